This is an optimization exercise on Yosys and OpenROAD, whose aim is small area, not a production implementation.
Only simulation tests tie the RTL to the original design; equivalence was not proved.
The runs stand in the order in which they began. Some may have run side by side, so a run need not build on the results above it, and the first need not be the original design.
Some runs may be left out. An edit can pass the tests and still lose a function that they never use.
Power and IR drop assume default switching activity.

<file path="design.v">
module cal_fp(
    input clk,
    input rst,
    output logic [127:0] fp_data,
    output logic                fp_valid,
    input [511:0] din,
    input [127:0] din_valid,
    input  last
);
logic [127:0] hit;
always_comb begin
    hit = '0;
    for (int k = 0; k < 128; k++)
        if (din_valid[k]) hit[16*(k/16) + din[4*k +: 4]] = 1'b1;
end
logic [127:0] s1, s2, s3, s4, s5, acc;
logic [4:0] last_p;
always @(posedge clk) begin
    s1 <= hit;
    s2 <= s1;
    s3 <= s2;
    s4 <= s3;
    s5 <= s4;
    last_p <= {last_p[3:0], last};
    if (rst || last_p[4])
        acc <= '0;
    else
        acc <= acc | s5;
    fp_data <= acc;
    fp_valid <= rst ? 1'b0 : last_p[4];
end
endmodule
</file>
<file path="run.sh">
#!/bin/bash
# synth_recipe.tcl (not shown) runs the flow's synth.tcl, then flattens the netlist and writes it again
# the make line also repeats each setting of config.mk as NAME=value (left out here)
make -C /OpenROAD-flow-scripts/flow DESIGN_CONFIG=/design/flow/config.mk WORK_HOME=/design/flow/orfs CLKGATE_MAP_FILE= SYNTH_SCRIPT=/design/flow/synth_recipe.tcl finish
</file>
<file path="config.mk">
export PLATFORM = sky130hd
export DESIGN_NAME = cal_fp
export DESIGN_NICKNAME = cal_fp
export VERILOG_FILES = /design/flow/design.v
export SDC_FILE = /design/flow/constraint.sdc
export NUM_CORES = 4
export LEC_CHECK = 0
export CAP_MARGIN = 20
export CORE_MARGIN = 2
export CORE_UTILIZATION = 40
export SLEW_MARGIN = 20
</file>
<file path="constraint.sdc">
create_clock -name core_clock -period 4.0 [get_ports {clk}]
set_input_delay 0.8000 -clock core_clock [delete_from_list [all_inputs] [get_ports {clk}]]
set_output_delay 0.8000 -clock core_clock [all_outputs]
set_load 0.01 [all_outputs]
</file>
==> results of run 1 <==
==> flip-flops by register name (all words and copies together) (netlist names) <==
name,flops
s2,128
s5,128
acc,128
fp_data,128
last_p,5
s3,128
fp_valid,1
s1,128
s4,128
==> power by group through the flow <==
stage	Sequential (mW)	Clock (mW)	Combinational [mW]
final	10.8	8.82	3.79
after global routing	10.9	9.30	3.89
after CTS	10.8	8.95	3.61
after detailed placement	10.9	0	3.58
after global placement	10.9	0	3.63
after floorplan	10.8	0	1.46
==> cells in the mapped netlist (all sizes together), types with 7 or more instances <==
library cell,count
a2111oi,41
a211oi,16
a21oi,37
a22oi,25
a31oi,20
a32o,7
a32oi,26
and2,8
and3,20
and3b,8
buf,11
clkbuf,74
dfxtp,902
ha,54
inv,97
nand2,257
nand2b,261
nand3,232
nand3b,197
nand4,92
nand4b,10
nor2,282
nor2b,55
nor3,440
nor3b,32
nor4,182
nor4b,11
o2111ai,8
o211ai,16
o21a,129
o21ai,34
o221ai,11
o22ai,567
o311ai,9
o31ai,7
o32ai,67
or2,12
or3,20
or3b,80
or4,15
xnor2,13
xor2,10
==> area by class of cell <==
type                            instances  area [um^2]  area share, %
Sequential cell                       902        18100           34.6
Timing Repair Buffer                  830         8190           15.7
Antenna cell                           29         72.6          0.139
Tap cell                             1287         1610           3.09
Clock buffer                          108         2350           4.50
Inverter                               97          364          0.698
Clock inverter                         52          783           1.50
Multi-Input combinational cell       3374        20700           39.8
==> per-stage QoR <==
stage | power [mW] | cell area [um^2] | instances
after global routing | 24.0 | 52200 | 6676
after floorplan | 12.2 | 39500 | 4458
after CTS | 23.3 | 52100 | 6650
after global placement | 14.5 | 49000 | 6490
final | 23.4 | 52200 | 6679
after detailed placement | 14.5 | 49000 | 6490
==> logic make-up (layout without fill, tap and decap cells) <==
group	after synthesis	in the layout	share of synthesized area, %
adders and majority gates	54	54	1.71
other	0	29	0
AOI/OAI and AO/OA	1070	1070	18.9
DFF	902	902	45.7
xor gates and xnor gates	23	23	0.510
buffers and inverters	182	1087	1.76
and+or+nand+nor	2227	2227	31.4
==> layer usage <==
metal | track usage (%) | vias to the layer above | part of all wire, %
li1 | - | 19005 | -
met1 | 49.8 | 21121 | 38
met2 | 63.9 | 3762 | 44
met3 | 11.2 | 961 | 12
met4 | 23.0 | 22 | 6.8
met5 | 0 | - | 0.069
==> worst max-delay path, delay by kind of cell <==
family	cells	cell delay [ps]
AO/OA/AOI/OAI	2	280
XOR/XNOR	1	680
adder cells (fa/ha/maj)	1	340
buffers and inverters	3	860
AND/OR/NAND/NOR	3	920
==> worst paths after layout <==
path / from / to / cells after the start
setup / recovery: din[5] / s1[5] / 10
hold / removal: s3[55] / s4[55] / 0
setup reg to reg: last_p[4] / acc[62] / 3
hold reg to reg: s3[55] / s4[55] / 0
==> reports/results.txt, run 1 <==
Hold WC Path Type -> reg -> reg
Sink Count -> 902
Final core occ -> 53.2%
Port bufs -> 771
Clock share of power -> 37.7%
CTS Buf Count -> 87
DR iter-0 viols -> 7123
Synth area leaders -> dfxtp_1 (46%), o22ai_1 (9.0%), nor3_1 (5.6%)
Critical path data required time -> 4640 ps
Seq cells post-synth -> 902
Worst skew pair latency -> 700 ps
Final Setup Violations -> 0
WHS -> 282 ps
Mean Syn Cell Area -> 8.86 um^2
Vias in the first global route -> 42749
Post-Syn Nets -> 5155
WS Path Type -> in -> reg
Root Driver -> clkbuf_16
Maximum VDD drop -> 0.398 mV
Status -> timing/DRC/antenna clean
Htree depth -> 3
Most frequent cells in the layout -> dfxtp_1 (902), clkdlybuf4s50_1 (771), o22ai_1 (567), nor3_1 (440), nor2_1 (281)
CP max-delay cell -> xor2_1
Post-CTS Setup Inserts -> 0
Pre-CTS setup slack -> 208 ps
Slew HR -> 12.3%
Worst-path clk slew -> 70 ps
Final GP Congestion -> 1.11
Gr usage total -> 40.5%
Crit-path cells -> clkdlybuf4s50_1 > inv_1 > ha_1 > xor2_1 > nand3_1 > nor3_1 > a2111oi_0 > buf_4 > o2111a_1 > nand3_1
Hold buffer count at CTS -> 0
GR Overflow Total -> 0
Vias -> 44871
Cell internal pwr -> 16.8 mW
TNS Setup -> 0 ps
MaxCap Viol Count -> 0
Sequential area share after synthesis -> 45.7%
Flop pwr share -> 46.0%
Die footprint -> 101000 um^2
CTS tree -> done
Wirelength per Cell -> 32.3 um
Least-Margin Pin Slew -> 1300 ps
Lkg Pwr -> 18.4 nW
Largest net degree at the start of global routing -> 76
Fill count -> 8954
Commonest non-fill, non-tap cell in the layout -> dfxtp_1
First-pass GRT wire length -> 304000 um
Unrepaired setup endpoints after global routing -> no
Buffer depth of the longest clock path -> 3
Chip width -> 318 um
Slowest stage delay, CP -> 680 ps
Netlist Area Pre-Place -> 39500 um^2
Die H -> 318 um
Post-synth EDFFs -> 0
DR vias/cell -> 6.72
Resized cells post-CTS -> 0
Initial antenna violation count -> 41
Reg2reg setup slack -> 2650 ps
Sw Pwr -> 6.56 mW
Antenna-violating nets left -> 0
Share of cells above drive strength 1 -> 5.84%
Nets -> 5989
Setup WS post-layout -> 757 ps
YS warnings -> 1
Final hold vios -> 0
Synth area leader -> dfxtp_1
Fin. max-slew vios -> 0
Cell Rows -> 115
Core region area -> 98100 um^2
DRC -> 0
Comb pwr share -> 16.2%
CP Capture Type -> flop
Max Freq -> 0.308 GHz
Power Density -> 448 nW/um^2
Final Critical Period -> 3240 ps
Switching Share -> 28.1%
# IOs -> 772
Most frequent CP cell -> nand3_1
Crit path max fanout -> 8
DP HPWL -> 172000 um
Final wirelength -> 216000 um
Initial Utilization -> 40.2%
Post-synth top area share -> 45.7%
Netlist cell types -> 78
Router iterations before antenna repair -> 7
Ys async rst share -> 0%
Post-synth top flop -> dfxtp_1
P&R area growth vs syn -> 32.1%
Arrival @ worst endpoint -> 3890 ps
Setup Skew -> 65.7 ps
Post-synthesis cell count -> 4458
Crit start category -> input pin
Final worst path period share -> 81.1%
==> run 2: changes to the inputs <==
==> design.v (replaced) <==
module cal_fp(
    input clk,
    input rst,
    output logic [127:0] fp_data,
    output logic                fp_valid,
    input [511:0] din,
    input [127:0] din_valid,
    input  last
);
logic [3:0] lo [128];
logic [3:0] hi [128];
logic [127:0] hit;
always_comb begin
    for (int k = 0; k < 128; k++)
        for (int a = 0; a < 4; a++) begin
            lo[k][a] = din[4*k +: 2] == a;
            hi[k][a] = din_valid[k] && din[4*k+2 +: 2] == a;
        end
    for (int b = 0; b < 8; b++)
        for (int c = 0; c < 4; c++)
            for (int a = 0; a < 4; a++) begin
                hit[16*b + 4*c + a] = 1'b0;
                for (int j = 0; j < 16; j++)
                    hit[16*b + 4*c + a] = hit[16*b + 4*c + a] | (lo[16*b+j][a] & hi[16*b+j][c]);
            end
end
logic [127:0] bank0, bank1, bank2;
logic [2:0] wp;           
logic [2:0] rp;           
logic first;              
logic [4:0] v_p;          
logic [4:0] n_p;          
wire [2:0] cur = first ? {wp[1:0], wp[2]} : wp;
wire [2:0] we = last ? 3'b000 : cur;
wire [2:0] ow = first ? we : 3'b000;
wire [2:0] rs = n_p[4] ? rp : 3'b000;
always @(posedge clk) begin
    bank0 <= (bank0 & {128{~ow[0]}}) | (hit & {128{we[0]}});
    bank1 <= (bank1 & {128{~ow[1]}}) | (hit & {128{we[1]}});
    bank2 <= (bank2 & {128{~ow[2]}}) | (hit & {128{we[2]}});
    fp_data <= (bank0 & {128{rs[0]}}) | (bank1 & {128{rs[1]}}) | (bank2 & {128{rs[2]}});
    if (rst) begin
        wp <= 3'b100;
        rp <= 3'b001;
        first <= 1'b1;
        v_p <= '0;
        n_p <= '0;
        fp_valid <= 1'b0;
    end else begin
        if (!last) wp <= cur;
        if (n_p[4]) rp <= {rp[1:0], rp[2]};
        first <= last;
        v_p <= {v_p[3:0], last};
        n_p <= {n_p[3:0], last & ~first};
        fp_valid <= v_p[4];
    end
end
endmodule
==> run 2 against run 1 <==
  * Synthesized area decreased by 16%
  * Sequential share of layout area decreased by 10 points
  * Worst setup slack improved by 760 ps
  * Combinational power up 6.1%
  * Utilization increased by 0.14 points
  * Critical path depth is 9 lower
  * Total power fell by 29%
  * Clock skew fell by 36 ps
  * Still clean on timing, DRC and antenna
  * Design area fell by 16%
  * Routed wire length shrank 29%
==> reports/results.txt, run 2 <==
Setup Skew -> 30.1 ps (-35.6 ps)
Multiplexer area fraction after synthesis -> 0.0909% (+0.091 points)
Critical path data required time -> 3200 ps (-1440 ps)
First-pass GRT wire length -> 228000 um (-25%)
Slowest stage delay, CP -> 600 ps (-80 ps)
DR iter-0 viols -> 4058 (-43%)
Vias -> 39934 (-11%)
GR Overflow Total -> 0 (unchanged)
WS Path Type -> reg -> out
Die footprint -> 84900 um^2 (-16%)
Worst-path clk slew -> 60 ps (about the same)
Worst skew pair latency -> 600 ps (-100 ps)
Cell with the most instances after synthesis -> o22ai_1
Post-Synth XOR/XNOR Area -> 0% (-0.51 points)
Final wirelength -> 152000 um (-29%)
Power Density -> 378 nW/um^2 (-16%)
Post-Syn Nets -> 4944 (-4.1%)
CP max-delay cell -> clkdlybuf4s50_1
Buffer depth of the longest clock path -> 3 (unchanged)
Netlist cell types -> 32 (-59%)
Slew HR -> 35.0% (+23 points)
Main combinational cell family by area after synthesis -> simple AND/OR/NAND/NOR gates
Root Driver -> clkbuf_16
Hold wc startpoint -> bank0[81]
Final hold vios -> 0 (unchanged)
Reg2reg setup slack -> 1980 ps (-670 ps)
Synth Area in Adders -> 0% (-1.7 points)
CTS tree -> done
Final worst path period share -> 62.0% (-19 points)
Die H -> 291 um (-8.4%)
Least-Margin Pin Slew -> 975 ps (-329 ps)
Final Power -> 16.5 mW (-29%)
Port bufs -> 771 (unchanged)
Post-synthesis compound-gate area fraction -> 27.7% (+8.8 points)
Synth cell count leaders -> o22ai_1 (768), dfxtp_1 (530), nor3_1 (488), nand2_1 (415), nor2_1 (388)
Unrepaired setup endpoints after global routing -> no
YS warnings -> 3 (+2)
Arrival @ worst endpoint -> 1680 ps (-2210 ps)
Post-synth top flop -> dfxtp_1
Worst hold stages -> 2 (+2)
Sink Count -> 530 (-41%)
Fill count -> 7948 (-11%)
Netlist Area Pre-Place -> 33000 um^2 (-16%)
Post-synth top area share -> 32.1% (-14 points)
Hold WC Path Type -> reg -> reg
Max Freq -> 0.403 GHz (+31%)
Cell Rows -> 105 (-8.7%)
DP HPWL -> 118000 um (-32%)
Ys async rst share -> 0% (unchanged)
MaxCap Viol Count -> 0 (unchanged)
Most frequent cells in the layout -> clkdlybuf4s50_1 (771), o22ai_1 (768), dfxtp_1 (530), nor3_1 (488), nand2_1 (412)
Chip width -> 291 um (-8.4%)
Delay-heaviest family, CP -> buffers and inverters
Post-CTS Setup Inserts -> 0 (unchanged)
Core region area -> 82000 um^2 (-16%)
Fin. max-slew vios -> 0 (unchanged)
TNS Setup -> 0 ps (unchanged)
Crit-path cells -> clkdlybuf4s50_1
CP Capture Type -> output port
End of the worst register-to-register path -> bank2[45]
Hold buffer count at CTS -> 0 (unchanged)
Resized cells post-CTS -> 0 (unchanged)
Commonest non-fill, non-tap cell in the layout -> clkdlybuf4s50_1
Sequential area share after synthesis -> 32.1% (-14 points)
DR vias/cell -> 6.50 (-3.2%)
Nets -> 5659 (-5.5%)
DRC -> 0 (unchanged)
Crit start category -> flop
Non-Filler Instances -> 6141 (-8.1%)
Hold EP -> fp_data[81]
P&R area growth vs syn -> 32.3%
Htree depth -> 2 (-1)
Post-Synth Simple-Gate Area -> 38.3% (+6.9 points)
# IOs -> 772 (unchanged)
Synth area leaders -> dfxtp_1 (32%), o22ai_1 (15%), a22o_1 (9.5%)
Wirelength per Cell -> 24.8 um (-23%)
Placed instance count -> 6032 (-7.1%)
Router iterations before antenna repair -> 6 (-1)
Gr usage total -> 33.9% (-6.7 points)
Final Setup Violations -> 0 (unchanged)
Initial Utilization -> 40.3% (+0.062 points)
Post-synthesis cell count -> 4301 (-3.5%)
Initial antenna violation count -> 14 (-66%)
Final GP Congestion -> 1.12 (+0.58%)
Post-synth EDFFs -> 0 (unchanged)
CTS Buf Count -> 52 (-40%)
Antenna-violating nets left -> 0 (unchanged)
Share of cells above drive strength 1 -> 2.98% (-2.9 points)
Length in cells of the worst reg-to-reg path -> 4 (+1)
R2r startpoint -> first
Mean Syn Cell Area -> 7.68 um^2 (-13%)
Vias in the first global route -> 37204 (-13%)
Maximum VDD drop -> 0.320 mV (-19%)
Largest net degree at the start of global routing -> 73 (-3.9%)
Status -> timing/DRC/antenna clean
Crit path max fanout -> 1 (-7)
CP bufs+invs -> 1 (-2)
Seq cells post-synth -> 530 (-41%)
Final Critical Period -> 2480 ps (-764 ps)
Lkg Pwr -> 15.2 nW (-18%)
Synth area leader -> dfxtp_1
-- run 2: per-stage QoR --
stage	instance area (um^2)	util (%)	hold slack, ps	worst slack (ps)
final	43700	53.3	424	1520
after global routing	43700	53.3	443	1500
after CTS	43700	53.3	423	1510
after detailed placement	41800	51.0	424	979
after global placement	41800	51.0	416	1020
after floorplan	33000	-	414	2200
-- run 2: cell families (layout without fill, tap and decap cells) --
| family | Yosys count | in the layout |
|---|---|---|
| other cells | 0 | 12 |
| simple gates | 2349 | 2349 |
| flops | 530 | 530 |
| buf+inv | 129 | 887 |
| compound gates | 1290 | 1290 |
| mux | 3 | 3 |
-- run 2: area by class of cell --
type	count	area, um^2	share of cell area (%)
diodes	12	30.0	0.0687
clock buffers	76	1550	3.55
clock inverters	21	332	0.759
inverters	1	3.75	0.00859
multi-input cells	3642	21900	50.1
flip-flops and latches	530	10600	24.3
well taps	1070	1340	3.06
repair buffers	789	7950	18.2
-- run 2: worst max-delay path by stage --
stage / to / slack (ps) / cells after the start / startpoint
6_report: fp_data[77] / 1520 / 1 / fp_data[77]
3_3_place_gp: bank2[44] / 1020 / 6 / last
2_1_floorplan: bank0[112] / 2200 / 5 / din[459]
3_5_place_dp: bank2[46] / 980 / 6 / last
4_1_cts: fp_data[77] / 1510 / 1 / fp_data[77]
5_1_grt: bank2[0] / 1500 / 7 / last
-- run 2: power breakdown --
part | total, mW | internal [mW] | switching, mW
combinational | 4.02 | 1.97 | 2.04
sequential | 7.21 | 6.55 | 0.659
clock | 5.28 | 3.16 | 2.12
-- run 2: metal layers --
layer | global-route usage (%) | vias to the layer above | wire length (um) | part of all wire [%]
met2 | 55.0 | 2286 | 69300 | 46
met4 | 16.7 | 2 | 8470 | 5.6
met3 | 5.05 | 388 | 12900 | 8.4
met5 | 0 | - | 9 | 0.0059
li1 | - | 18535 | - | -
met1 | 43.9 | 18723 | 61600 | 40
==> run 3: changes to the inputs <==
==> flow/run.sh (new file) <==
#!/bin/bash
# The standard layout, with two changes to how it is made: ports are buffered
# with the smallest buffer (buf_1) instead of the one buffer_ports picks, and
# clock tree synthesis inserts no dummy loads.
set -euo pipefail
export BUFFER_PORTS_ARGS="-buffer_cell sky130_fd_sc_hd__buf_1"
export CTS_ARGS="-sink_clustering_enable -repair_clock_nets -dont_use_dummy_load"
bash standard.sh > standard.log 2>&1
==> standard.sh (new file) <==
#!/bin/bash
# synth_recipe.tcl (not shown) runs the flow's synth.tcl, then flattens the netlist and writes it again
# the make line also repeats each setting of config.mk as NAME=value (left out here)
make -C /OpenROAD-flow-scripts/flow DESIGN_CONFIG=/design/flow/config.mk WORK_HOME=/design/flow/orfs CLKGATE_MAP_FILE= SYNTH_SCRIPT=/design/flow/synth_recipe.tcl "${@:-finish}"
removed: run.sh
==> run 3 against run 2 <==
  * Sequential cell count unchanged
  * Sequential power about the same
  * Synthesized area unchanged
  * Largest power group unchanged
  * Maximum frequency increased by 11%
  * Combinational power decreased by 11%
  * Non-clock buffer count decreased by 1
  * Via count decreased by 0.46%
  * Still clean
==> reports/results.txt, run 3 <==
Initial antenna violation count -> 19 (+5)
TNS Setup -> 0 ps (unchanged)
Lkg Pwr -> 12.8 nW (-15%)
Slew HR -> 32.2% (-2.8 points)
Hold EP -> fp_data[22]
Commonest non-fill, non-tap cell in the layout -> buf_1
Post-DP Area -> 36900 um^2 (-12%)
First-pass GRT wire length -> 220000 um (-3.4%)
YS warnings -> 3 (unchanged)
Vias in the first global route -> 36506 (-1.9%)
Buffer depth of the longest clock path -> 3 (unchanged)
Max Freq -> 0.447 GHz (+11%)
DP HPWL -> 115000 um (-2.5%)
Seq cells post-synth -> 530 (unchanged)
Worst hold stages -> 2 (unchanged)
Core region area -> 82000 um^2 (unchanged)
Comb pwr share -> 23.9% (-0.4 points)
Maximum VDD drop -> 0.297 mV (-7.4%)
Setup WS post-layout -> 1760 ps (+242 ps)
Gr usage total -> 32.7% (-1.2 points)
Worst-path clk slew -> 60 ps (about the same)
Ys async rst share -> 0% (unchanged)
Length in cells of the worst reg-to-reg path -> 4 (unchanged)
Clock share of power -> 27.7% (-4.3 points)
Pre-CTS setup slack -> 1170 ps (+195 ps)
Final hold vios -> 0 (unchanged)
R2r startpoint -> first
Hold WC Path Type -> reg -> reg
Initial Utilization -> 40.3% (unchanged)
Status -> timing/DRC/antenna clean
Largest net degree at the start of global routing -> 97 (+33%)
Arrival @ worst endpoint -> 2720 ps (+1040 ps)
CP Capture Type -> flop
Crit path max fanout -> 4 (+3)
Final core occ -> 46.7% (-6.6 points)
Cell internal pwr -> 10.4 mW (-11%)
Chip width -> 291 um (unchanged)
Final GP Congestion -> 1.07 (-4.1%)
Worst skew pair latency -> 590 ps (about the same)
Netlist Area Pre-Place -> 33000 um^2 (unchanged)
Synth cell count leaders -> o22ai_1 (768), dfxtp_1 (530), nor3_1 (488), nand2_1 (415), nor2_1 (388)
Final worst path period share -> 55.9% (-6.0 points)
Power Density -> 389 nW/um^2 (+3.1%)
Mean Syn Cell Area -> 7.68 um^2 (unchanged)
Cell with the most instances after synthesis -> o22ai_1
DR iter-0 viols -> 3993 (-1.6%)
End of the worst register-to-register path -> bank1[43]
Hold wc startpoint -> bank0[22]
Fin. max-slew vios -> 0 (unchanged)
Root Driver -> clkbuf_16
Post-synthesis cell count -> 4301 (unchanged)
Htree depth -> 2 (unchanged)
P&R area growth vs syn -> 15.9%
Design area -> 38300 um^2 (-12%)
CTS tree -> done
Netlist cell types -> 32 (unchanged)
Post-CTS Setup Inserts -> 0 (unchanged)
Port bufs -> 771 (unchanged)
Crit start category -> input pin
CTS Buf Count -> 52 (unchanged)
Nets -> 5658 (-0.018%)
DRC -> 0 (unchanged)
Share of cells above drive strength 1 -> 2.27% (-0.71 points)
Router iterations before antenna repair -> 12 (+6)
Most frequent cells in the layout -> buf_1 (771), o22ai_1 (768), dfxtp_1 (530), nor3_1 (488), nand2_1 (412)
Die H -> 291 um (unchanged)
MaxCap Viol Count -> 0 (unchanged)
Critical path data required time -> 4480 ps (+1280 ps)
Synth area leaders -> dfxtp_1 (32%), o22ai_1 (15%), a22o_1 (9.5%)
Wirelength per Cell -> 24.3 um (-2.0%)
WS Path Type -> in -> reg
# IOs -> 772 (unchanged)
Sw Pwr -> 4.54 mW (-5.8%)
Post-synth EDFFs -> 0 (unchanged)
Setup Skew -> 35.3 ps (+5.19 ps)
Switching Share -> 30.5% (+1.2 points)
Post-Syn Nets -> 4944 (unchanged)
Final Setup Violations -> 0 (unchanged)
Reg2reg setup slack -> 1930 ps (-50 ps)
Die footprint -> 84900 um^2 (unchanged)
Synth area leader -> dfxtp_1
Hold buffer count at CTS -> 0 (unchanged)
Post-synth top area share -> 32.1% (unchanged)
DR vias/cell -> 6.51 (+0.17%)
Unrepaired setup endpoints after global routing -> no
Cell Rows -> 105 (unchanged)
GR Overflow Total -> 0 (unchanged)
Least-Margin Pin Slew -> 1020 ps (+41.9 ps)
Final Critical Period -> 2240 ps (-242 ps)
Final wirelength -> 148000 um (-2.6%)
Sequential area share after synthesis -> 32.1% (unchanged)
Flop pwr share -> 48.4% (+4.7 points)
Resized cells post-CTS -> 0 (unchanged)
Sink Count -> 530 (unchanged)
Antenna-violating nets left -> 0 (unchanged)
Post-synth top flop -> dfxtp_1
Vias -> 39749 (-0.46%)
[run 3: cells by family (layout without fill, tap and decap cells)]
logic type,after synthesis,in the layout,synth area share [%]
buffers and inverters,129,841,1.84
and+or+nand+nor,2349,2349,38.3
AOI/OAI and AO/OA,1290,1290,27.7
muxes,3,3,0.0909
DFF,530,530,32.1
other,0,19,0
[run 3: stage by stage]
stage               instances  hold slack, ps  total power [mW]
detailed placement       6031             425              10.8
finish                   6102             418              14.9
CTS                      6083             415              14.9
global placement         6031             420              10.7
global route             6101             446              15.6
floorplan                4301             414              9.37
[run 3: area by class of cell]
class	instances	area [um^2]
Clock buffer	52	1300
Sequential cell	530	10600
Timing Repair Buffer	788	3120
Tap cell	1070	1340
Fill cell	8550	43700
Inverter	1	3.75
Multi-Input combinational cell	3642	21900
Antenna cell	19	47.5
[run 3: worst max path at each step]
| stage | start | end | slack (ps) |
|---|---|---|---|
| after floorplan | din[459] | bank0[112] | 2200 |
| after global placement | last | bank2[12] | 1220 |
| after detailed placement | last | bank2[15] | 1170 |
| after CTS | last | bank2[15] | 1810 |
| after global routing | last | bank2[19] | 1650 |
| final | din[54] | bank1[12] | 1760 |
[run 3: layer usage]
metal	wire (um)	up-vias	share of wire, %	global-route usage [%]
met5	12	-	0.0081	0
met4	8570	2	5.8	17.3
met3	13200	386	8.9	4.87
met2	66700	2277	45	52.1
met1	59900	18598	40	42.7
li1	-	18486	-	-
[run 3: worst max-delay path, stage by stage]
cell	delay (ps)
buf_1	130
nand3_1	210
nor3_1	70
nor4_1	790
nand4_1	400
a22o_1	310
[run 3: power groups by stage]
stage	clock, mW	combinational, mW	sequential (mW)
2_1_floorplan	0	2.25	7.12
3_3_place_gp	0	3.42	7.28
3_5_place_dp	0	3.50	7.28
4_1_cts	4.24	3.50	7.20
5_1_grt	4.42	3.86	7.35
6_report	4.13	3.57	7.22
==> run 4: changes to the inputs <==
==> flow/run.sh (replaced) <==
#!/bin/bash
# The standard layout, with changes to how it is made: ports are buffered with
# the smallest buffer (buf_1) instead of the one buffer_ports picks, and clock
# tree synthesis builds the tree from clkbuf_4/clkbuf_8 and inserts no dummy
# loads.
set -euo pipefail
export BUFFER_PORTS_ARGS="-buffer_cell sky130_fd_sc_hd__buf_1"
export CTS_ARGS="-sink_clustering_enable -repair_clock_nets -dont_use_dummy_load -buf_list {sky130_fd_sc_hd__clkbuf_4 sky130_fd_sc_hd__clkbuf_8}"
bash standard.sh > standard.log 2>&1
==> run 4 against run 3 <==
  * Total power down 2.5%
  * Sequential share of layout area grew 0.084 points
  * Register-to-register slack about the same
  * Non-clock buffer count unchanged
  * Combinational power is essentially flat
  * Still clean
  * Utilization fell by 0.14 points
  * Highest routed layer unchanged
  * Maximum frequency increased by 2.7%
  * First-iteration DRC count fell by 1.1%
  * Design area down 0.30%
  * Via count is 0.82% higher
==> reports/results.txt, run 4 <==
Status -> timing/DRC/antenna clean
CP max-delay cell -> nor4_1
Worst-path clk slew -> 60 ps (about the same)
YS warnings -> 3 (unchanged)
CP bufs+invs -> 1 (unchanged)
Post-synth EDFFs -> 0 (unchanged)
CTS Buf Count -> 86 (+65%)
Final worst path period share -> 54.5% (-1.5 points)
Ys async rst share -> 0% (unchanged)
Die footprint -> 84900 um^2 (unchanged)
Hold WC Path Type -> reg -> reg
Post-synth top flop -> dfxtp_1
Final Setup Violations -> 0 (unchanged)
Initial antenna violation count -> 20 (+1)
WS Path Type -> in -> reg
Mean Syn Cell Area -> 7.68 um^2 (unchanged)
Netlist Area Pre-Place -> 33000 um^2 (unchanged)
Seq cells post-synth -> 530 (unchanged)
Buffer depth of the longest clock path -> 3 (unchanged)
Non-Filler Instances -> 6137 (+0.57%)
CTS tree -> done
Fill count -> 8579 (+0.34%)
Post-Synth Simple-Gate Area -> 38.3% (unchanged)
Synth area leader -> dfxtp_1
Least-Margin Pin Slew -> 1020 ps (+4.46 ps)
Vias -> 40074 (+0.82%)
Maximum VDD drop -> 0.227 mV (-23%)
Hold buffer count at CTS -> 0 (unchanged)
Critical path data required time -> 4540 ps (+60 ps)
Final Power -> 14.5 mW (-2.5%)
Largest net degree at the start of global routing -> 97 (unchanged)
Final hold vios -> 0 (unchanged)
Reg2reg setup slack -> 1940 ps (about the same)
Delay-heaviest family, CP -> simple AND/OR/NAND/NOR gates
DR iter-0 viols -> 3948 (-1.1%)
Placed instance count -> 6031 (unchanged)
Chip width -> 291 um (unchanged)
Final Critical Period -> 2180 ps (-58.3 ps)
Arrival @ worst endpoint -> 2710 ps (about the same)
Slew HR -> 31.9% (-0.30 points)
Die H -> 291 um (unchanged)
Commonest non-fill, non-tap cell in the layout -> buf_1
Crit-path cells -> buf_1 > nand3_1 > nor3_1 > nor4_1 > nand4_1 > a22o_1
Cell Rows -> 105 (unchanged)
DP HPWL -> 115000 um (unchanged)
Post-synthesis cell count -> 4301 (unchanged)
Post-Synth XOR/XNOR Area -> 0% (unchanged)
TNS Setup -> 0 ps (unchanged)
Crit start category -> input pin
Gr usage total -> 32.9% (+0.16 points)
First-pass GRT wire length -> 220000 um (+0.30%)
# IOs -> 772 (unchanged)
Sequential area share after synthesis -> 32.1% (unchanged)
Nets -> 5692 (+0.60%)
Crit path max fanout -> 4 (unchanged)
Wirelength per Cell -> 24.2 um (-0.43%)
Htree depth -> 3 (+1)
Pre-CTS setup slack -> 1170 ps (unchanged)
Post-CTS Setup Inserts -> 0 (unchanged)
DRC -> 0 (unchanged)
CP Capture Type -> flop
GR Overflow Total -> 0 (unchanged)
Share of cells above drive strength 1 -> 2.93% (+0.66 points)
Netlist cell types -> 32 (unchanged)
Initial Utilization -> 40.3% (unchanged)
Final GP Congestion -> 1.07 (unchanged)
Power Density -> 381 nW/um^2 (-2.2%)
Sink Count -> 530 (unchanged)
Setup Skew -> 65.2 ps (+29.9 ps)
Synth Area in Adders -> 0% (unchanged)
Synth area leaders -> dfxtp_1 (32%), o22ai_1 (15%), a22o_1 (9.5%)
Root Driver -> clkbuf_8
Synth cell count leaders -> o22ai_1 (768), dfxtp_1 (530), nor3_1 (488), nand2_1 (415), nor2_1 (388)
DR vias/cell -> 6.53 (+0.24%)
WHS -> 383 ps (-35.0 ps)
Fin. max-slew vios -> 0 (unchanged)
Design area -> 38200 um^2 (-0.30%)
Port bufs -> 771 (unchanged)
P&R area growth vs syn -> 15.6%
Final core occ -> 46.6% (-0.14 points)
Multiplexer area fraction after synthesis -> 0.0909% (unchanged)
Vias in the first global route -> 36777 (+0.74%)
Setup WS post-layout -> 1820 ps (+58.3 ps)
Antenna-violating nets left -> 0 (unchanged)
Lkg Pwr -> 12.8 nW (-0.18%)
Post-synthesis compound-gate area fraction -> 27.7% (unchanged)
Main combinational cell family by area after synthesis -> simple AND/OR/NAND/NOR gates
Core region area -> 82000 um^2 (unchanged)
Post-Syn Nets -> 4944 (unchanged)
Unrepaired setup endpoints after global routing -> no
Worst skew pair latency -> 670 ps (+80 ps)
Final wirelength -> 149000 um (+0.14%)
Router iterations before antenna repair -> 10 (-2)
Max Freq -> 0.459 GHz (+2.7%)
Most frequent cells in the layout -> buf_1 (771), o22ai_1 (768), dfxtp_1 (530), nor3_1 (488), nand2_1 (412)
Cell with the most instances after synthesis -> o22ai_1
Multi-input logic area -> 21900 um^2 (unchanged)
Resized cells post-CTS -> 0 (unchanged)
MaxCap Viol Count -> 0 (unchanged)
Reg area -> 10600 um^2 (unchanged)
Slowest stage delay, CP -> 780 ps (about the same)
Post-synth top area share -> 32.1% (unchanged)
Post-DP Area -> 36900 um^2 (unchanged)
==> run 4: cell types whose count changed in the layout (fill, tap and decap cells not counted), sizes merged <==
cell / change
clkbuf: +34
diode: +1
==> run 4: layout make-up <==
class	count	share of cell area [%]
diodes	20	0.131
clock buffers	86	3.10
inverters	1	0.00983
multi-input cells	3642	57.3
flip-flops and latches	530	27.8
well taps	1070	3.51
repair buffers	788	8.18
==> run 4: worst paths after layout <==
check,depth (start not counted),endpoint,startpoint
worst max register to register,4,bank1[86],first
worst max-delay path,6,bank1[12],din[54]
worst min-delay path,2,fp_data[32],bank0[32]
worst min register to register,2,fp_data[32],bank0[32]
==> run 4: routing by layer <==
metal / wire length [um] / GRT usage, % / vias to the layer above
li1: - / - / 18557
met1: 60100 / 42.7 / 18783
met2: 66600 / 52.1 / 2317
met3: 13000 / 4.96 / 415
met4: 8880 / 18.4 / 2
met5: 12 / 0 / -
==> run 4: power by group <==
group	switching, mW	leakage [nW]	internal (mW)
Clock	1.86	0.618	1.89
Combinational	2.02	7.80	1.55
Sequential	0.663	4.40	6.56
Total	4.55	12.8	9.99
==> run 4: cell families (layout without fill, tap and decap cells) <==
logic type | Yosys count | after routing
and+or+nand+nor | 2349 | 2349
AOI/OAI and AO/OA | 1290 | 1290
other | 0 | 20
muxes | 3 | 3
DFF | 530 | 530
buffers and inverters | 129 | 875
==> run 4: tightest hold or removal path: cells and delay by family, from the launching register on <==
kind             cells  cell delay [ps]
and+or+nand+nor      2               90
DFF                  1              300
==> run 5: changes to the inputs <==
==> design.v (replaced) <==
module cal_fp(
    input clk,
    input rst,
    output logic [127:0] fp_data,
    output logic                fp_valid,
    input [511:0] din,
    input [127:0] din_valid,
    input  last
);
logic [3:0] nlo [128];
logic [3:0] nhi [128];
logic [127:0] nhit0, nhit1;    
logic [127:0] bank0, bank1, bank2;
logic [127:0] bank0_d, bank1_d, bank2_d, fp_d;
logic [2:0] wp;           
logic [2:0] rp;           
logic first;              
logic [4:0] v_p;          
logic [4:0] n_p;          
wire [2:0] cur = first ? {wp[1:0], wp[2]} : wp;
wire [2:0] we = last ? 3'b000 : cur;            
wire [2:0] keep = first ? ~we : 3'b111;         
wire [2:0] rs = n_p[4] ? rp : 3'b000;           
genvar gk, gb, gv, gh, gj;
generate
    for (gk = 0; gk < 128; gk++) begin : lane
        fp_lane u (.d(din[4*gk +: 4]), .v(din_valid[gk]), .nlo(nlo[gk]), .nhi(nhi[gk]));
    end
    for (gb = 0; gb < 8; gb++) begin : bucket
        for (gv = 0; gv < 16; gv++) begin : value
            for (gh = 0; gh < 2; gh++) begin : half
                logic [7:0] l, h;
                for (gj = 0; gj < 8; gj++) begin : input_j
                    assign l[gj] = nlo[16*gb + 8*gh + gj][gv % 4];
                    assign h[gj] = nhi[16*gb + 8*gh + gj][gv / 4];
                end
                if (gh == 0)
                    fp_half u (.nlo(l), .nhi(h), .nhit(nhit0[16*gb + gv]));
                else
                    fp_half u (.nlo(l), .nhi(h), .nhit(nhit1[16*gb + gv]));
            end
        end
    end
    for (gk = 0; gk < 128; gk++) begin : slice
        fp_slice u (
            .nhit0(nhit0[gk]), .nhit1(nhit1[gk]),
            .bank0(bank0[gk]), .bank1(bank1[gk]), .bank2(bank2[gk]),
            .we(we), .keep(keep), .rs(rs),
            .bank0_d(bank0_d[gk]), .bank1_d(bank1_d[gk]), .bank2_d(bank2_d[gk]), .fp_d(fp_d[gk])
        );
    end
endgenerate
always @(posedge clk) begin
    bank0 <= bank0_d;
    bank1 <= bank1_d;
    bank2 <= bank2_d;
    fp_data <= fp_d;
    if (rst) begin
        wp <= 3'b100;
        rp <= 3'b001;
        first <= 1'b1;
        v_p <= '0;
        n_p <= '0;
        fp_valid <= 1'b0;
    end else begin
        if (!last) wp <= cur;
        if (n_p[4]) rp <= {rp[1:0], rp[2]};
        first <= last;
        v_p <= {v_p[3:0], last};
        n_p <= {n_p[3:0], last & ~first};
        fp_valid <= v_p[4];
    end
end
endmodule
module fp_lane(
    input [3:0] d,
    input v,
    output logic [3:0] nlo,
    output logic [3:0] nhi
);
assign nlo[0] = d[1] | d[0];
assign nlo[1] = d[1] | ~d[0];
assign nlo[2] = ~d[1] | d[0];
assign nlo[3] = ~d[1] | ~d[0];
assign nhi[0] = ~v | d[3] | d[2];
assign nhi[1] = ~v | d[3] | ~d[2];
assign nhi[2] = ~v | ~d[3] | d[2];
assign nhi[3] = ~v | ~d[3] | ~d[2];
endmodule
module fp_half(
    input [7:0] nlo,
    input [7:0] nhi,
    output logic nhit
);
assign nhit = ~|(~nlo & ~nhi);
endmodule
module fp_slice(
    input nhit0,
    input nhit1,
    input bank0,
    input bank1,
    input bank2,
    input [2:0] we,
    input [2:0] keep,
    input [2:0] rs,
    output logic bank0_d,
    output logic bank1_d,
    output logic bank2_d,
    output logic fp_d
);
wire hit = ~(nhit0 & nhit1);
assign bank0_d = (bank0 & keep[0]) | (hit & we[0]);
assign bank1_d = (bank1 & keep[1]) | (hit & we[1]);
assign bank2_d = (bank2 & keep[2]) | (hit & we[2]);
assign fp_d = (bank0 & rs[0]) | (bank1 & rs[1]) | (bank2 & rs[2]);
endmodule
==> flow/run.sh (replaced) <==
#!/bin/bash
# The standard layout, with changes to how it is made: ports are buffered with
# the smallest buffer (buf_1) instead of the one buffer_ports picks, clock tree
# synthesis builds the tree from clkbuf_4/clkbuf_8 and inserts no dummy loads,
# and global routing downsizes gates off the critical paths (RECOVER_POWER).
set -euo pipefail
export BUFFER_PORTS_ARGS="-buffer_cell sky130_fd_sc_hd__buf_1"
export CTS_ARGS="-sink_clustering_enable -repair_clock_nets -dont_use_dummy_load -buf_list {sky130_fd_sc_hd__clkbuf_4 sky130_fd_sc_hd__clkbuf_8}"
export RECOVER_POWER=100
bash standard.sh > standard.log 2>&1
--- a/config.mk
+++ b/config.mk
@@ -9,3 +9,4 @@
 export CORE_MARGIN = 2
 export CORE_UTILIZATION = 40
 export SLEW_MARGIN = 20
+export SYNTH_HIERARCHICAL = 1
==> run 5 against run 4 <==
  * The layout now fails its checks (capacitance limit, slew limit)
  * Sequential cell count is the same
  * Hold slack improved by 25 ps
  * Utilization rose by 1.1 points
  * Critical path type is now reg -> reg
  * Routed wire length decreased by 5.2%
  * Via count decreased by 8.0%
  * Highest routed layer unchanged
  * Synthesized area is 1.1% lower
  * Combinational power grew 4%
  * Critical endpoint is now bank0[76]
  * Clock skew shrank 9.4 ps
==> reports/results.txt, run 5 <==
Status -> complete, but fails checks
Failing Checks -> capacitance limit, slew limit
Vias -> 36850 (-8.0%)
Power Density -> 383 nW/um^2 (+0.53%)
DP HPWL -> 110000 um (-4.1%)
Unrepaired setup endpoints after global routing -> no
Final Setup Violations -> 0 (unchanged)
Final Critical Period -> 2940 ps (+766 ps)
Post-CTS Setup Inserts -> 0 (unchanged)
Worst Setup SP -> first
Core region area -> 80700 um^2 (-1.6%)
Pre-CTS setup slack -> 1370 ps (+193 ps)
GR Overflow Total -> 0 (unchanged)
Fill count -> 8135 (-5.2%)
DR vias/cell -> 6.56 (+0.45%)
Synth cell count leaders -> o22ai_1 (1024), dfxtp_1 (530), a22o_1 (384), nand2_1 (258), nand2b_1 (258)
Netlist Area Pre-Place -> 32700 um^2 (-1.1%)
Cell Rows -> 104 (-0.95%)
Cell internal pwr -> 10.2 mW (+2.3%)
Critical path data required time -> 4510 ps (-30 ps)
Mean Syn Cell Area -> 8.97 um^2 (+17%)
Netlist cell types -> 25 (-22%)
CTS tree -> done
DRC -> 0 (unchanged)
Switching Share -> 30.5% (-0.74 points)
Comb pwr share -> 25.2% (+0.7 points)
Router iterations before antenna repair -> 19 (+9)
TNS Setup -> 0 ps (unchanged)
Antenna-violating nets left -> 0 (unchanged)
Crit start category -> flop
Sink Count -> 530 (unchanged)
Buffer depth of the longest clock path -> 3 (unchanged)
Post-synth top area share -> 32.5% (+0.35 points)
Htree depth -> 3 (unchanged)
Maximum VDD drop -> 0.191 mV (-16%)
Die footprint -> 84000 um^2 (-1.1%)
Final worst path period share -> 73.6% (+19 points)
Resized cells post-CTS -> 0 (unchanged)
Post-synthesis cell count -> 3643 (-15%)
Final GP Congestion -> 1.06 (-1.0%)
Gr usage total -> 31.3% (-1.5 points)
Setup WS post-layout -> 1060 ps (-766 ps)
Hold wc startpoint -> n_p[1]
YS warnings -> 9 (+6)
Post-synth top flop -> dfxtp_1
Port bufs -> 771 (unchanged)
Die H -> 290 um (-0.54%)
DR iter-0 viols -> 4149 (+5.1%)
Max Freq -> 0.340 GHz (-26%)
Largest net degree at the start of global routing -> 130 (+34%)
Vias in the first global route -> 34560 (-6.0%)
Nets -> 5163 (-9.3%)
Post-synth EDFFs -> 0 (unchanged)
CTS Buf Count -> 84 (-2.3%)
Root Driver -> clkbuf_8
WS Path Type -> reg -> reg
Initial antenna violation count -> 66 (+230%)
# IOs -> 772 (unchanged)
Fin. max-slew vios -> 279 (+279)
Hold buffer count at CTS -> 0 (unchanged)
Sequential area share after synthesis -> 32.5% (+0.35 points)
Lkg Pwr -> 13.3 nW (+4.1%)
P&R area growth vs syn -> 17.6%
Cell with the most instances after synthesis -> o22ai_1
Synth area leader -> dfxtp_1
Chip width -> 290 um (-0.54%)
Synth area leaders -> dfxtp_1 (32%), o22ai_1 (20%), a22o_1 (10%)
CP Capture Type -> flop
Share of cells above drive strength 1 -> 11.0% (+8.1 points)
Most frequent cells in the layout -> o22ai_1 (1024), buf_1 (759), dfxtp_1 (530), a22o_1 (384), nand2b_1 (258)
Final hold vios -> 0 (unchanged)
MaxCap Viol Count -> 3 (+3)
Initial Utilization -> 40.5% (+0.21 points)
Wirelength per Cell -> 25.1 um (+3.5%)
Slew HR -> -26.2% (-58 points)
Ys async rst share -> 0% (unchanged)
Crit path max fanout -> 56 (+52)
Post-Syn Nets -> 4286 (-13%)
Seq cells post-synth -> 530 (unchanged)
Commonest non-fill, non-tap cell in the layout -> o22ai_1
Arrival @ worst endpoint -> 3450 ps (+740 ps)
R2r startpoint -> first
First-pass GRT wire length -> 208000 um (-5.6%)
Hold WC Path Type -> reg -> reg
Final Power -> 14.7 mW (+1.2%)
Post-DP Area -> 37200 um^2 (+0.80%)
Flop pwr share -> 49.2% (-0.5 points)
Sw Pwr -> 4.49 mW (-1.2%)
Worst-path clk slew -> 60 ps (about the same)
Final wirelength -> 141000 um (-5.2%)
Worst skew pair latency -> 660 ps (about the same)
Final core occ -> 47.7% (+1.1 points)
Clock share of power -> 25.6% (-0.2 points)
Design area -> 38400 um^2 (+0.70%)
Least-Margin Pin Slew -> 1890 ps (+872 ps)
Setup Skew -> 55.7 ps (-9.44 ps)
-- run 5: changes by cell type after synthesis, sizes merged, moves of 130 or more --
cell   previous run  this run
inv               1       131
o22ai           768      1024
nor3            502         0
nand2           415       258
nor2            388         5
-- run 5: worst max-delay path, stage by stage (launching register included) --
cell      delay, ps
dfxtp_1         480
nor2b_1         560
nand2_4         580
clkbuf_2        720
a22o_1          410
-- run 5: final timing paths --
kind / end / cells past startpoint / slack, ps
hold / removal: n_p[2] / 1 / 410
setup / recovery: bank0[76] / 4 / 1060
hold reg to reg: n_p[2] / 1 / 410
setup reg to reg: bank0[76] / 4 / 1060
-- run 5: cell type report --
cell class | instances | area (um^2) | area share [%]
inverters | 131 | 492 | 1.28
clock buffers | 84 | 1160 | 3.01
diodes | 40 | 100 | 0.260
flip-flops and latches | 530 | 10600 | 27.6
repair buffers | 793 | 3170 | 8.24
multi-input cells | 2980 | 21600 | 56.2
well taps | 1060 | 1330 | 3.45
-- run 5: power groups by stage --
stage               logic (mW)  registers, mW  clock network, mW
floorplan                 2.57           7.14                  0
global placement          3.56           7.31                  0
detailed placement        3.65           7.31                  0
CTS                       3.65           7.22               3.87
global route              4.01           7.39               4.08
finish                    3.71           7.24               3.77
-- run 5: kinds of logic (layout without fill, tap and decap cells) --
family / after synthesis / count (layout) / share of synthesized area (%)
AO/OA/AOI/OAI: 1539 / 1539 / 33.9
other: 0 / 40 / 0
AND/OR/NAND/NOR: 1435 / 1435 / 31.9
buffers and inverters: 133 / 1008 / 1.56
flip-flops: 530 / 530 / 32.5
multiplexers: 6 / 6 / 0.184
-- run 5: metrics by stage --
step                hold slack (ps)  cells
floorplan                       411   3643
global placement                412   5494
detailed placement              421   5494
CTS                             413   5578
global route                    453   5606
finish                          408   5618
-- run 5: Yosys stat by module, one instance, submodules excluded --
| module | flip-flops and latches | cell area [um^2] | cells |
|---|---|---|---|
| fp_lane | 0 | 51.3 | 8 |
| fp_slice | 0 | 43.8 | 6 |
| cal_fp | 530 | 10900 | 571 |
| fp_half | 0 | 37.5 | 5 |
-- run 5: routing by layer --
metal	up-vias	track usage [%]	wire, um
met5	-	0	299
met4	48	13.8	6330
met3	378	8.11	13700
met2	2037	49.2	62300
met1	17261	40.5	58100
li1	17126	-	-
==> run 6: changes to the inputs <==
==> flow/run.sh (replaced) <==
#!/bin/bash
# The standard layout, with changes to how it is made:
# - after the standard synthesis, every combinational cell is swapped to the
#   drive-1 cell of the same function (flow/downsize.tcl); the later repair
#   steps upsize where timing, slew or capacitance need it;
# - ports are buffered with the smallest buffer (buf_1) instead of the one
#   buffer_ports picks;
# - clock tree synthesis clusters up to 15 flip-flops within 50 um under each
#   clkbuf_8 and inserts no dummy loads.
set -euo pipefail
export BUFFER_PORTS_ARGS="-buffer_cell sky130_fd_sc_hd__buf_1"
export CTS_ARGS="-sink_clustering_enable -sink_clustering_size 15 -sink_clustering_max_diameter 50 -repair_clock_nets -dont_use_dummy_load -buf_list {sky130_fd_sc_hd__clkbuf_8}"
bash standard.sh synth > standard_synth.log 2>&1
DS_ODB=orfs/results/$FLOW_PLATFORM/cal_fp/base/1_synth.odb \
  openroad -no_init -exit flow/downsize.tcl > downsize.log 2>&1
bash standard.sh > standard.log 2>&1
==> flow/downsize.tcl (new file) <==
# Swap every combinational cell to the drive-1 cell of the same function
# (registers and clock cells are left alone); later repair steps upsize
# where timing or slew needs it.
set f $::env(DS_ODB)
read_db $f
set db [ord::get_db]
set block [ord::get_db_block]
set n 0
set before 0.0
set after 0.0
foreach inst [$block getInsts] {
  set master [$inst getMaster]
  set m [$master getName]
  if {[regexp {^(sky130_fd_sc_hd__([a-z0-9]+))_([0-9]+)$} $m -> base fn drive]} {
    if {$drive > 1 && ![regexp {^(df|sdf|edf|sedf|dl|sdl|clk|conb|tap|fill|decap|diode|lpflow|probe)} $fn]} {
      set new [$db findMaster ${base}_1]
      if {$new != "NULL"} {
        set a0 [expr {[$master getWidth] * [$master getHeight]}]
        set a1 [expr {[$new getWidth] * [$new getHeight]}]
        if {$a1 < $a0} {
          $inst swapMaster $new
          incr n
          set before [expr {$before + $a0 / 1e6}]
          set after [expr {$after + $a1 / 1e6}]
        }
      }
    }
  }
}
puts "downsize: swapped $n instances, area $before -> $after um2"
write_db $f
==> run 6 against run 5 <==
  * Now clean on timing, DRC and antenna
  * Clock power shrank about 20%
  * Largest cell class unchanged
  * Critical path depth grew 2
  * Largest power group unchanged
  * Via count grew 0.66%
  * Non-clock buffer count grew 5
  * First-iteration DRC count shrank 3.8%
  * Hold slack gained 2.4 ps
==> reports/results.txt, run 6 <==
CP Capture Type -> flop
Reg area -> 10600 um^2 (unchanged)
Htree depth -> 2 (-1)
Worst-path clk slew -> 90 ps (+30 ps)
Setup Skew -> 68.8 ps (+13.1 ps)
Critical path data required time -> 4530 ps (+20 ps)
Crit path max fanout -> 4 (-93%)
Status -> timing/DRC/antenna clean
Fin. max-slew vios -> 0 (-100%)
P&R area growth vs syn -> 17.5%
Crit-path cells -> buf_1 > nand2b_1 > o22ai_1 > nor4_1 > nand2_1 > a22o_1
Nets -> 5141 (-0.43%)
Arrival @ worst endpoint -> 2780 ps (-670 ps)
Initial antenna violation count -> 53 (-20%)
Netlist Area Pre-Place -> 31100 um^2 (-5.0%)
Vias -> 37094 (+0.66%)
DR iter-0 viols -> 3993 (-3.8%)
Resized cells post-CTS -> 0 (unchanged)
Unrepaired setup endpoints after global routing -> no
Sink Count -> 530 (unchanged)
Power Density -> 379 nW/um^2 (-1.1%)
Final hold vios -> 0 (unchanged)
Final core occ -> 47.3% (-0.40 points)
Post-Syn Nets -> 4286 (unchanged)
Slew HR -> 30.4% (+57 points)
CP max-delay cell -> nor4_1
Hold buffer count at CTS -> 0 (unchanged)
Crit start category -> input pin
Fill count -> 7827 (-3.8%)
Max Freq -> 0.445 GHz (+31%)
Share of cells above drive strength 1 -> 4.89% (-6.1 points)
Core region area -> 77200 um^2 (-4.3%)
CTS Buf Count -> 57 (-32%)
MaxCap Viol Count -> 0 (-3)
Cell Rows -> 102 (-1.9%)
Final Critical Period -> 2250 ps (-695 ps)
DR vias/cell -> 6.67 (+1.7%)
# IOs -> 772 (unchanged)
Final wirelength -> 139000 um (-1.1%)
Maximum VDD drop -> 0.251 mV (+31%)
DRC -> 0 (unchanged)
Least-Margin Pin Slew -> 1030 ps (-859 ps)
First-pass GRT wire length -> 200000 um (-4.1%)
Antenna-violating nets left -> 0 (unchanged)
Mean Syn Cell Area -> 8.52 um^2 (-5.0%)
Largest net degree at the start of global routing -> 129 (-0.77%)
Port bufs -> 771 (unchanged)
Final GP Congestion -> 1.00 (-5.7%)
DP HPWL -> 108000 um (-1.7%)
Most frequent cells in the layout -> o22ai_1 (1024), buf_1 (771), dfxtp_1 (530), a22o_1 (384), nand2b_1 (258)
YS warnings -> 9 (unchanged)
Hold WC Path Type -> reg -> reg
Post-CTS Setup Inserts -> 0 (unchanged)
Wirelength per Cell -> 25.0 um (-0.14%)
Die H -> 283 um (-2.5%)
Initial Utilization -> 40.2% (-0.29 points)
Gr usage total -> 32.2% (+0.82 points)
Root Driver -> clkbuf_8
Multi-input logic area -> 20000 um^2 (-7.4%)
Commonest non-fill, non-tap cell in the layout -> o22ai_1
Lkg Pwr -> 12.8 nW (-3.9%)
CTS tree -> done
Final Setup Violations -> 0 (unchanged)
Buffer depth of the longest clock path -> 3 (unchanged)
TNS Setup -> 0 ps (unchanged)
Die footprint -> 79900 um^2 (-4.9%)
Slowest stage delay, CP -> 890 ps (+170 ps)
Final worst path period share -> 56.2% (-17 points)
WS Path Type -> in -> reg
Chip width -> 283 um (-2.5%)
Vias in the first global route -> 33737 (-2.4%)
Worst skew pair latency -> 660 ps (about the same)
Post-synthesis cell count -> 3643 (unchanged)
Router iterations before antenna repair -> 8 (-11)
GR Overflow Total -> 0 (unchanged)
[run 6: cell types whose count changed in the layout (fill, tap and decap cells not counted), sizes merged]
cell | before | now
diode | 40 | 27
buf | 778 | 798
clkbuf | 99 | 57
[run 6: final timing paths]
check,end,slack [ps],cells past startpoint,startpoint
worst max register to register,bank1[13],1900,4,first
worst min register to register,fp_data[4],410,2,bank2[4]
worst max-delay path,bank0[45],1750,6,din[165]
worst min-delay path,fp_data[4],410,2,bank2[4]
[run 6: final cells by class]
cell class	instances	share of cell area (%)
sequential	530	29.1
antenna	27	0.185
inverter	131	1.35
timing repair buffer	798	8.90
tap	1040	3.57
multi-input combinational	2980	54.8
clock buffer	57	2.15
[run 6: critical path: cells and delay by family]
| family | cells | cell delay [ps] |
|---|---|---|
| AND/OR/NAND/NOR | 3 | 1410 |
| AO/OA/AOI/OAI | 2 | 390 |
| buffers and inverters | 1 | 170 |
[run 6: metal layers]
layer,GRT usage [%],up-vias,wire length (um)
li1,-,17073,-
met1,41.2,17530,56200
met2,50.9,2056,62700
met3,7.49,383,13300
met4,15.4,52,6600
met5,0,-,313
[run 6: per-stage QoR]
step / hold WS (ps) / total power, mW / instance area [um^2] / setup WS [ps] / cells
finish: 411 / 13.8 / 36500 / 1750 / 5563
global route: 431 / 14.5 / 36500 / 1760 / 5554
CTS: 412 / 13.8 / 36400 / 1760 / 5536
detailed placement: 420 / 10.8 / 35600 / 1300 / 5479
global placement: 417 / 10.7 / 35600 / 1270 / 5479
floorplan: 411 / 9.55 / 31100 / 176 / 3643
[run 6: report_power, final]
group | internal (mW) | leakage (nW) | switching [mW]
combinational | 1.71 | 8.02 | 1.86
clock | 1.26 | 0.410 | 1.76
sequential | 6.56 | 4.40 | 0.676
total | 9.53 | 12.8 | 4.29
==> run 7: changes to the inputs <==
==> design.v (replaced) <==
module cal_fp(
    input clk,
    input rst,
    output logic [127:0] fp_data,
    output logic                fp_valid,
    input [511:0] din,
    input [127:0] din_valid,
    input  last
);
logic [3:0] lo [128];
logic [3:0] hi [128];
logic [127:0] hit;
always_comb begin
    for (int k = 0; k < 128; k++)
        for (int a = 0; a < 4; a++) begin
            lo[k][a] = din[4*k +: 2] == a;
            hi[k][a] = din_valid[k] && din[4*k+2 +: 2] == a;
        end
    for (int b = 0; b < 8; b++)
        for (int c = 0; c < 4; c++)
            for (int a = 0; a < 4; a++) begin
                hit[16*b + 4*c + a] = 1'b0;
                for (int j = 0; j < 16; j++)
                    hit[16*b + 4*c + a] = hit[16*b + 4*c + a] | (lo[16*b+j][a] & hi[16*b+j][c]);
            end
end
logic [127:0] bank0, bank1, bank2;
logic [2:0] wp;           
logic [2:0] rp;           
logic first;              
logic [4:0] v_p;          
logic [4:0] n_p;          
wire [2:0] cur = first ? {wp[1:0], wp[2]} : wp;
wire [2:0] we = last ? 3'b000 : cur;
wire [2:0] ow = first ? we : 3'b000;
wire [2:0] rs = n_p[4] ? rp : 3'b000;
always @(posedge clk) begin
    bank0 <= (bank0 & {128{~ow[0]}}) | (hit & {128{we[0]}});
    bank1 <= (bank1 & {128{~ow[1]}}) | (hit & {128{we[1]}});
    bank2 <= (bank2 & {128{~ow[2]}}) | (hit & {128{we[2]}});
    fp_data <= (bank0 & {128{rs[0]}}) | (bank1 & {128{rs[1]}}) | (bank2 & {128{rs[2]}});
    if (rst) begin
        wp <= 3'b100;
        rp <= 3'b001;
        first <= 1'b1;
        v_p <= '0;
        n_p <= '0;
        fp_valid <= 1'b0;
    end else begin
        if (!last) wp <= cur;
        if (n_p[4]) rp <= {rp[1:0], rp[2]};
        first <= last;
        v_p <= {v_p[3:0], last};
        n_p <= {n_p[3:0], last & ~first};
        fp_valid <= v_p[4];
    end
end
endmodule
--- a/config.mk
+++ b/config.mk
@@ -9,4 +9,3 @@
 export CORE_MARGIN = 2
 export CORE_UTILIZATION = 40
 export SLEW_MARGIN = 20
-export SYNTH_HIERARCHICAL = 1
==> run 7 against run 6 <==
  * Via count is 7.7% higher
  * Sequential power hardly changed
  * Hold slack worse by 1.1 ps
  * Sequential cell count stayed put
  * Highest routed layer unchanged
==> reports/results.txt, run 7 <==
Port bufs -> 771 (unchanged)
Maximum VDD drop -> 0.219 mV (-13%)
Lkg Pwr -> 12.6 nW (-2.1%)
YS warnings -> 3 (-6)
CP Capture Type -> flop
Hold WC Path Type -> reg -> reg
Netlist Area Pre-Place -> 32800 um^2 (+5.6%)
Critical path data required time -> 4510 ps (-20 ps)
Hold wc startpoint -> bank0[72]
Crit path max fanout -> 4 (unchanged)
Power Density -> 362 nW/um^2 (-4.3%)
Placed instance count -> 6026 (+10%)
Final Critical Period -> 2180 ps (-70.1 ps)
Slew HR -> 29.8% (-0.68 points)
DP HPWL -> 120000 um (+10%)
Worst hold stages -> 2 (unchanged)
Cell with the most instances after synthesis -> o22ai_1
Vias -> 39939 (+7.7%)
Gr usage total -> 33.8% (+1.7 points)
Hold EP -> fp_data[72]
Post-synth top flop -> dfxtp_1
Post-CTS Setup Inserts -> 0 (unchanged)
Status -> timing/DRC/antenna clean
CTS tree -> done
End of the worst register-to-register path -> fp_data[68]
Worst skew pair latency -> 640 ps (-20 ps)
Post-synthesis cell count -> 4301 (+18%)
Chip width -> 290 um (+2.7%)
DR vias/cell -> 6.54 (-1.9%)
MaxCap Viol Count -> 0 (unchanged)
Buffer depth of the longest clock path -> 3 (unchanged)
Final Setup Violations -> 0 (unchanged)
Vias in the first global route -> 36319 (+7.7%)
Nets -> 5663 (+10%)
Synth cell count leaders -> o22ai_1 (768), dfxtp_1 (530), nor3_1 (488), nand2_1 (415), nor2_1 (388)
Ys async rst share -> 0%
Htree depth -> 2 (unchanged)
Sink Count -> 530 (unchanged)
Multi-input logic area -> 21800 um^2 (+8.9%)
TNS Setup -> 0 ps (unchanged)
Final worst path period share -> 54.5% (-1.8 points)
Max Freq -> 0.459 GHz (+3.2%)
Resized cells post-CTS -> 0 (unchanged)
First-pass GRT wire length -> 224000 um (+12%)
WS Path Type -> in -> reg
Final wirelength -> 152000 um (+9.5%)
Cell Rows -> 104 (+2.0%)
DRC -> 0 (unchanged)
P&R area growth vs syn -> 14.9%
Reg2reg setup slack -> 1980 ps (+80 ps)
Largest net degree at the start of global routing -> 99 (-23%)
Design area -> 37700 um^2 (+3.2%)
Arrival @ worst endpoint -> 2690 ps (-90 ps)
Non-Filler Instances -> 6107 (+9.8%)
Final core occ -> 46.6% (-0.65 points)
Unrepaired setup endpoints after global routing -> no
Fin. max-slew vios -> 0 (unchanged)
DR iter-0 viols -> 4282 (+7.2%)
Share of cells above drive strength 1 -> 1.81% (-3.1 points)
Fill count -> 8405 (+7.4%)
Post-Syn Nets -> 4944 (+15%)
Worst-path clk slew -> 90 ps (about the same)
Mean Syn Cell Area -> 7.62 um^2 (-11%)
Final Power -> 13.6 mW (-1.3%)
Post-DP Area -> 36900 um^2 (+3.4%)
Seq cells post-synth -> 530
Commonest non-fill, non-tap cell in the layout -> buf_1
Setup Skew -> 53.9 ps (-14.9 ps)
R2r startpoint -> n_p[4]
Router iterations before antenna repair -> 8 (unchanged)
Hold buffer count at CTS -> 0 (unchanged)
Initial antenna violation count -> 37 (-30%)
Crit start category -> input pin
Least-Margin Pin Slew -> 1040 ps (+10.1 ps)
Die H -> 290 um (+2.7%)
Reg area -> 10600 um^2 (unchanged)
CTS Buf Count -> 52 (-8.8%)
Area reported by Yosys stat -> 33000 um^2
Synth area leaders -> dfxtp_1 (32%), o22ai_1 (15%), a22o_1 (9.5%)
Core region area -> 80800 um^2 (+4.7%)
Netlist cell types -> 32
Post-synth EDFFs -> 0
# IOs -> 772 (unchanged)
Synth area leader -> dfxtp_1
Final hold vios -> 0 (unchanged)
Die footprint -> 84300 um^2 (+5.5%)
Root Driver -> clkbuf_8
Sequential area share after synthesis -> 32.1%
Antenna-violating nets left -> 0 (unchanged)
GR Overflow Total -> 0 (unchanged)
Final GP Congestion -> 1.05 (+4.4%)
Most frequent cells in the layout -> buf_1 (771), o22ai_1 (768), dfxtp_1 (530), nor3_1 (502), nand2_1 (412)
Wirelength per Cell -> 24.9 um (-0.29%)
Initial Utilization -> 40.6% (+0.36 points)
Length in cells of the worst reg-to-reg path -> 4 (unchanged)
Post-synth top area share -> 32.1%
## run 7: report_power, final
part           switching [mW]  internal, mW  total, mW
registers               0.659          6.54       7.20
clock network            1.72          1.15       2.87
logic                    2.03          1.54       3.57
## run 7: worst max-delay path by stage
stage	from	endpoint
after floorplan	last	bank1[104]
after global placement	din[482]	bank1[120]
after detailed placement	last	bank0[115]
after CTS	last	bank0[108]
after global routing	last	bank0[108]
final	din[482]	bank0[120]
## run 7: routing by layer
layer | part of all wire, % | global-route usage (%) | up-vias
met1 | 41 | 44.8 | 18761
li1 | - | - | 18535
met4 | 4.6 | 15.2 | 16
met5 | 0.073 | 0 | -
met3 | 9.5 | 6.60 | 356
met2 | 45 | 53.2 | 2271
## run 7: cells by family (layout without fill, tap and decap cells)
family                 Yosys count  after routing  share of synthesized area (%)
buffers and inverters          129            846                           1.84
AO/OA/AOI/OAI                 1290           1290                           27.7
flip-flops                     530            530                           32.1
AND/OR/NAND/NOR               2349           2349                           38.3
multiplexers                     3              3                         0.0909
other                            0             29                              0
## run 7: stage by stage
step,setup WS (ps),hold slack [ps]
finish,1820,410
global route,1730,418
CTS,1870,415
detailed placement,1230,424
global placement,1170,421
floorplan,2100,414
## run 7: final cells by class
cell class / instances / area share [%]
Antenna cell: 29 / 0.193
Clock buffer: 52 / 1.90
Inverter: 1 / 0.00997
Multi-Input combinational cell: 3642 / 57.8
Sequential cell: 530 / 28.2
Tap cell: 1060 / 3.52
Timing Repair Buffer: 793 / 8.42
## run 7: worst max-delay path: stages
cell and delay [ps]:
buf_1 190, nand3b_1 280, nor3_1 80, nor4_1 550
nand4_1 460, a22o_1 320
==> run 8: changes to the inputs <==
==> design.v (replaced) <==
module cal_fp(
    input clk,
    input rst,
    output logic [127:0] fp_data,
    output logic                fp_valid,
    input [511:0] din,
    input [127:0] din_valid,
    input  last
);
logic [3:0] nlo [128];
logic [3:0] nhi [128];
logic [127:0] nhit0, nhit1;    
logic [127:0] bank0, bank1, bank2;
logic [127:0] bank0_d, bank1_d, bank2_d, fp_d;
logic [2:0] wp;           
logic [2:0] rp;           
logic first;              
logic [4:0] v_p;          
logic [4:0] n_p;          
wire [2:0] cur = first ? {wp[1:0], wp[2]} : wp;
wire [2:0] we = last ? 3'b000 : cur;            
wire [2:0] keep = first ? ~we : 3'b111;         
wire [2:0] rs = n_p[4] ? rp : 3'b000;           
genvar gk, gb, gv, gh, gj;
generate
    for (gk = 0; gk < 128; gk++) begin : lane
        fp_lane u (.d(din[4*gk +: 4]), .v(din_valid[gk]), .nlo(nlo[gk]), .nhi(nhi[gk]));
    end
    for (gb = 0; gb < 8; gb++) begin : bucket
        for (gv = 0; gv < 16; gv++) begin : value
            for (gh = 0; gh < 2; gh++) begin : half
                logic [7:0] l, h;
                for (gj = 0; gj < 8; gj++) begin : input_j
                    assign l[gj] = nlo[16*gb + 8*gh + gj][gv % 4];
                    assign h[gj] = nhi[16*gb + 8*gh + gj][gv / 4];
                end
                if (gh == 0)
                    fp_half u (.nlo(l), .nhi(h), .nhit(nhit0[16*gb + gv]));
                else
                    fp_half u (.nlo(l), .nhi(h), .nhit(nhit1[16*gb + gv]));
            end
        end
    end
    for (gk = 0; gk < 128; gk++) begin : slice
        fp_slice u (
            .nhit0(nhit0[gk]), .nhit1(nhit1[gk]),
            .bank0(bank0[gk]), .bank1(bank1[gk]), .bank2(bank2[gk]),
            .we(we), .keep(keep), .rs(rs),
            .bank0_d(bank0_d[gk]), .bank1_d(bank1_d[gk]), .bank2_d(bank2_d[gk]), .fp_d(fp_d[gk])
        );
    end
endgenerate
always @(posedge clk) begin
    bank0 <= bank0_d;
    bank1 <= bank1_d;
    bank2 <= bank2_d;
    fp_data <= fp_d;
    if (rst) begin
        wp <= 3'b100;
        rp <= 3'b001;
        first <= 1'b1;
        v_p <= '0;
        n_p <= '0;
        fp_valid <= 1'b0;
    end else begin
        if (!last) wp <= cur;
        if (n_p[4]) rp <= {rp[1:0], rp[2]};
        first <= last;
        v_p <= {v_p[3:0], last};
        n_p <= {n_p[3:0], last & ~first};
        fp_valid <= v_p[4];
    end
end
endmodule
module fp_lane(
    input [3:0] d,
    input v,
    output logic [3:0] nlo,
    output logic [3:0] nhi
);
assign nlo[0] = d[1] | d[0];
assign nlo[1] = d[1] | ~d[0];
assign nlo[2] = ~d[1] | d[0];
assign nlo[3] = ~d[1] | ~d[0];
wire [3:2] dn;
fp_not u2 (.a(d[2]), .y(dn[2]));
fp_not u3 (.a(d[3]), .y(dn[3]));
assign nhi[0] = ~(v & dn[3] & dn[2]);
assign nhi[1] = ~(v & dn[3] & d[2]);
assign nhi[2] = ~(v & d[3] & dn[2]);
assign nhi[3] = ~(v & d[3] & d[2]);
endmodule
module fp_not(
    input a,
    output logic y
);
assign y = ~a;
endmodule
module fp_half(
    input [7:0] nlo,
    input [7:0] nhi,
    output logic nhit
);
assign nhit = ~|(~nlo & ~nhi);
endmodule
module fp_slice(
    input nhit0,
    input nhit1,
    input bank0,
    input bank1,
    input bank2,
    input [2:0] we,
    input [2:0] keep,
    input [2:0] rs,
    output logic bank0_d,
    output logic bank1_d,
    output logic bank2_d,
    output logic fp_d
);
wire hit = ~(nhit0 & nhit1);
assign bank0_d = (bank0 & keep[0]) | (hit & we[0]);
assign bank1_d = (bank1 & keep[1]) | (hit & we[1]);
assign bank2_d = (bank2 & keep[2]) | (hit & we[2]);
assign fp_d = (bank0 & rs[0]) | (bank1 & rs[1]) | (bank2 & rs[2]);
endmodule
--- a/config.mk
+++ b/config.mk
@@ -9,3 +9,4 @@
 export CORE_MARGIN = 2
 export CORE_UTILIZATION = 40
 export SLEW_MARGIN = 20
+export SYNTH_HIERARCHICAL = 1
==> run 8 against run 7 <==
  * Still clean on timing, DRC and antenna
  * Global-route usage shrank 0.86 points
  * Register-to-register slack got worse by 130 ps
  * Clock skew is 10 ps higher
  * Cell count fell by 5.1%
  * Sequential power about the same
  * Synthesized area shrank 5.8%
  * Critical path depth down 5
  * Total power up 0.63%
  * Sequential cell count is the same
  * Die area shrank 5.7%
  * Non-clock buffer count down 8
  * Largest power group unchanged
  * Highest routed layer unchanged
==> reports/results.txt, run 8 <==
Router iterations before antenna repair -> 9 (+1)
Final Setup Violations -> 0 (unchanged)
Chip width -> 282 um (-2.9%)
Htree depth -> 2 (unchanged)
Nets -> 5380 (-5.0%)
Arrival @ worst endpoint -> 1440 ps (-1250 ps)
Antenna-violating nets left -> 0 (unchanged)
First-pass GRT wire length -> 204000 um (-8.9%)
Final hold vios -> 0 (unchanged)
TNS Setup -> 0 ps (unchanged)
Post-CTS Setup Inserts -> 0 (unchanged)
Delay-heaviest family, CP -> flip-flops
Design area -> 36100 um^2 (-4.1%)
Vias -> 37704 (-5.6%)
Crit path max fanout -> 1 (-3)
Largest net degree at the start of global routing -> 130 (+31%)
Fill count -> 7924 (-5.7%)
Post-DP Area -> 35300 um^2 (-4.2%)
Final worst path period share -> 56.1% (+1.6 points)
MaxCap Viol Count -> 0 (unchanged)
Gr usage total -> 33.0% (-0.86 points)
Setup Skew -> 63.9 ps (+9.97 ps)
# IOs -> 772 (unchanged)
Status -> timing/DRC/antenna clean
CP bufs+invs -> 1 (unchanged)
Crit start category -> flop
Setup WS post-layout -> 1760 ps (-63.5 ps)
Hold buffer count at CTS -> 0 (unchanged)
Final Critical Period -> 2240 ps (+63.5 ps)
Unrepaired setup endpoints after global routing -> no
Pre-CTS setup slack -> 1420 ps (+193 ps)
Final wirelength -> 141000 um (-7.6%)
Most frequent cells in the layout -> o22ai_1 (1024), buf_1 (771), dfxtp_1 (530), nand3_1 (512), inv_1 (387)
Final GP Congestion -> 1.05 (+0.19%)
Vias in the first global route -> 34371 (-5.4%)
Fin. max-slew vios -> 0 (unchanged)
DRC -> 0 (unchanged)
CTS Buf Count -> 53 (+1.9%)
Lkg Pwr -> 13.7 nW (+9.2%)
CP Capture Type -> output port
Buffer depth of the longest clock path -> 3 (unchanged)
Least-Margin Pin Slew -> 905 ps (-139 ps)
Cell Rows -> 101 (-2.9%)
Crit-path cells -> buf_1
Port bufs -> 771 (unchanged)
DR iter-0 viols -> 4200 (-1.9%)
DP HPWL -> 109000 um (-8.7%)
Die H -> 282 um (-2.9%)
Root Driver -> clkbuf_8
Die footprint -> 79500 um^2 (-5.7%)
Netlist Area Pre-Place -> 30900 um^2 (-5.8%)
Critical path data required time -> 3200 ps (-1310 ps)
Post-synthesis cell count -> 3899 (-9.3%)
Resized cells post-CTS -> 0 (unchanged)
Worst-path clk slew -> 90 ps (about the same)
Max Freq -> 0.446 GHz (-2.8%)
Initial Utilization -> 40.5% (about the same)
Power Density -> 380 nW/um^2 (+4.9%)
Share of cells above drive strength 1 -> 1.58% (-0.23 points)
YS warnings -> 9 (+6)
WS Path Type -> reg -> out
Hold WC Path Type -> reg -> reg
Core region area -> 76200 um^2 (-5.7%)
Commonest non-fill, non-tap cell in the layout -> o22ai_1
Slew HR -> 39.1% (+9.3 points)
Post-Syn Nets -> 4542 (-8.1%)
Wirelength per Cell -> 24.3 um (-2.7%)
Multi-input logic area -> 18900 um^2 (-13%)
Slowest stage delay, CP -> 490 ps (-60 ps)
GR Overflow Total -> 0 (unchanged)
Mean Syn Cell Area -> 7.92 um^2 (+3.9%)
Reg area -> 10600 um^2 (unchanged)
Sink Count -> 530 (unchanged)
DR vias/cell -> 6.51 (-0.51%)
CP max-delay cell -> dfxtp_1
CTS tree -> done
Maximum VDD drop -> 0.206 mV (-5.8%)
WHS -> 440 ps (+30.1 ps)
Initial antenna violation count -> 47 (+27%)
P&R area growth vs syn -> 16.9%
Worst skew pair latency -> 670 ps (+30 ps)
[run 8: cell type report]
class,instances,area share [%]
inverter,387,4.02
antenna,30,0.208
tap,1030,3.57
clock buffer,53,2.02
sequential,530,29.4
multi-input combinational,2980,52.2
timing repair buffer,785,8.58
[run 8: worst paths after layout]
| kind | startpoint | to | slack, ps | cells past startpoint |
|---|---|---|---|---|
| max | fp_data[126] | fp_data[126] | 1760 | 1 |
| min | v_p[0] | v_p[1] | 440 | 1 |
| max reg2reg | n_p[4] | fp_data[67] | 1850 | 4 |
| min reg2reg | v_p[0] | v_p[1] | 440 | 1 |
[run 8: metrics by stage]
stage	total power, mW	util (%)	cells
6_report	13.7	47.4	5795
5_1_grt	14.4	47.4	5785
4_1_cts	13.7	47.3	5765
3_5_place_dp	10.8	46.3	5712
3_3_place_gp	10.8	46.3	5712
2_1_floorplan	9.55	-	3899
[run 8: worst reg2reg max path: cells and delay by family, from the launching register on]
| kind | cells | cell delay (ps) |
|---|---|---|
| and+or+nand+nor | 1 | 770 |
| buffers and inverters | 2 | 650 |
| DFF | 1 | 450 |
| AOI/OAI and AO/OA | 1 | 170 |
[run 8: power breakdown]
part / internal, mW / total, mW / switching, mW
clock: 1.17 / 2.93 / 1.76
sequential: 6.55 / 7.23 / 0.677
combinational: 1.66 / 3.57 / 1.91
[run 8: layer usage]
layer | GRT usage (%) | routed length (um) | up-vias
met4 | 16.9 | 7190 | 34
met2 | 51.8 | 63100 | 2150
li1 | - | - | 17524
met3 | 7.50 | 13600 | 408
met1 | 42.2 | 56600 | 17588
met5 | 0 | 216 | -
==> run 9: changes to the inputs <==
--- a/config.mk
+++ b/config.mk
@@ -7,6 +7,6 @@
 export LEC_CHECK = 0
 export CAP_MARGIN = 20
 export CORE_MARGIN = 2
-export CORE_UTILIZATION = 40
+export CORE_UTILIZATION = 55
 export SLEW_MARGIN = 20
 export SYNTH_HIERARCHICAL = 1
==> run 9 against run 8 <==
  * Sequential power increased by 0.6%
  * Combinational power about the same
  * Still clean on timing, DRC and antenna
  * Count of clock-buffer cells in the layout decreased by 7
  * Register-to-register slack got worse by 130 ps
  * Routed wire length decreased by 6.4%
  * Critical path type is now in -> reg
  * Synthesized cell count unchanged
  * Worst setup slack got worse by 49 ps
  * Maximum frequency decreased by 2.1%
  * Utilization increased by 17 points
  * Sequential share of layout area increased by 0.36 points
==> reports/results.txt, run 9 <==
Worst hold stages -> 1 (unchanged)
Setup WS post-layout -> 1710 ps (-49.2 ps)
Hold buffer count at CTS -> 0 (unchanged)
Share of cells above drive strength 1 -> 1.52% (-0.062 points)
Maximum VDD drop -> 0.273 mV (+32%)
Router iterations before antenna repair -> 11 (+2)
Worst skew pair latency -> 630 ps (-40 ps)
Critical path data required time -> 4500 ps (+1300 ps)
Least-Margin Pin Slew -> 1140 ps (+237 ps)
Final Power -> 13.5 mW (-1.5%)
Chip width -> 241 um (-15%)
Core region area -> 55300 um^2 (-27%)
Post-Syn Nets -> 4542 (unchanged)
Die H -> 241 um (-15%)
Post-CTS Setup Inserts -> 0 (unchanged)
Sink Count -> 530 (unchanged)
# IOs -> 772 (unchanged)
DR vias/cell -> 7.02 (+7.8%)
Antenna-violating nets left -> 0 (unchanged)
DRC -> 0 (unchanged)
Placed instance count -> 5434 (-4.9%)
Fin. max-slew vios -> 0 (unchanged)
Slew HR -> 23.2% (-16 points)
Arrival @ worst endpoint -> 2790 ps (+1350 ps)
Delay-heaviest family, CP -> simple AND/OR/NAND/NOR gates
Crit-path cells -> buf_1 > inv_1 > nand3_1 > o22ai_1 > nor4_1 > nand2_1 > a22o_1
Design area -> 35700 um^2 (-1.2%)
Initial antenna violation count -> 44 (-6.4%)
GR Overflow Total -> 0 (unchanged)
DP HPWL -> 102000 um (-6.3%)
Max Freq -> 0.436 GHz (-2.1%)
CP bufs+invs -> 2 (+1)
First-pass GRT wire length -> 194000 um (-4.8%)
CTS Buf Count -> 46 (-13%)
Non-Filler Instances -> 5513 (-4.9%)
P&R area growth vs syn -> 15.5%
Largest net degree at the start of global routing -> 129 (-0.77%)
Unrepaired setup endpoints after global routing -> no
Htree depth -> 2 (unchanged)
Final Setup Violations -> 0 (unchanged)
Final wirelength -> 132000 um (-6.4%)
Slowest stage delay, CP -> 980 ps (+490 ps)
CP max-delay cell -> nor4_1
Hold EP -> v_p[4]
Vias -> 38682 (+2.6%)
Wirelength per Cell -> 23.9 um (-1.6%)
Worst-path clk slew -> 90 ps (about the same)
TNS Setup -> 0 ps (unchanged)
Gr usage total -> 42.4% (+9.5 points)
Post-DP Area -> 35000 um^2 (-0.98%)
DR iter-0 viols -> 5588 (+33%)
Pre-CTS setup slack -> 1290 ps (-128 ps)
Netlist Area Pre-Place -> 30900 um^2 (unchanged)
Final worst path period share -> 57.3% (+1.2 points)
Commonest non-fill, non-tap cell in the layout -> o22ai_1
Reg area -> 10600 um^2 (unchanged)
Status -> timing/DRC/antenna clean
Hold WC Path Type -> reg -> reg
CTS tree -> done
CP Capture Type -> flop
Most frequent cells in the layout -> o22ai_1 (1024), buf_1 (771), dfxtp_1 (530), nand3_1 (512), inv_1 (387)
Fill count -> 5084 (-36%)
MaxCap Viol Count -> 0 (unchanged)
Mean Syn Cell Area -> 7.92 um^2 (unchanged)
Vias in the first global route -> 35150 (+2.3%)
Port bufs -> 771 (unchanged)
YS warnings -> 9 (unchanged)
Final core occ -> 64.5% (+17 points)
Final Critical Period -> 2290 ps (+49.2 ps)
Reg2reg setup slack -> 1720 ps (-130 ps)
WS Path Type -> in -> reg
Nets -> 5377 (-0.056%)
Final GP Congestion -> 1.05 (-0.17%)
Post-synthesis cell count -> 3899 (unchanged)
Buffer depth of the longest clock path -> 3 (unchanged)
Multi-input logic area -> 18900 um^2 (unchanged)
R2r startpoint -> n_p[4]
Power Density -> 379 nW/um^2 (-0.26%)
Hold wc startpoint -> v_p[3]
WHS -> 431 ps (-8.70 ps)
Die footprint -> 58100 um^2 (-27%)
Initial Utilization -> 55.9% (+15 points)
Resized cells post-CTS -> 0 (unchanged)
Length in cells of the worst reg-to-reg path -> 4 (unchanged)
Final hold vios -> 0 (unchanged)
Cell Rows -> 86 (-15%)
Lkg Pwr -> 13.7 nW (-0.28%)
End of the worst register-to-register path -> fp_data[88]
Crit path max fanout -> 4 (+3)
Setup Skew -> 56.9 ps (-6.98 ps)
Crit start category -> input pin
Root Driver -> clkbuf_8
run 9: power by group:
| group | switching (mW) | leakage, nW | internal, mW | total, mW |
|---|---|---|---|---|
| Combinational | 1.92 | 8.94 | 1.66 | 3.58 |
| Sequential | 0.719 | 4.40 | 6.55 | 7.27 |
| Clock | 1.65 | 0.331 | 1.03 | 2.67 |
| Total | 4.29 | 13.7 | 9.24 | 13.5 |
run 9: how the worst max path moves through the flow:
stage,from,endpoint,slack [ps],depth (start not counted)
global placement,last,bank2[0],1310,4
global route,n_p[4],fp_data[13],1660,4
detailed placement,last,bank2[60],1290,4
finish,din[283],bank1[66],1710,7
floorplan,last,bank2[0],180,2
CTS,n_p[4],fp_data[125],1800,4
run 9: cell type report:
| cell class | instances | share of cell area, % |
|---|---|---|
| Antenna cell | 33 | 0.231 |
| Clock buffer | 46 | 1.77 |
| Inverter | 387 | 4.07 |
| Multi-Input combinational cell | 2980 | 52.9 |
| Sequential cell | 530 | 29.7 |
| Tap cell | 748 | 2.62 |
| Timing Repair Buffer | 789 | 8.70 |
run 9: metal layers:
layer / global-route usage, % / part of all wire, % / vias to the layer above / routed length (um)
met2: 66.4 / 44 / 2821 / 58200
met5: 0 / 0.13 / - / 174
li1: - / - / 17559 / -
met4: 25.4 / 6.3 / 30 / 8240
met1: 52.3 / 38 / 17716 / 49600
met3: 11.2 / 12 / 556 / 15500
==> run 10: changes to the inputs <==
--- a/config.mk
+++ b/config.mk
@@ -7,6 +7,7 @@
 export LEC_CHECK = 0
 export CAP_MARGIN = 20
 export CORE_MARGIN = 2
-export CORE_UTILIZATION = 55
+export CORE_UTILIZATION = 70
+export PLACE_DENSITY = 0.8
 export SLEW_MARGIN = 20
 export SYNTH_HIERARCHICAL = 1
==> run 10 against run 9 <==
  * The run now fails in I/O pin placement
  * Synthesized area unchanged
  * Synthesized cell count unchanged
==> reports/results.txt, run 10 <==
Cell Rows -> 76 (-12%)
Chip width -> 214 um (-11%)
Status -> stopped before the end
Mean Syn Cell Area -> 7.92 um^2 (unchanged)
Initial Utilization -> 71.2% (+15 points)
Die H -> 214 um (-11%)
Last stage reached -> I/O pin placement
Netlist Area Pre-Place -> 30900 um^2 (unchanged)
YS warnings -> 9 (unchanged)
Stop err -> [ERROR PPL-0024] Number of IO pins (772) exceeds maximum number of available positions (770). Increase the die perimeter from 856.30um to 1049.92um.
Post-Syn Nets -> 4542 (unchanged)
Post-synthesis cell count -> 3899 (unchanged)
==> run 11: changes to the inputs <==
--- a/config.mk
+++ b/config.mk
@@ -7,7 +7,7 @@
 export LEC_CHECK = 0
 export CAP_MARGIN = 20
 export CORE_MARGIN = 2
-export CORE_UTILIZATION = 70
-export PLACE_DENSITY = 0.8
+export CORE_UTILIZATION = 60
+export PLACE_DENSITY = 0.7
 export SLEW_MARGIN = 20
 export SYNTH_HIERARCHICAL = 1
==> run 11 against run 10 <==
  * The run now finishes clean
  * Synthesized area is the same
  * Synthesized cell count is the same
==> reports/results.txt, run 11 <==
Netlist Area Pre-Place -> 30900 um^2 (unchanged)
Critical path data required time -> 4470 ps
Final Critical Period -> 2520 ps
DR vias/cell -> 7.32
Antenna-violating nets left -> 0
Post-CTS Setup Inserts -> 0
Router iterations before antenna repair -> 15
Port bufs -> 771
Chip width -> 231 um (+7.9%)
Core region area -> 51100 um^2
TNS Setup -> 0 ps
Largest net degree at the start of global routing -> 118
Die H -> 231 um (+7.9%)
GR Overflow Total -> 0
Sink Count -> 530
CTS Buf Count -> 44
Initial Utilization -> 60.5% (-11 points)
Die footprint -> 53300 um^2
Nets -> 5376
Pre-CTS setup slack -> 980 ps
Post-Syn Nets -> 4542 (unchanged)
Final worst path period share -> 63.0%
DR iter-0 viols -> 6692
Root Driver -> clkbuf_8
# IOs -> 772
Fin. max-slew vios -> 0
Final hold vios -> 0
Hold WC Path Type -> reg -> reg
Max Freq -> 0.397 GHz
Resized cells post-CTS -> 0
Setup WS post-layout -> 1480 ps
MaxCap Viol Count -> 0
Final GP Congestion -> 1.09
Hold buffer count at CTS -> 0
Crit start category -> flop
Mean Syn Cell Area -> 7.92 um^2 (unchanged)
Gr usage total -> 47.6%
Least-Margin Pin Slew -> 1280 ps
Wirelength per Cell -> 24.9 um
Commonest non-fill, non-tap cell in the layout -> o22ai_1
Arrival @ worst endpoint -> 2990 ps
Final Setup Violations -> 0
Final wirelength -> 136000 um
Slew HR -> 14.2%
Worst skew pair latency -> 640 ps
Vias -> 39891
DP HPWL -> 106000 um
Worst-path clk slew -> 100 ps
P&R area growth vs syn -> 15.3%
Unrepaired setup endpoints after global routing -> no
Power Density -> 383 nW/um^2
Buffer depth of the longest clock path -> 3
Vias in the first global route -> 36334
Initial antenna violation count -> 46
Htree depth -> 2
CP Capture Type -> flop
Status -> timing/DRC/antenna clean
Cell Rows -> 83 (+9.2%)
DRC -> 0
Post-synthesis cell count -> 3899 (unchanged)
Most frequent cells in the layout -> o22ai_1 (1024), buf_1 (771), dfxtp_1 (530), nand3_1 (512), inv_1 (387)
Crit path max fanout -> 61
Lkg Pwr -> 13.7 nW
Setup Skew -> 63.8 ps
Share of cells above drive strength 1 -> 1.54%
YS warnings -> 9 (unchanged)
Maximum VDD drop -> 0.298 mV
First-pass GRT wire length -> 202000 um
CTS tree -> done
WS Path Type -> reg -> reg
## run 11: where the power goes
part | leakage [nW] | internal, mW | switching [mW]
clock | 0.317 | 0.985 | 1.65
combinational | 8.94 | 1.66 | 1.99
sequential | 4.40 | 6.55 | 0.778
total | 13.7 | 9.20 | 4.42
## run 11: worst max-delay path: stages (launching register included)
cell     delay, ps
dfxtp_1        500
nor2b_1        560
nand2_4        560
buf_4          460
a22o_1         260
## run 11: final cells by class
class	count	area, um^2
Sequential cell	530	10600
Multi-Input combinational cell	2980	18900
Fill cell	4250	15500
Timing Repair Buffer	790	3110
Inverter	387	1450
Antenna cell	41	103
Tap cell	680	851
Clock buffer	44	606
## run 11: per-layer routing
| layer | wire, um | global-route usage, % | vias up |
|---|---|---|---|
| li1 | - | - | 17572 |
| met1 | 48700 | 58.7 | 18028 |
| met2 | 58500 | 73.2 | 3538 |
| met3 | 18200 | 12.5 | 725 |
| met4 | 10300 | 31.3 | 28 |
| met5 | 150 | 0 | - |
## run 11: final timing paths
| kind | startpoint | to | slack (ps) | cells past startpoint |
|---|---|---|---|---|
| max reg2reg | first | bank0[57] | 1480 | 4 |
| max | first | bank0[57] | 1480 | 4 |
| min | bank2[54] | fp_data[54] | 440 | 2 |
| min reg2reg | bank2[54] | fp_data[54] | 440 | 2 |
## run 11: per-stage QoR
stage	util, %	hold WS, ps	power [mW]	area, um^2	cells
after floorplan	-	411	9.55	30900	3899
after global placement	68.3	416	10.6	34900	5367
after detailed placement	68.3	434	10.9	34900	5367
after CTS	69.5	428	13.4	35500	5411
after global routing	69.6	470	14.1	35600	5437
final	69.7	439	13.6	35600	5452

separate check: timing with driven ports:
Ports are ideal in the flow. The routed layouts listed here were re-timed in OpenROAD.
Step 1: set_driving_cell puts a clkbuf_16 on clk and a buf_2 on each other input, an assumption about the parent block.
Step 2 times the ports against the registers' clock, not the clock port: input delays grow and output delays shrink by t, the midpoint of the rising clock arrivals with the driver on.
a / b / c = no drivers / after step 1 / after step 2; a / b = the first two.
run | t, ns | setup slack, ns | hold slack, ns | worst setup path after step 2 | pins driven straight from the clock port
run 1 | 0.744 | 0.757 / 0.700 / -0.044 | 0.282 / 0.282 / 0.282 | input to register | 1
run 2 | 0.653 | 1.521 / 1.455 / 0.833 | 0.424 / 0.424 / 0.424 | input to register | 1
run 3 | 0.641 | 1.763 / 1.745 / 1.104 | 0.418 / 0.418 / 0.418 | input to register | 1
run 4 | 0.693 | 1.821 / 1.780 / 1.087 | 0.383 / 0.383 / 0.383 | input to register | 1
run 5 | 0.699 | 1.055 / 1.055 / 0.485 | 0.408 / 0.408 / 0.408 | input to register | 1
run 6 | 0.693 | 1.751 / 1.745 / 1.065 | 0.411 / 0.411 / 0.411 | input to register | 1
run 7 | 0.680 | 1.821 / 1.804 / 1.124 | 0.410 / 0.410 / 0.410 | input to register | 1
run 8 | 0.702 | 1.757 / 1.698 / 1.266 | 0.440 / 0.440 / 0.440 | input to register | 1
run 9 | 0.667 | 1.708 / 1.722 / 1.069 | 0.431 / 0.431 / 0.431 | input to register | 1
run 11 | 0.658 | 1.480 / 1.480 / 0.871 | 0.439 / 0.439 / 0.439 | input to register | 1
Met with ideal ports but missed after step 2: setup timing in run 1. For run 1, which loses most, drivers alone change the setup slack by -0.057 ns; drivers and shift together by -0.801 ns.
